Context: an optimization exercise on an open-source flow, tuned for small area, a short achievable clock period and few clock cycles. The choices shown serve that exercise and are no tape-out recipe.
The RTL was checked by simulation tests, not by an equivalence proof against the original design.
Order is by start time. A run may have started before the one above it ended, and the first run may already hold edits.
Not every run is shown, and edits may drop behaviour that the tests do not exercise.
Power is estimated from default activity; no workload was simulated.

--- design/flow/config.mk ---
export PLATFORM = sky130hd
export DESIGN_NAME = mips_top
export DESIGN_NICKNAME = mips_top
export VERILOG_FILES = /design/flow/design.v
export SDC_FILE = /design/flow/constraint.sdc
export NUM_CORES = 4
export LEC_CHECK = 0
export CAP_MARGIN = 20
export CORE_MARGIN = 2
export CORE_UTILIZATION = 40
export PLACE_DENSITY = 0.6
export SLEW_MARGIN = 20
--- design/flow/constraint.sdc ---
create_clock -name core_clock -period 8.0 [get_ports {clk}]
set_input_delay 1.6000 -clock core_clock [delete_from_list [all_inputs] [get_ports {clk}]]
set_output_delay 1.6000 -clock core_clock [all_outputs]
set_load 0.01 [all_outputs]
--- design/flow/design.v ---
`timescale 1ns/1ns
module IF (
    input           clk,rst,sel,
    input   [31:0]  Shift_address,
    output  [31:0]  PC,
    output  [31:0]  PC_out);
    wire [31:0] PC1;
    assign PC_out = PC + 32'd1;
    mux2_1 mux (PC_out, Shift_address,sel,PC1);
    D_32 d1(PC1,PC,clk,rst);
endmodule
module IF_ID (
    input   [31:0]  in1,in2,
    input           clk,rst,flush,
    output  [31:0]  out1,out2);
    reg [31:0] instr;
    D_32 d1(in1,out1,clk,rst);
    always @ (posedge clk or posedge rst)
    begin
    if(rst==1)
    instr<=32'hFC000000;
    else if(flush)
    instr<=32'hFC000000;
    else
    instr<=in2;
    end
    assign out2 = instr;
endmodule
module ID (
    input       [31:0]  in1,WriteData,
    input               clk,rst,RegWrite,
    input       [4:0]   Destination,
    output      [31:0]  Data1,Data2,
    output      [31:0]  extend,
    output      [4:0]   Rd,Rs,Rt);
    assign extend = {{16{in1[15]}}, in1[15:0]};
    assign Rd = in1[15:11];
    assign Rs = in1[25:21];
    assign Rt = in1[20:16];
    RegFile File (clk,rst,RegWrite,in1[25:21],in1[20:16],Destination,WriteData,Data1,Data2);
endmodule
module control( Instruction, WB,MEM,EX);
    input [31:0] Instruction;
    output       MEM,WB;
    output [3:0] EX;
    reg     [1:0]   ALUOp;
    reg             ALUSrc,Branch,RegWrite,RegDst;
    always @(*) begin
        case(Instruction[31:26])
            6'b000000: begin
                ALUOp = 2'b10;
                ALUSrc = 0;
                Branch = 0;
                RegWrite = 1;
                RegDst = 1;
            end
            6'b000100: begin
                ALUOp = 2'b01;
                ALUSrc = 0;
                Branch = 1;
                RegWrite = 0;
                RegDst = 0;
            end
            6'b001000: begin
                ALUOp = 2'b00;
                ALUSrc = 1;
                Branch = 0;
                RegWrite = 1;
                RegDst = 0;
            end
            default: begin
                ALUOp = 2'b00;
                ALUSrc = 0;
                Branch = 0;
                RegWrite = 0;
                RegDst = 0;
            end
        endcase
    end
    assign WB = RegWrite;
    assign MEM = Branch;
    assign EX = {RegDst,ALUOp,ALUSrc};
endmodule
module RegFile(
    input           clk,reset,RegWrite,
    input   [4:0]   ReadReg1,ReadReg2,WriteReg,
    input   [31:0]  WriteData,
    output  [31:0]  ReadData1,ReadData2);
    wire [31:0] r[31:0];
    wire [31:0] enable;
    wire [31:0] out1,out2;
    genvar i;
    decoder d(WriteReg,enable);
    generate
    for(i=0;i<32;i=i+1) begin : regs
    dff_reg f(clk,reset,RegWrite & enable[i],WriteData,r[i]);
    end
    endgenerate
    assign out1 = r[ReadReg1];
    assign out2 = r[ReadReg2];
    assign ReadData1 = (RegWrite && WriteReg == ReadReg1) ? WriteData : out1;
    assign ReadData2 = (RegWrite && WriteReg == ReadReg2) ? WriteData : out2;
endmodule
module ID_EX (
    input   [31:0]  in1, in2, in3, in4,
    input   [4:0]   in5,in6,in7,
    input   [3:0]   ex_in,
    input           clk,rst,flush,mem_in,wb_in,
    output  [4:0]   Rd,Rs,Rt,
    output  [31:0]  A,B,Address,extend,
    output          mem_out,wb_out,ALUSrc,RegDst,
    output  [1:0]   ALUOp);
    D_32 d1(in1,A,clk,rst);
    D_32 d2(in2,B,clk,rst);
    D_32 d3(in3,Address,clk,rst);
    D_32 d4(in4,extend,clk,rst);
    D_5 d5(in5,Rd,clk,rst);
    D_5 d6(in6,Rs,clk,rst);
    D_5 d7(in7,Rt,clk,rst);
    d_ff     ff1     (.clk(clk),.rst(rst),.d(wb_in & ~flush),.q(wb_out));
    d_ff     ff3     (.clk(clk),.rst(rst),.d(mem_in & ~flush),.q(mem_out));
    d_ff     ff6     (.clk(clk),.rst(rst),.d(ex_in[0]),.q(ALUSrc));
    d_ff     ff8     (.clk(clk),.rst(rst),.d(ex_in[1]),.q(ALUOp[0]));
    d_ff     ff9     (.clk(clk),.rst(rst),.d(ex_in[2]),.q(ALUOp[1]));
    d_ff     ff10    (.clk(clk),.rst(rst),.d(ex_in[3]),.q(RegDst));
endmodule
module EX(
    input   [31:0]  pc,extended,reg1,reg2,data,wbdata,
    input           ALUSrc,RegDst,
    input   [1:0]   ALUOp,
    input   [4:0]   Rd,Rt,
    input   [1:0]   A,B,
    output  [31:0]  pc_in,alu_result,
    output  [4:0]   dst,
    output          zero);
    wire [31:0] ALUIn1,ALUIn2,ALUIn2_temp;
    wire op0,op1,op2;
    bit32ADD pc_add      (.in1(pc),.in2(extended<<2),.out(pc_in));
    mux2_1   mux_alu     (.in1(ALUIn2_temp),.in2(extended),.sel(ALUSrc),.out(ALUIn2));
    mux3_1   mux_alu_2   (.in1(reg2),.in2(data),.in3(wbdata),.sel(B),.out(ALUIn2_temp));
    mux3_1   mux_alu_1   (.in1(reg1),.in2(data),.in3(wbdata),.sel(A),.out(ALUIn1));
    MyALU    alu         (.in1(ALUIn1),.in2(ALUIn2),.op({op0|op2,op1}),.alu_result(alu_result),.zero(zero));
    ALU_ctrl ctrl        (.func(extended[5:0]),.alu_op0(ALUOp[0]),.alu_op1(ALUOp[1]),.op({op2,op1,op0}));
    assign dst = RegDst ? Rd : Rt;
endmodule
module MyALU(
    input [31:0] in1,in2,
    input [1:0] op,
    output [31:0] alu_result,
    output zero);
    wire [31:0] and_wire, or_wire, add_wire, sub_wire;
    bit32AND  and_op    (.in1(in1),.in2(in2),.out(and_wire));
    bit32OR   or_op     (.in1(in1),.in2(in2),.out(or_wire));
    bit32ADD  add_op    (.in1(in1),.in2(in2),.out(add_wire));
    bit32SUB  sub_op    (.in1(in1),.in2(in2),.out(sub_wire));
    bit32_4to1mux mux (.in1(and_wire),.in2(add_wire),.in3(or_wire),.in4(sub_wire),.sel(op),.out(alu_result));
    assign zero = (alu_result == 32'b0);
endmodule
module ALU_ctrl (func,alu_op0,alu_op1,op);
    input alu_op0,alu_op1;
    input [5:0] func;
    output [2:0] op;
    assign op[0] = (~alu_op1 & alu_op0) | (alu_op1 & func[1]);
    assign op[1] = (~func[2]) | (~alu_op1);
    assign op[2] = (func[1] & alu_op1) | alu_op0;
endmodule
module EX_MEM(
    input   [31:0]  pc_in,alu_result_in,
    input   [4:0]   dstreg_in,
    input           zero_in,clk,rst,flush,wb_in,mem_in,
    output  [31:0]  pc_out,alu_result_out,
    output  [4:0]   dstreg_out,
    output          zero_out,mem_out,wb_out);
    D_32   pc_reg              (.in(pc_in),.clk(clk),.rst(rst),.out(pc_out));
    D_32   alu_result_reg      (.in(alu_result_in),.clk(clk),.rst(rst),.out(alu_result_out));
    D_5    dstreg_reg          (.in(dstreg_in),.clk(clk),.rst(rst),.out(dstreg_out));
    d_ff   zero_reg            (.d(zero_in),.clk(clk),.rst(rst),.q(zero_out));
    d_ff   RegWrite_reg        (.d(wb_in & ~flush),.clk(clk),.rst(rst),.q(wb_out));
    d_ff   branch_reg          (.d(mem_in & ~flush),.clk(clk),.rst(rst),.q(mem_out));
endmodule
module MEM(
    input           branch,zero,
    output          PCSrc);
    and     g1          (PCSrc,branch,zero);
endmodule
module MEM_WB(
    input   [31:0]  alu_result_in,
    input   [4:0]   dstreg_in,
    input           clk,rst,wb_in,
    output  [31:0]  alu_result_out,
    output  [4:0]   dstreg_out,
    output          RegWrite);
    D_32   alu_result  (.in(alu_result_in),.clk(clk),.rst(rst),.out(alu_result_out));
    D_5    dstreg_reg  (.in(dstreg_in),.clk(clk),.rst(rst),.out(dstreg_out));
    d_ff   wb_reg      (.d(wb_in),.clk(clk),.rst(rst),.q(RegWrite));
endmodule
module WB(
    input   [31:0]  alu_result,
    output  [31:0]  write_data);
    assign write_data = alu_result;
endmodule
module hazard(input [4:0] Rs,Rt,Rd_mem,Rd_wb,
    input wb_mem,wb_wb,
    output reg [1:0] A,B);
    always @(*) begin
        if (wb_mem && Rs == Rd_mem)     A = 2'd1;
        else if (wb_wb && Rs == Rd_wb)  A = 2'd2;
        else                            A = 2'd0;
        if (wb_mem && Rt == Rd_mem)     B = 2'd1;
        else if (wb_wb && Rt == Rd_wb)  B = 2'd2;
        else                            B = 2'd0;
    end
endmodule
module mux2_1(in1,in2,sel,out);
    input [31:0] in1,in2;
    input sel;
    output reg [31:0]out;
    always @*
    begin
    case (sel)
    1'b0: out=in1;
    1'b1: out=in2;
    endcase
    end
endmodule
module mux3_1(in1,in2,in3,sel,out);
    input [31:0] in1,in2,in3;
    input [1:0] sel;
    output reg [31:0]out;
    always @*
    begin
    case (sel)
    2'd1: out=in2;
    2'd2: out=in3;
    default: out=in1;
    endcase
    end
endmodule
module bit32_4to1mux(
    output [31:0] out,
    input [31:0] in1,in2,in3,in4,
    input [1:0] sel);
    wire [31:0] out1,out2;
    mux2_1 mux1(.out(out1),.sel(sel[0]),.in1(in1),.in2(in2));
    mux2_1 mux2(.out(out2),.sel(sel[0]),.in1(in3),.in2(in4));
    mux2_1 mux3(.out(out),.sel(sel[1]),.in1(out1),.in2(out2));
endmodule
module bit32AND (
    output [31:0] out,
    input [31:0] in1,in2);
    assign {out}=in1 & in2;
endmodule
module bit32OR (
    output [31:0] out,
    input [31:0] in1,in2);
    assign {out}=in1 | in2;
endmodule
module bit32ADD (
    output [31:0] out,
    input [31:0] in1,in2);
    assign {out}=in1 + in2;
endmodule
module bit32SUB (
    output [31:0] out,
    input [31:0] in1,in2);
    assign {out}=in1 + (~in2) + 1;
endmodule
module d_ff(
    input d,clk,rst,
    output reg q);
    always @(posedge clk or posedge rst) begin
        if(rst)
            q <= 1'b0;
        else
            q <= d;
    end
endmodule
module D_32(in,out,clk,rst);
    input[31:0] in;
    input clk,rst;
    output reg [31:0] out;
    always @ (posedge clk or posedge rst)
    begin
    if(rst==1)
    out<=0;
    else
    out<=in;
    end
endmodule
module dff_reg(clk,rst,en,D,Q);
    input [31:0] D;
    input clk,rst,en;
    output reg [31:0]Q;
    always @(posedge clk or posedge rst)
    begin
    if(rst==1)
    Q<=32'd0;
    else if(en)
    Q<=D;
    end
endmodule
module D_5(in,out,clk,rst);
    input[4:0] in;
    input clk,rst;
    output reg [4:0] out;
    always @ (posedge clk or posedge rst)
    begin
    if(rst==1)
    out<=0;
    else
    out<=in;
    end
endmodule
module decoder(in,out);
    input [4:0] in;
    output [31:0] out;
    assign out = 32'd1 << in;
endmodule
module mips_top (
    input           clk,
    input           rst,
    output  [31:0]  imem_addr,
    input   [31:0]  imem_data,
    output          wb_en,
    output  [4:0]   wb_reg,
    output  [31:0]  wb_data);
    wire            flush;
    wire            PCSrc,RegWrite,ALUSrc,RegDst,zero_EXOut,zero_MEMIn,branch;
    wire    [1:0]   ALUOp;
    wire    [3:0]   EX_ctrl;
    wire            MEM_ctrl,MEM_ctrl1;
    wire            WB_ctrl,WB_ctrl1,WB_ctrl2;
    wire    [31:0]  Shift_address,WriteData;
    wire    [31:0]  Rs_IDOut,Rt_IDOut,Rs_EXIn,Rt_EXIn;
    wire    [31:0]  extended_IDOut,extended_EXIn;
    wire    [31:0]  instr_IDIn;
    wire    [31:0]  PC_IFOut,PC_IDIn,PC_EXIn,PC_EXOut;
    wire    [31:0]  ALUResult_EXOut,ALUResult_MEMIn,ALUResult_WBIn;
    wire    [1:0]   a,b;
    wire    [4:0]   WriteReg,Rs_out,Rt_out,Rd_addr_IDOut,Rs_Addr_ID_out,Rt_Addr_ID_out,Rd_addr_EXIn,Dst_EXOut,Rd_addr_MEMIn;
    IF      fetch   (.clk(clk),.rst(rst),.sel(PCSrc),.Shift_address(Shift_address),.PC_out(PC_IFOut),.PC(imem_addr));
    IF_ID   if_id   (.clk(clk),.rst(rst),.flush(flush),.in1(PC_IFOut),.in2(imem_data),.out1(PC_IDIn),.out2(instr_IDIn));
    ID      decode  (.clk(clk),.rst(rst),.in1(instr_IDIn),.WriteData(WriteData),.RegWrite(RegWrite),
                     .Destination(WriteReg),.Data1(Rs_IDOut),.Data2(Rt_IDOut),.extend(extended_IDOut),
                     .Rd(Rd_addr_IDOut),.Rs(Rs_out),.Rt(Rt_out));
    control ctrl    (.Instruction(instr_IDIn),.EX(EX_ctrl),.MEM(MEM_ctrl),.WB(WB_ctrl));
    ID_EX   id_ex   (.clk(clk),.rst(rst),.flush(flush),.in1(Rs_IDOut),.in2(Rt_IDOut),.in3(PC_IDIn),.in4(extended_IDOut),
                     .in5(Rd_addr_IDOut),.in6(Rs_out),.in7(Rt_out),.ex_in(EX_ctrl),.mem_in(MEM_ctrl),.wb_in(WB_ctrl),
                     .Rd(Rd_addr_EXIn),.A(Rs_EXIn),.B(Rt_EXIn),.Address(PC_EXIn),.extend(extended_EXIn),
                     .wb_out(WB_ctrl1),.mem_out(MEM_ctrl1),.ALUSrc(ALUSrc),.RegDst(RegDst),.ALUOp(ALUOp),
                     .Rs(Rs_Addr_ID_out),.Rt(Rt_Addr_ID_out));
    EX      execute (.pc(PC_EXIn),.extended(extended_EXIn),.reg1(Rs_EXIn),.reg2(Rt_EXIn),.ALUSrc(ALUSrc),.RegDst(RegDst),
                     .ALUOp(ALUOp),.Rd(Rd_addr_EXIn),.Rt(Rt_Addr_ID_out),.dst(Dst_EXOut),
                     .pc_in(PC_EXOut),.alu_result(ALUResult_EXOut),.zero(zero_EXOut),
                     .data(ALUResult_MEMIn),.wbdata(WriteData),.A(a),.B(b));
    EX_MEM  ex_mem  (.clk(clk),.rst(rst),.flush(flush),.pc_in(PC_EXOut),.alu_result_in(ALUResult_EXOut),.dstreg_in(Dst_EXOut),
                     .zero_in(zero_EXOut),.wb_in(WB_ctrl1),.mem_in(MEM_ctrl1),.pc_out(Shift_address),
                     .alu_result_out(ALUResult_MEMIn),.dstreg_out(Rd_addr_MEMIn),.zero_out(zero_MEMIn),.mem_out(branch),
                     .wb_out(WB_ctrl2));
    MEM     mem     (.PCSrc(PCSrc),.branch(branch),.zero(zero_MEMIn));
    MEM_WB  mem_wb  (.clk(clk),.rst(rst),.alu_result_in(ALUResult_MEMIn),.dstreg_in(Rd_addr_MEMIn),.wb_in(WB_ctrl2),
                     .alu_result_out(ALUResult_WBIn),.dstreg_out(WriteReg),.RegWrite(RegWrite));
    WB      WriteBack (.alu_result(ALUResult_WBIn),.write_data(WriteData));
    hazard  hz      (.Rs(Rs_Addr_ID_out),.Rt(Rt_Addr_ID_out),.Rd_mem(Rd_addr_MEMIn),.Rd_wb(WriteReg),
                     .wb_mem(WB_ctrl2),.wb_wb(RegWrite),.A(a),.B(b));
    assign flush = PCSrc;
    assign wb_en   = RegWrite;
    assign wb_reg  = WriteReg;
    assign wb_data = WriteData;
endmodule
--- design/flow/run.sh ---
#!/bin/bash
# synth_recipe.tcl (not shown) runs the flow's synth.tcl, then flattens the netlist and writes it again
# the make line also repeats each setting of config.mk as NAME=value (left out here)
make -C /OpenROAD-flow-scripts/flow DESIGN_CONFIG=/design/flow/config.mk WORK_HOME=/design/flow/orfs CLKGATE_MAP_FILE= SYNTH_SCRIPT=/design/flow/synth_recipe.tcl finish
==> results of run 1 <==
[stage by stage]
stage | hold WS, ns | cells | setup slack (ns) | utilization | total power [W]
floorplan | 0.331 | 5808 | -12.38 | - | 0.00800
global placement | 0.332 | 7773 | 1.52 | 0.426 | 0.00849
detailed placement | 0.335 | 7774 | 1.47 | 0.426 | 0.00850
CTS | 0.325 | 8049 | 1.41 | 0.456 | 0.0156
global route | 0.336 | 8051 | 0.936 | 0.456 | 0.0161
finish | 0.323 | 8055 | 1.39 | 0.456 | 0.0157
[layout by cell type, fill, tap and decap left out, types with 42 or more instances in the layout]
| cell type | instances |
|---|---|
| a211oi_1 | 64 |
| nor2_1 | 151 |
| o32ai_1 | 60 |
| dfrtp_1 | 1345 |
| nand2_1 | 168 |
| a22o_1 | 320 |
| o21ai_0 | 142 |
| a221oi_1 | 329 |
| mux2i_1 | 70 |
| nand4_1 | 139 |
| mux2_2 | 1061 |
| a22oi_1 | 322 |
| xnor2_1 | 67 |
| nor2_4 | 77 |
| nand3_1 | 89 |
| buf_4 | 175 |
| ha_1 | 126 |
| inv_1 | 117 |
| clkbuf_16 | 150 |
| clkdlybuf4s50_1 | 103 |
| and2_1 | 42 |
| a21oi_1 | 166 |
[worst min path at each step]
stage / from / to / cells after the start
after floorplan: id_ex.d3.out[0] / ex_mem.pc_reg.out[0] / 0
after global placement: if_id.d1.out[24] / id_ex.d3.out[24] / 0
after detailed placement: if_id.d1.out[15] / id_ex.d3.out[15] / 0
after CTS: if_id.d1.out[23] / id_ex.d3.out[23] / 0
after global routing: if_id.d1.out[23] / id_ex.d3.out[23] / 0
final: if_id.d1.out[23] / id_ex.d3.out[23] / 0
[routing by layer]
layer  share of wire  vias up  routed length [um]  track usage
met5         0.00050        -                 155      0.00139
met4           0.085       16               26200        0.229
met1            0.37    28777              113000        0.442
met3            0.15     1589               46100        0.149
met2            0.40     4817              124000        0.485
li1                -    21935                   -            -
[cell families (layout without fill, tap and decap cells)]
logic type      after synthesis  in the layout  synth area share
flops                      1358           1358             0.499
buf+inv                     664            688            0.0372
simple gates                839            839            0.0618
mux                        1132           1132             0.186
fa+ha+maj                   128            128            0.0237
compound gates             1579           1579             0.178
other cells                   0              5                 0
xor+xnor                    108            108            0.0139
[critical path: cells and delay by family (launching register included)]
kind | cells | cell delay, ns
compound gates | 6 | 1.14
xor+xnor | 1 | 0.14
fa+ha+maj | 2 | 0.71
buf+inv | 2 | 0.60
flops | 1 | 0.81
mux | 1 | 0.17
simple gates | 9 | 2.88
[power groups by stage]
| stage | clock (W) | combinational, W | sequential [W] |
|---|---|---|---|
| floorplan | 0 | 0.000679 | 0.00732 |
| global placement | 0 | 0.00113 | 0.00736 |
| detailed placement | 0 | 0.00114 | 0.00736 |
| CTS | 0.00726 | 0.00115 | 0.00724 |
| global route | 0.00756 | 0.00125 | 0.00726 |
| finish | 0.00725 | 0.00118 | 0.00724 |
[cell type report]
| type | instances | share of cell area |
|---|---|---|
| Antenna cell | 5 | 0.000162 |
| Clock buffer | 214 | 0.0556 |
| Clock inverter | 61 | 0.0104 |
| Inverter | 121 | 0.00593 |
| Multi-Input combinational cell | 3786 | 0.418 |
| Sequential cell | 1358 | 0.440 |
| Tap cell | 2218 | 0.0359 |
| Timing Repair Buffer | 292 | 0.0340 |
==> results.sh, run 1 <==
export IMPL_final_area_sq_um=77200
export IMPL_ant_nets=0
export IMPL_postCtsSetupRepairBufs=0
export IMPL_dpl_hpwl_um=175000
export IMPL_crit_slowest_cell="dfrtp_1"
export IMPL_grt_use_total=0.349
export IMPL_tns_ns=0
export IMPL_path_cells="xor2_1 > nor4_1 > and3_2 > buf_4 > mux2i_1 > o21ai_0 > inv_1 > ha_1 > fa_1 > nor2_1 > o31a_1 > o22ai_2 > nor4_4 > o31ai_1 > o211ai_1 > a31oi_1 > or4_1 > or4_1 > nor4_1 > nand4b_1 > nor4_2"
export IMPL_grt_overflow=0
export IMPL_drc=0
export IMPL_syn_area_per_cell_sq_um=11.7
export IMPL_max_cap_violations=0
export IMPL_ir_worst_vdd_uv=189
export IMPL_skew_ns=0.0651
export IMPL_first_iter_violations=9935
export IMPL_ios=104
export IMPL_slew_violations=0
export IMPL_wl_per_cell_um=38.4
export IMPL_clk_path_buf_depth=3
export IMPL_hold_viol_final=0
export IMPL_vias=57134
export IMPL_synth_edf_count=0
export IMPL_hold_class="reg -> reg"
export IMPL_cts_sinks=1358
export IMPL_tightestPinTransition_ns=1.26
export IMPL_nets=5869
export IMPL_grt_first_pass_wirelength_um=431000
export IMPL_required_ns=8.69
export IMPL_worstPathArrival_ns=7.30
export IMPL_multi_input_area_sq_um=32300
export IMPL_slew_headroom=0.155
export IMPL_dr_pass1_iters=8
export IMPL_regArea_sq_um=34000
export IMPL_yosysTopAreaCell="dfrtp_1"
export IMPL_cts_tree="done"
export IMPL_cp_max_fo=31
export IMPL_synth_cell_type_count=99
export IMPL_netlist_instances=5808
export IMPL_setup_violations=0
export IMPL_worstReg2RegEnd="ex_mem.zero_reg.q"
export IMPL_reg2reg_slack_ns=1.39
export IMPL_rsz0062_at_grt="no"
export IMPL_p_switching_w=0.00406
export IMPL_leakagePower_nw=35.4
export IMPL_synth_common_cells="dfrtp_1 (1352), mux2_2 (1061), clkbuf_1 (448)"
export IMPL_cts_resized_gates=0
export IMPL_gp_congestion=0.939
export IMPL_die_y_um=417
export IMPL_die_w_um=417
export IMPL_fillers=15380
export IMPL_crit_start="mem_wb.dstreg_reg.out[2]"
export IMPL_placed_area_sq_um=72100
export IMPL_reg2regPathDepth=21
export IMPL_synth_seq_cells=1358
export IMPL_grt_pass1_vias=55039
export IMPL_die_area_sq_um=174000
export IMPL_ys_seq_area_frac=0.499
export IMPL_period_needed_ns=6.61
export IMPL_synth_top_area_share=0.497
export IMPL_cts_root_buffer_cell="clkbuf_16"
export IMPL_p_int_w=0.0116
export IMPL_synth_area_leaders="dfrtp_1 (50%), mux2_2 (18%), a221oi_1 (4.2%), a22o_1 (4.1%), a22oi_1 (3.6%)"
export IMPL_cts_hold_buffers=0
export IMPL_wirelength_um=310000
export IMPL_syn_num_nets=5970
export IMPL_synthArstFlopShare=1.00
export IMPL_swShare=0.259
export IMPL_synthFlopType="dfrtp_1"
export IMPL_port_buffers=103
export IMPL_core_area_sq_um=169000
export IMPL_rows=151
export IMPL_antenna_found_initial=19
export IMPL_regToRegStartpoint="mem_wb.dstreg_reg.out[2]"
export IMPL_grt_max_degree=173
export IMPL_p_seq_frac=0.462
export IMPL_period_share=0.827
export IMPL_yosysWarnings=10
export IMPL_via_per_inst=7.09
export IMPL_outcome="complete, no violations"
export IMPL_fmax_mhz=151
export IMPL_cpPeakStageDelay_ns=0.81
export IMPL_endpoint="ex_mem.zero_reg.q"
export IMPL_largest_reg_flops=1024
export IMPL_initial_core_util=0.402
export IMPL_synth_area_sq_um=68100
export IMPL_yosysMostFrequentCell="dfrtp_1"
export IMPL_p_per_area_nw_per_um2=203
export IMPL_clkTransAtPathRegs_ns=0.06
export IMPL_clkPwrFrac=0.463
export IMPL_insertion_delay_ns=0.84
export IMPL_combPwrFrac=0.075
export IMPL_drive_gt1_frac=0.283
export IMPL_critical_path_class="reg -> reg"
export IMPL_critPathLaunchType="flip-flop"
export IMPL_syn_to_final_growth_pct=13.4
export IMPL_cts_max_level=4
export IMPL_top_register="decode.File.regs.f.Q"
export IMPL_endpoint_kind="flip-flop"
export IMPL_numCtsBuffers=148
Testbench counts, summed over its fixed seeds: cycles 22,818.
==> inputs of run 2 (changes only) <==
==> design/flow/design.v (replaced) <==
`timescale 1ns/1ns
module mips_top (
    input           clk,
    input           rst,
    output  [31:0]  imem_addr,
    input   [31:0]  imem_data,
    output          wb_en,
    output  [4:0]   wb_reg,
    output  [31:0]  wb_data);
    reg  [31:0] pc;
    reg         e_we, e_br;
    reg  [4:0]  e_dst;
    reg  [1:0]  e_op;            
    reg  [31:0] e_a, e_b, e_tgt;
    reg         e_fa, e_fb;      
    reg         w_en;
    reg  [4:0]  w_reg;
    reg  [31:0] w_data;
    reg  [31:0] rf [0:31];
    reg  [31:0] rf_v;
    wire [31:0] a = e_fa ? w_data : e_a;
    wire [31:0] b = e_fb ? w_data : e_b;
    wire [31:0] sum = a + ((e_op == 2'd1) ? ~b : b) + {31'd0, e_op == 2'd1};
    reg  [31:0] res;
    always @(*) begin
        case (e_op)
            2'd2:    res = a & b;
            2'd3:    res = a | b;
            default: res = sum;
        endcase
    end
    wire taken_e = e_br && (a == b);
    wire [31:0] ins = imem_data;
    wire [5:0]  op  = ins[31:26];
    wire [4:0]  rs  = ins[25:21];
    wire [4:0]  rt  = ins[20:16];
    wire [4:0]  rd  = ins[15:11];
    wire [31:0] imm = {{16{ins[15]}}, ins[15:0]};
    wire is_r    = (op == 6'b000000);
    wire is_addi = (op == 6'b001000);
    wire is_beq  = (op == 6'b000100);
    wire same    = (rs == rt);
    wire br_u    = is_beq && same;                           
    wire br_c    = is_beq && !same && (ins[15:0] != 16'd0);  
    wire [31:0] pc1 = pc + 32'd1;
    wire [31:0] tgt = pc1 + {imm[29:0], 2'b00};
    reg [31:0] ra, rb;
    integer k;
    always @(*) begin
        ra = 32'd0; rb = 32'd0;
        for (k = 0; k < 32; k = k + 1) begin
            ra = ra | (((rs == k) && rf_v[k]) ? rf[k] : 32'd0);
            rb = rb | (((rt == k) && rf_v[k]) ? rf[k] : 32'd0);
        end
    end
    wire [31:0] da = (w_en && w_reg == rs) ? w_data : ra;
    wire [31:0] db = (w_en && w_reg == rt) ? w_data : rb;
    always @(posedge clk or posedge rst) begin
        if (rst) begin
            pc   <= 32'd0;
            e_we <= 1'b0;
            e_br <= 1'b0;
            w_en <= 1'b0;
            rf_v <= 32'd0;
        end else begin
            pc   <= taken_e ? e_tgt : (br_u ? tgt : pc1);
            e_we <= !taken_e && (is_r || is_addi);
            e_br <= !taken_e && br_c;
            w_en <= e_we;
            if (w_en) rf_v[w_reg] <= 1'b1;
        end
    end
    always @(posedge clk) begin
        e_dst  <= is_r ? rd : rt;
        e_op   <= is_r ? ins[2:1] : 2'd0;
        e_a    <= da;
        e_b    <= is_addi ? imm : db;
        e_tgt  <= tgt;
        e_fa   <= e_we && (e_dst == rs);
        e_fb   <= e_we && (e_dst == rt) && !is_addi;
        w_reg  <= e_dst;
        w_data <= res;
        if (w_en) rf[w_reg] <= w_data;
    end
    assign imem_addr = pc;
    assign wb_en     = w_en;
    assign wb_reg    = w_reg;
    assign wb_data   = w_data;
endmodule
==> run 2 against run 1 <==
Effect of this change:
- flip-flop and latch count decreased by 125
- register-to-register slack improved by 1.6 ns
- utilization increased by 0.40 points
- maximum frequency is 31% higher
- cell area shrank 18%
- largest power group is now sequential cells
- setup slack better by 1.6 ns
- hold slack improved by 0.073 ns
- largest cell class unchanged
- non-clock buffer count fell by 29
- sequential share of layout area is 12 points higher
- clock power decreased by 16%
- sequential power is 2% higher
- synthesized cell count is 28% lower
==> results.sh, run 2 <==
export IMPL_layout_common_cells="edfxtp_1 (1024), a22oi_1 (448), a221oi_1 (289)"
export IMPL_initial_core_util=0.404
export IMPL_rsz0062_at_grt="no"
export IMPL_core_area_sq_um=138000
export IMPL_ios=104
export IMPL_synth_area_leaders="edfxtp_1 (55%), a22oi_1 (6.0%), dfxtp_1 (5.1%), a221oi_1 (4.5%), a22o_1 (4.5%)"
export IMPL_yosysWarnings=1
export IMPL_hold_viol_final=0
export IMPL_wirelength_um=258000
export IMPL_grt_first_pass_wirelength_um=349000
export IMPL_path_cells="buf_4 > nor2b_4 > buf_4 > xnor2_1 > fa_1 > a21o_1 > a21oi_1 > o21ai_1 > a21oi_1 > o2111ai_1 > a41oi_1 > a31oi_1 > o21a_1 > o31ai_2"
export IMPL_gp_congestion=0.986
export IMPL_synth_compound_area_frac=0.195
export IMPL_slew_violations=0
export IMPL_clk_path_buf_depth=3
export IMPL_cp_max_fo=56
export IMPL_synth_area_sq_um=55700
export IMPL_cts_hold_buffers=0
export IMPL_yosysTopAreaCell="edfxtp_1"
export IMPL_fillers=12145
export IMPL_finalNonFillerCells=6182
export IMPL_leakagePower_nw=22.1
export IMPL_synth_seq_cells=1233
export IMPL_endpoint_kind="flip-flop"
export IMPL_grt_use_total=0.355
export IMPL_syn_to_final_growth_pct=13.9
export IMPL_ant_nets=0
export IMPL_netlist_instances=4205
export IMPL_layout_commonest_cell="edfxtp_1"
export IMPL_grt_pass1_vias=43680
export IMPL_die_y_um=377
export IMPL_synthAdderAreaFrac=0.0295
export IMPL_fmax_mhz=199
export IMPL_synthXorXnorAreaFrac=0.0223
export IMPL_cts_max_level=4
export IMPL_dpl_hpwl_um=142000
export IMPL_synth_top_area_share=0.552
export IMPL_synthFlopType="edfxtp_1"
export IMPL_p_per_area_nw_per_um2=239
export IMPL_place_inst=5933
export IMPL_port_buffers=103
export IMPL_wl_per_cell_um=41.7
export IMPL_cts_resized_gates=0
export IMPL_hold_class="reg -> reg"
export IMPL_vias=46641
export IMPL_outcome="complete, no violations"
export IMPL_yosysMostFrequentCell="edfxtp_1"
export IMPL_synth_top_family_by_area="compound AO/OA/AOI/OAI gates"
export IMPL_synthArstFlopShare=0.0543
export IMPL_clkTransAtPathRegs_ns=0.06
export IMPL_nets=4435
export IMPL_grt_max_degree=68
export IMPL_cts_sinks=1233
export IMPL_synthMuxAreaShare=0.0178
export IMPL_synth_cell_type_count=78
export IMPL_first_iter_violations=12004
export IMPL_crit_slowest_cell="a41oi_1"
export IMPL_crit_buf_inv=2
export IMPL_cts_tree="done"
export IMPL_tns_ns=0
export IMPL_via_per_inst=7.54
export IMPL_syn_num_nets=4369
export IMPL_cts_root_buffer_cell="clkbuf_16"
export IMPL_numCtsBuffers=130
export IMPL_synth_edf_count=1024
export IMPL_worstPathArrival_ns=5.74
export IMPL_max_cap_violations=0
export IMPL_crit_family="compound AO/OA/AOI/OAI gates"
export IMPL_synth_simple_gate_area_frac=0.0710
export IMPL_cpPeakStageDelay_ns=0.56
export IMPL_ys_seq_area_frac=0.633
export IMPL_grt_overflow=0
export IMPL_antenna_found_initial=8
export IMPL_syn_area_per_cell_sq_um=13.2
export IMPL_setup_violations=0
export IMPL_required_ns=8.70
export IMPL_critical_path_class="reg -> reg"
export IMPL_dr_pass1_iters=17
export IMPL_postCtsSetupRepairBufs=0
export IMPL_tightestPinTransition_ns=1.32
export IMPL_insertion_delay_ns=0.80
export IMPL_post_place_ws_ns=2.65
export IMPL_die_area_sq_um=142000
export IMPL_top_register="rf"
export IMPL_period_needed_ns=5.03
export IMPL_ir_worst_vdd_uv=224
export IMPL_largest_reg_flops=1024
export IMPL_slew_headroom=0.120
export IMPL_die_w_um=377
export IMPL_timing_final_ws_setup_ns=2.97
export IMPL_drc=0
export IMPL_critPathLaunchType="flip-flop"
export IMPL_rows=136
export IMPL_skew_ns=0.0332
export IMPL_drive_gt1_frac=0.109
export IMPL_synth_common_cells="edfxtp_1 (1024), a22oi_1 (448), a221oi_1 (289)"
export IMPL_period_share=0.629
run 2: changes by cell type after synthesis, moves of 85 or more:
cell,change
dfrtp_1,-1285
buf_2,+87
edfxtp_1,+1024
nor2_1,-102
o21ai_0,-85
mux2_2,-1054
a22oi_1,+126
clkbuf_1,-245
dfxtp_1,+142
run 2: worst reg2reg max path, delay by kind of cell, from the launching register on:
family                     cells  cell delay, ns
AOI/OAI and AO/OA              9            2.63
buffers and inverters          2            1.02
adders and majority gates      1            0.45
DFF                            1            0.32
and+or+nand+nor                1            0.31
xor gates and xnor gates       1            0.24
run 2: per-stage QoR:
step / total power (W) / hold slack [ns] / instance area (sq um) / util
floorplan: 0.00855 / 0.366 / 55700 / -
global placement: 0.00915 / 0.395 / 59200 / 0.429
detailed placement: 0.00918 / 0.392 / 59200 / 0.429
CTS: 0.0152 / 0.400 / 63400 / 0.460
global route: 0.0156 / 0.402 / 63400 / 0.460
finish: 0.0152 / 0.397 / 63400 / 0.460
run 2: worst paths after layout:
| check | start | end | slack [ns] | cells after the start |
|---|---|---|---|---|
| min in group asynchronous | rst | pc[21] | 1.41 | 3 |
| max in group asynchronous | rst | pc[2] | 5.99 | 3 |
| hold / removal | e_dst[3] | w_reg[3] | 0.40 | 0 |
| hold reg to reg | e_dst[3] | w_reg[3] | 0.40 | 0 |
| setup / recovery | e_op[0] | w_data[30] | 2.97 | 14 |
| setup reg to reg | e_op[0] | w_data[30] | 2.97 | 14 |
run 2: per-layer routing:
metal	vias to the layer above	part of all wire	global-route usage
met4	20	0.090	0.239
met5	-	0.0010	0.00377
met1	22269	0.34	0.444
met2	5402	0.39	0.482
met3	1681	0.18	0.168
li1	17269	-	-
run 2: final cells by class:
class | count | area (sq um) | share of cell area
diodes | 13 | 32.5 | 0.000513
clock buffers | 173 | 3550 | 0.0559
clock inverters | 63 | 669 | 0.0106
inverters | 100 | 375 | 0.00592
multi-input cells | 2543 | 19000 | 0.300
flip-flops and latches | 1233 | 35300 | 0.556
well taps | 1794 | 2240 | 0.0354
repair buffers | 263 | 2240 | 0.0354
run 2: kinds of logic (layout without fill, tap and decap cells):
kind of cell / Yosys count / after routing
buffers and inverters: 429 / 599
adder cells (fa/ha/maj): 130 / 130
XOR/XNOR: 142 / 142
AND/OR/NAND/NOR: 755 / 755
other: 0 / 13
AO/OA/AOI/OAI: 1418 / 1418
multiplexers: 98 / 98
flip-flops: 1233 / 1233
run 2: power breakdown:
part           switching (W)  internal (W)
registers           0.000187       0.00722
logic               0.000988      0.000681
clock network        0.00264       0.00347
Testbench counts for the RTL of run 2, summed over its fixed seeds: cycles 17,895.
==> inputs of run 3 (changes only) <==
==> design/flow/design.v (replaced) <==
`timescale 1ns/1ns
module add_sk #(parameter W = 32, parameter L = 5) (
    input  [W-1:0] a, b,
    input          ci,
    output [W-1:0] s);
    wire [W-1:0] p = a ^ b;
    wire [W-1:0] g = {a[W-1:1] & b[W-1:1], (a[0] & b[0]) | (p[0] & ci)};
    wire [W-1:0] gg [0:L];
    wire [W-1:0] pp [0:L];
    assign gg[0] = g;
    assign pp[0] = p;
    genvar l, i;
    generate
        for (l = 0; l < L; l = l + 1) begin : lv
            for (i = 0; i < W; i = i + 1) begin : bt
                if ((i >> l) & 1) begin : m
                    assign gg[l+1][i] = gg[l][i] | (pp[l][i] & gg[l][((i >> l) << l) - 1]);
                    assign pp[l+1][i] = pp[l][i] & pp[l][((i >> l) << l) - 1];
                end else begin : k
                    assign gg[l+1][i] = gg[l][i];
                    assign pp[l+1][i] = pp[l][i];
                end
            end
        end
    endgenerate
    assign s = p ^ {gg[L][W-2:0], ci};
endmodule
module mips_top (
    input           clk,
    input           rst,
    output  [31:0]  imem_addr,
    input   [31:0]  imem_data,
    output          wb_en,
    output  [4:0]   wb_reg,
    output  [31:0]  wb_data);
    reg  [31:0] pc;
    reg         e_we, e_br;
    reg  [4:0]  e_dst;
    reg         e_sub, e_log, e_and;     
    reg  [31:0] e_a, e_b, e_tgt;
    reg         e_fa, e_fb;              
    reg         w_en;
    reg  [4:0]  w_reg;
    reg  [31:0] w_data;
    reg  [31:0] rf [0:31];
    reg  [31:0] rf_v;
    wire [31:0] a = e_fa ? w_data : e_a;
    wire [31:0] b = e_fb ? w_data : e_b;
    wire [31:0] sum;
    add_sk #(32, 5) alu_add (.a(a), .b(b ^ {32{e_sub}}), .ci(e_sub), .s(sum));
    wire [31:0] lres = e_and ? (a & b) : (a | b);
    wire [31:0] res  = e_log ? lres : sum;
    wire taken_e = e_br && (a == b);
    wire [31:0] ins = imem_data;
    wire [5:0]  op  = ins[31:26];
    wire [4:0]  rs  = ins[25:21];
    wire [4:0]  rt  = ins[20:16];
    wire [4:0]  rd  = ins[15:11];
    wire [31:0] imm = {{16{ins[15]}}, ins[15:0]};
    wire is_r    = (op == 6'b000000);
    wire is_addi = (op == 6'b001000);
    wire is_beq  = (op == 6'b000100);
    wire same    = (rs == rt);
    wire br_u    = is_beq && same;                           
    wire br_c    = is_beq && !same && (ins[15:0] != 16'd0);  
    wire [31:0] pc1 = pc + 32'd1;
    wire [13:0] hi_p = pc1[31:18] + 14'd1;
    wire [13:0] hi_m = pc1[31:18] - 14'd1;
    wire [16:0] lo;
    add_sk #(17, 5) tgt_add (.a({1'b0, pc1[17:2]}), .b({1'b0, ins[15:0]}), .ci(1'b0), .s(lo));
    wire [13:0] hi = ins[15] ? (lo[16] ? pc1[31:18] : hi_m)
                             : (lo[16] ? hi_p : pc1[31:18]);
    wire [31:0] tgt = {hi, lo[15:0], pc1[1:0]};
    wire [31:0] wsel = w_en ? (32'd1 << w_reg) : 32'd0;
    wire byp_a = w_en && (w_reg == rs);
    wire byp_b = w_en && (w_reg == rt) && !is_addi;
    reg [31:0] da, db;
    integer k;
    always @(*) begin
        da = byp_a ? w_data : 32'd0;
        db = (byp_b ? w_data : 32'd0) | (is_addi ? imm : 32'd0);
        for (k = 0; k < 32; k = k + 1) begin
            da = da | (((rs == k) && rf_v[k] && !wsel[k]) ? rf[k] : 32'd0);
            db = db | (((rt == k) && rf_v[k] && !wsel[k] && !is_addi) ? rf[k] : 32'd0);
        end
    end
    always @(posedge clk or posedge rst) begin
        if (rst) begin
            pc   <= 32'd0;
            e_we <= 1'b0;
            e_br <= 1'b0;
            w_en <= 1'b0;
            rf_v <= 32'd0;
        end else begin
            pc   <= taken_e ? e_tgt : (br_u ? tgt : pc1);
            e_we <= !taken_e && (is_r || is_addi);
            e_br <= !taken_e && br_c;
            w_en <= e_we;
            rf_v <= rf_v | wsel;
        end
    end
    always @(posedge clk) begin
        e_dst  <= is_r ? rd : rt;
        e_sub  <= is_r && (ins[2:1] == 2'd1);
        e_log  <= is_r && ins[2];
        e_and  <= !ins[1];
        e_a    <= da;
        e_b    <= db;
        e_tgt  <= tgt;
        e_fa   <= e_we && (e_dst == rs);
        e_fb   <= e_we && (e_dst == rt) && !is_addi;
        w_reg  <= e_dst;
        w_data <= res;
        if (w_en) rf[w_reg] <= w_data;
    end
    assign imem_addr = pc;
    assign wb_en     = w_en;
    assign wb_reg    = w_reg;
    assign wb_data   = w_data;
endmodule
--- a/design/flow/config.mk
+++ b/design/flow/config.mk
@@ -9,4 +9,5 @@
 export CORE_MARGIN = 2
 export CORE_UTILIZATION = 40
 export PLACE_DENSITY = 0.6
+export SETUP_SLACK_MARGIN = 4.0
 export SLEW_MARGIN = 20
==> run 3 against run 2 <==
Effect of this change:
- hold slack got worse by 0.0072 ns
- clock power rose by 2%
- via count down 1.4%
- critical endpoint is now e_b[21]
- highest routed layer unchanged
==> results.sh, run 3 <==
export IMPL_max_cap_violations=0
export IMPL_skew_ns=0.0244
export IMPL_wirelength_um=260000
export IMPL_p_switching_w=0.00343
export IMPL_largest_reg_flops=1024
export IMPL_period_share=0.505
export IMPL_ant_nets=0
export IMPL_netlist_instances=4019
export IMPL_cp_max_fo=32
export IMPL_synth_edf_count=1024
export IMPL_cts_root_buffer_cell="clkbuf_16"
export IMPL_grt_pass1_vias=42248
export IMPL_fillers=11663
export IMPL_first_iter_violations=12455
export IMPL_via_per_inst=7.55
export IMPL_yosysMostFrequentCell="edfxtp_1"
export IMPL_grt_use_total=0.359
export IMPL_drc=0
export IMPL_insertion_delay_ns=0.80
export IMPL_gp_congestion=0.941
export IMPL_crit_buf_inv=2
export IMPL_min_from="e_dst[2]"
export IMPL_endpoint_kind="flip-flop"
export IMPL_hold_class="reg -> reg"
export IMPL_grt_overflow=0
export IMPL_synth_top_area_share=0.564
export IMPL_synth_area_sq_um=54500
export IMPL_syn_area_per_cell_sq_um=13.6
export IMPL_cpPeakStageDelay_ns=0.64
export IMPL_yosysWarnings=3
export IMPL_initial_core_util=0.403
export IMPL_layout_common_cells="edfxtp_1 (1024), a22oi_1 (446), a221oi_1 (258)"
export IMPL_outcome="complete, no violations"
export IMPL_drive_gt1_frac=0.147
export IMPL_clk_path_buf_depth=3
export IMPL_path_cells="clkdlybuf4s15_1 > nand2b_1 > or3b_2 > nor3_2 > buf_6 > a22o_1 > a221oi_1 > nand4_1 > nor3_1 > nand2_1"
export IMPL_fmax_mhz=248
export IMPL_port_buffers=103
export IMPL_ir_worst_vdd_uv=263
export IMPL_dr_pass1_iters=14
export IMPL_core_area_sq_um=135000
export IMPL_clkPwrFrac=0.428
export IMPL_rsz0062_at_grt="yes"
export IMPL_top_layer="met5"
export IMPL_p_per_area_nw_per_um2=228
export IMPL_crit_start="imem_data[16]"
export IMPL_clkTransAtPathRegs_ns=0.06
export IMPL_period_needed_ns=4.04
export IMPL_leakagePower_nw=24.2
export IMPL_rows=135
export IMPL_slew_violations=0
export IMPL_wl_per_cell_um=42.7
export IMPL_wl_met2_um=103000
export IMPL_combPwrFrac=0.078
export IMPL_cts_hold_buffers=0
export IMPL_top_register="rf"
export IMPL_cts_max_level=4
export IMPL_syn_num_nets=4173
export IMPL_p_int_w=0.0111
export IMPL_synth_common_cells="edfxtp_1 (1024), a22oi_1 (446), a221oi_1 (258)"
export IMPL_die_area_sq_um=139000
export IMPL_dpl_hpwl_um=128000
export IMPL_hold_viol_final=0
export IMPL_cts_sinks=1234
export IMPL_tightestPinTransition_ns=1.19
export IMPL_layout_commonest_cell="edfxtp_1"
export IMPL_numCtsBuffers=130
export IMPL_multi_input_area_sq_um=18600
export IMPL_grt_max_degree=68
export IMPL_critical_path_class="in -> reg"
export IMPL_slew_headroom=0.208
export IMPL_ios=104
export IMPL_vias=45971
export IMPL_crit_family="simple AND/OR/NAND/NOR gates"
export IMPL_cts_tree="done"
export IMPL_regArea_sq_um=35300
export IMPL_p_seq_frac=0.494
export IMPL_yosysTopAreaCell="edfxtp_1"
export IMPL_synth_seq_cells=1234
export IMPL_regToRegStartpoint="w_reg[3]"
export IMPL_die_y_um=373
export IMPL_wl_met3_um=48600
export IMPL_drt_met1_wl_um=84800
export IMPL_synth_area_leaders="edfxtp_1 (56%), a22oi_1 (6.1%), dfxtp_1 (5.3%), a221oi_1 (4.1%), a22o_1 (3.9%)"
export IMPL_die_w_um=373
export IMPL_antenna_found_initial=13
export IMPL_synthFlopType="edfxtp_1"
export IMPL_worstPathArrival_ns=4.77
export IMPL_grt_first_pass_wirelength_um=346000
export IMPL_required_ns=8.73
export IMPL_setup_violations=0
export IMPL_swShare=0.236
export IMPL_total_power_w=0.0145
export IMPL_synth_cell_type_count=81
export IMPL_crit_slowest_cell="buf_6"
export IMPL_ys_seq_area_frac=0.647
export IMPL_tns_ns=0
export IMPL_nets=4350
export IMPL_syn_to_final_growth_pct=16.8
export IMPL_critPathLaunchType="primary input"
export IMPL_synthArstFlopShare=0.0543
export IMPL_fin_util=0.471
[run 3: through the flow]
step	instance area, sq um	hold WS (ns)	setup slack, ns	cells
2_1_floorplan	54500	0.366	4.01	4019
3_3_place_gp	58500	0.382	2.18	5802
3_5_place_dp	58500	0.383	2.20	5802
4_1_cts	63200	0.390	3.98	6058
5_1_grt	63700	0.400	3.92	6084
6_report	63700	0.389	3.96	6092
[run 3: cells by family after synthesis]
logic type,count (synthesis),synth area share
AOI/OAI and AO/OA,1238,0.179
DFF,1234,0.647
and+or+nand+nor,830,0.0795
buffers and inverters,371,0.0272
xor gates and xnor gates,148,0.0239
adders and majority gates,120,0.0288
muxes,78,0.0145
[run 3: worst paths after layout]
| check | to | slack [ns] | depth (start not counted) |
|---|---|---|---|
| max | e_b[21] | 3.96 | 10 |
| min | w_reg[2] | 0.39 | 0 |
| max reg2reg | e_a[24] | 4.07 | 10 |
| min reg2reg | w_reg[2] | 0.39 | 0 |
| max in group asynchronous | pc[0] | 5.84 | 3 |
| min in group asynchronous | rf_v[1] | 1.43 | 3 |
[run 3: metal layers]
metal	global-route usage	vias to the layer above
met5	0.0144	-
met1	0.437	21925
met3	0.178	1691
li1	-	16846
met2	0.499	5497
met4	0.232	12
[run 3: power groups by stage]
stage / clock [W] / combinational (W) / sequential, W
floorplan: 0 / 0.000647 / 0.00730
global placement: 0 / 0.000992 / 0.00730
detailed placement: 0 / 0.00101 / 0.00730
CTS: 0.00619 / 0.00104 / 0.00717
global route: 0.00645 / 0.00124 / 0.00720
finish: 0.00621 / 0.00113 / 0.00718
[run 3: layout make-up]
type / count / area share
Antenna cell: 8 / 0.000314
Clock buffer: 177 / 0.0571
Clock inverter: 62 / 0.0104
Inverter: 103 / 0.00611
Multi-Input combinational cell: 2414 / 0.292
Sequential cell: 1234 / 0.554
Tap cell: 1781 / 0.0350
Timing Repair Buffer: 313 / 0.0444
[run 3: what timing repair did]
item | CTS | global route
gates cloned | 0 | 1
gates resized for setup | 75 | 75
setup endpoints to repair | 108 | 84
pin swaps | 5 | 21
setup buffers | 17 | 25
[run 3: worst reg2reg max path: stages, from the launching register on]
cell and delay (ns):
dfxtp_1 0.72, nand3b_1 0.60, o21ai_0 0.57, nor3_2 0.12
buf_4 0.28, buf_4 0.40, a22o_1 0.32, a221oi_1 0.22
nand4_1 0.14, nor3_1 0.24, nand2_1 0.16
Testbench counts for the RTL of run 3, summed over its fixed seeds: cycles 17,895.
==> inputs of run 4 (changes only) <==
--- a/design/flow/design.v
+++ b/design/flow/design.v
@@ -73,15 +73,15 @@
     wire [31:0] tgt = {hi, lo[15:0], pc1[1:0]};
     wire [31:0] wsel = w_en ? (32'd1 << w_reg) : 32'd0;
     wire byp_a = w_en && (w_reg == rs);
-    wire byp_b = w_en && (w_reg == rt) && !is_addi;
+    wire byp_b = w_en && (w_reg == rt);
     reg [31:0] da, db;
     integer k;
     always @(*) begin
         da = byp_a ? w_data : 32'd0;
-        db = (byp_b ? w_data : 32'd0) | (is_addi ? imm : 32'd0);
+        db = byp_b ? w_data : 32'd0;
         for (k = 0; k < 32; k = k + 1) begin
             da = da | (((rs == k) && rf_v[k] && !wsel[k]) ? rf[k] : 32'd0);
-            db = db | (((rt == k) && rf_v[k] && !wsel[k] && !is_addi) ? rf[k] : 32'd0);
+            db = db | (((rt == k) && rf_v[k] && !wsel[k]) ? rf[k] : 32'd0);
         end
     end
     always @(posedge clk or posedge rst) begin
@@ -105,7 +105,7 @@
         e_log  <= is_r && ins[2];
         e_and  <= !ins[1];
         e_a    <= da;
-        e_b    <= db;
+        e_b    <= is_addi ? imm : db;
         e_tgt  <= tgt;
         e_fa   <= e_we && (e_dst == rs);
         e_fb   <= e_we && (e_dst == rt) && !is_addi;
==> design/flow/flow/run.sh (new file) <==
#!/bin/bash
# The standard layout (standard.sh: the standard flow's own synthesis, floorplan, power
# grid, placement, CTS and routing), with one change: the buffers that
# placement puts on every input and output port are sky130_fd_sc_hd__buf_4
# cells, which timing repair can resize, instead of the default delay-cell
# buffer. The make output goes to standard.log; each ORFS step keeps its own
# log under orfs/logs/.
set -euo pipefail
export BUFFER_PORTS_ARGS="-buffer_cell sky130_fd_sc_hd__buf_4"
bash standard.sh > standard.log 2>&1
==> design/flow/standard.sh (new file) <==
#!/bin/bash
# synth_recipe.tcl (not shown) runs the flow's synth.tcl, then flattens the netlist and writes it again
# the make line also repeats each setting of config.mk as NAME=value (left out here)
make -C /OpenROAD-flow-scripts/flow DESIGN_CONFIG=/design/flow/config.mk WORK_HOME=/design/flow/orfs CLKGATE_MAP_FILE= SYNTH_SCRIPT=/design/flow/synth_recipe.tcl "${@:-finish}"
--- a/design/flow/config.mk
+++ b/design/flow/config.mk
@@ -8,6 +8,9 @@
 export CAP_MARGIN = 20
 export CORE_MARGIN = 2
 export CORE_UTILIZATION = 40
+export CTS_BUF_LIST = sky130_fd_sc_hd__clkbuf_16
+export CTS_CLUSTER_DIAMETER = 60
+export CTS_CLUSTER_SIZE = 20
 export PLACE_DENSITY = 0.6
-export SETUP_SLACK_MARGIN = 4.0
+export SETUP_SLACK_MARGIN = 4.5
 export SLEW_MARGIN = 20
removed: design/flow/run.sh
==> run 4 against run 3 <==
Effect of this change:
- non-clock buffer count up 23
- clock skew grew 0.0090 ns
- cell count up 0.15%
- power decreased by 1.6%
- hold slack better by 0.0026 ns
- global-route usage grew 0.41 points
- via count increased by 1.6%
- setup slack improved by 0.42 ns
- die area up 0.60%
- register-to-register slack gained 0.36 ns
- combinational power rose by 42%
- clock power fell by 15%
- highest routed layer unchanged
==> results.sh, run 4 <==
export IMPL_dpl_hpwl_um=135000
export IMPL_yosysWarnings=3
export IMPL_syn_to_final_growth_pct=15.6
export IMPL_slew_violations=0
export IMPL_p_per_area_nw_per_um2=225
export IMPL_synthFlopType="edfxtp_1"
export IMPL_tightestPinTransition_ns=1.26
export IMPL_port_buffers=103
export IMPL_ys_seq_area_frac=0.643
export IMPL_regToRegStartpoint="pc[1]"
export IMPL_numCtsBuffers=97
export IMPL_synth_edf_count=1024
export IMPL_cts_sinks=1234
export IMPL_min_path_cells=0
export IMPL_ir_worst_vdd_uv=185
export IMPL_dr_pass1_iters=11
export IMPL_via_per_inst=7.66
export IMPL_wl_per_cell_um=43.3
export IMPL_die_y_um=374
export IMPL_reg2regPathDepth=15
export IMPL_wirelength_um=264000
export IMPL_synth_area_leaders="edfxtp_1 (56%), a22oi_1 (5.7%), dfxtp_1 (5.2%), a22o_1 (4.6%), a221oi_1 (4.6%)"
export IMPL_tns_ns=0
export IMPL_leakagePower_nw=21.9
export IMPL_total_power_w=0.0143
export IMPL_critPathLaunchType="primary input"
export IMPL_layout_commonest_cell="edfxtp_1"
export IMPL_synth_common_cells="edfxtp_1 (1024), a22oi_1 (415), a22o_1 (291)"
export IMPL_rsz0062_at_grt="yes"
export IMPL_first_iter_violations=12005
export IMPL_min_from="e_dst[3]"
export IMPL_drc=0
export IMPL_synthArstFlopShare=0.0543
export IMPL_critical_path_class="in -> reg"
export IMPL_cts_tree="done"
export IMPL_cp_max_fo=26
export IMPL_timing_final_ws_setup_ns=4.38
export IMPL_cts_root_buffer_cell="clkbuf_16"
export IMPL_cts_max_level=3
export IMPL_max_cap_violations=0
export IMPL_die_w_um=374
export IMPL_yosysTopAreaCell="edfxtp_1"
export IMPL_grt_first_pass_wirelength_um=352000
export IMPL_die_area_sq_um=140000
export IMPL_grt_pass1_vias=42316
export IMPL_layout_common_cells="edfxtp_1 (1024), a22oi_1 (415), buf_4 (300)"
export IMPL_skew_ns=0.0334
export IMPL_endpoint_kind="flip-flop"
export IMPL_hold_ws_ns=0.392
export IMPL_core_area_sq_um=136000
export IMPL_syn_num_nets=4215
export IMPL_synth_top_area_share=0.561
export IMPL_final_area_sq_um=63400
export IMPL_hold_viol_final=0
export IMPL_synth_area_sq_um=54800
export IMPL_insertion_delay_ns=0.73
export IMPL_outcome="complete, no violations"
export IMPL_setup_violations=0
export IMPL_ant_nets=0
export IMPL_initial_core_util=0.404
export IMPL_top_register="rf"
export IMPL_synth_seq_cells=1234
export IMPL_post_place_ws_ns=3.49
export IMPL_slew_headroom=0.157
export IMPL_crit_start="imem_data[16]"
export IMPL_yosysMostFrequentCell="edfxtp_1"
export IMPL_nets=4383
export IMPL_drive_gt1_frac=0.180
export IMPL_grt_use_total=0.363
export IMPL_rows=135
export IMPL_clkTransAtPathRegs_ns=0.07
export IMPL_fmax_mhz=276
export IMPL_syn_area_per_cell_sq_um=13.5
export IMPL_period_needed_ns=3.62
export IMPL_netlist_instances=4061
export IMPL_grt_overflow=0
export IMPL_ios=104
export IMPL_largest_reg_flops=1024
export IMPL_worstPathArrival_ns=4.22
export IMPL_placed_area_sq_um=58800
export IMPL_hold_class="reg -> reg"
export IMPL_vias=46718
export IMPL_gp_congestion=0.952
export IMPL_required_ns=8.60
export IMPL_antenna_found_initial=12
export IMPL_grt_max_degree=68
export IMPL_synth_cell_type_count=81
export IMPL_clk_path_buf_depth=3
export IMPL_period_share=0.453
run 4: cell types whose count changed after synthesis, sizes merged, moves of 14 or more:
cell	delta
a222oi	-47
nor2	+19
a22oi	-32
or3	-14
clkbuf	-84
a221oi	+32
a22o	+50
a31oi	+26
buf	+83
run 4: cell families after synthesis:
family,synth area share
AOI/OAI and AO/OA,0.183
muxes,0.0157
adders and majority gates,0.0286
DFF,0.643
xor gates and xnor gates,0.0236
and+or+nand+nor,0.0786
buffers and inverters,0.0274
run 4: area by class of cell:
cell class / count / area, sq um
Clock buffer: 101 / 2530
Clock inverter: 77 / 872
Fill cell: 11968 / 72400
Timing Repair Buffer: 336 / 2760
Multi-Input combinational cell: 2458 / 19300
Antenna cell: 12 / 30.0
Inverter: 102 / 383
Tap cell: 1781 / 2230
Sequential cell: 1234 / 35300
run 4: final timing paths:
kind | to | slack (ns)
worst max-delay path | e_b[22] | 4.38
worst min-delay path | w_reg[3] | 0.39
worst max register to register | pc[30] | 4.43
worst min register to register | w_reg[3] | 0.39
max in group asynchronous | pc[0] | 6.06
min in group asynchronous | pc[30] | 1.19
run 4: where the power goes:
group	internal [W]	switching (W)	total (W)
registers	0.00721	0.000204	0.00741
clock network	0.00262	0.00263	0.00526
logic	0.000666	0.000948	0.00161
run 4: routing by layer:
| layer | global-route usage | share of wire | up-vias |
|---|---|---|---|
| li1 | - | - | 16951 |
| met1 | 0.447 | 0.33 | 22490 |
| met2 | 0.503 | 0.40 | 5522 |
| met3 | 0.180 | 0.18 | 1731 |
| met4 | 0.228 | 0.089 | 24 |
| met5 | 0.00206 | 0.00081 | - |
run 4: worst max-delay path, cell delays in order:
cell      delay [ns]
buf_4           0.19
nor2_1          0.12
nand2_1         0.16
nor3_2          0.28
buf_4           0.28
buf_4           0.69
a22o_1          0.26
a221oi_1        0.05
nand4_1         0.16
nor3_1          0.07
a31oi_1         0.26
run 4: through the flow:
step                std cells   util
floorplan                4061      -
global placement         5862  0.433
detailed placement       5862  0.433
CTS                      6064  0.461
global route             6089  0.467
finish                   6101  0.467
run 4: timing repair:
item	in CTS	in global routing
setup endpoints to repair	114	114
setup buffers	23	23
gates resized for setup	60	122
gates cloned	1	0
pin swaps	15	29
hold buffers	0	0
Testbench counts for the RTL of run 4, summed over its fixed seeds: cycles 17,895.
==> inputs of run 5 (changes only) <==
--- a/design/flow/config.mk
+++ b/design/flow/config.mk
@@ -9,8 +9,8 @@
 export CORE_MARGIN = 2
 export CORE_UTILIZATION = 40
 export CTS_BUF_LIST = sky130_fd_sc_hd__clkbuf_16
-export CTS_CLUSTER_DIAMETER = 60
-export CTS_CLUSTER_SIZE = 20
+export CTS_CLUSTER_DIAMETER = 70
+export CTS_CLUSTER_SIZE = 25
 export PLACE_DENSITY = 0.6
 export SETUP_SLACK_MARGIN = 4.5
 export SLEW_MARGIN = 20
==> run 5 against run 4 <==
Effect of this change:
- cell area shrank 1.4%
- synthesized area is the same
- synthesized cell count is the same
- first-iteration DRC count shrank 3.8%
- critical path depth shrank 3
- power shrank 5.9%
- via count shrank 1.2%
- die area is the same
- clock power shrank 17%
==> results.sh, run 5 <==
export IMPL_insertion_delay_ns=0.75
export IMPL_die_area_sq_um=140000
export IMPL_ir_worst_vdd_uv=175
export IMPL_p_per_area_nw_per_um2=215
export IMPL_port_buffers=103
export IMPL_timing_final_ws_setup_ns=4.38
export IMPL_outcome="complete, no violations"
export IMPL_via_per_inst=7.62
export IMPL_gp_congestion=0.952
export IMPL_rows=135
export IMPL_synth_area_leaders="edfxtp_1 (56%), a22oi_1 (5.7%), dfxtp_1 (5.2%), a22o_1 (4.6%), a221oi_1 (4.6%)"
export IMPL_ios=104
export IMPL_required_ns=8.58
export IMPL_synthFlopType="edfxtp_1"
export IMPL_ant_nets=0
export IMPL_synth_seq_cells=1234
export IMPL_dr_pass1_iters=12
export IMPL_clk_path_buf_depth=3
export IMPL_rsz0062_at_grt="yes"
export IMPL_core_area_sq_um=136000
export IMPL_crit_start="imem_data[27]"
export IMPL_cts_sinks=1234
export IMPL_grt_overflow=0
export IMPL_grt_first_pass_wirelength_um=351000
export IMPL_cts_tree="done"
export IMPL_synthArstFlopShare=0.0543
export IMPL_dpl_hpwl_um=135000
export IMPL_tightestPinTransition_ns=1.27
export IMPL_wirelength_um=263000
export IMPL_min_from="e_dst[3]"
export IMPL_regToRegStartpoint="pc[0]"
export IMPL_period_share=0.452
export IMPL_cts_root_buffer_cell="clkbuf_16"
export IMPL_die_y_um=374
export IMPL_syn_area_per_cell_sq_um=13.5
export IMPL_largest_reg_flops=1024
export IMPL_endpoint_kind="flip-flop"
export IMPL_drive_gt1_frac=0.171
export IMPL_first_iter_violations=11550
export IMPL_ys_seq_area_frac=0.643
export IMPL_max_cap_violations=0
export IMPL_period_needed_ns=3.62
export IMPL_critical_path_class="in -> reg"
export IMPL_crit_top_cell="buf_6"
export IMPL_netlist_instances=4061
export IMPL_synth_top_area_share=0.561
export IMPL_wl_per_cell_um=43.4
export IMPL_cp_max_fo=31
export IMPL_synth_area_sq_um=54800
export IMPL_initial_core_util=0.404
export IMPL_synth_common_cells="edfxtp_1 (1024), a22oi_1 (415), a22o_1 (291)"
export IMPL_yosysMostFrequentCell="edfxtp_1"
export IMPL_antenna_found_initial=9
export IMPL_clkTransAtPathRegs_ns=0.10
export IMPL_layout_commonest_cell="edfxtp_1"
export IMPL_synth_edf_count=1024
export IMPL_hold_viol_final=0
export IMPL_cts_max_level=3
export IMPL_slew_violations=0
export IMPL_grt_busiest_layer="met2"
export IMPL_yosysTopAreaCell="edfxtp_1"
export IMPL_grt_use_total=0.362
export IMPL_hold_class="reg -> reg"
export IMPL_crit_slowest_cell="or4_1"
export IMPL_skew_ns=0.0355
export IMPL_drc=0
export IMPL_crit_family="simple AND/OR/NAND/NOR gates"
export IMPL_slew_headroom=0.156
export IMPL_fmax_mhz=276
export IMPL_worstPathArrival_ns=4.20
export IMPL_reg2reg_slack_ns=4.43
export IMPL_crit_buf_inv=3
export IMPL_path_cells="buf_4 > or4_1 > nor2_1 > nand2_4 > buf_6 > nor2_2 > buf_6 > a31oi_1"
export IMPL_grt_met2_usage=0.502
export IMPL_post_place_ws_ns=3.49
export IMPL_grt_pass1_vias=42089
export IMPL_grt_met3_usage=0.176
export IMPL_leakagePower_nw=21.5
export IMPL_syn_num_nets=4215
export IMPL_critPathLaunchType="primary input"
export IMPL_synth_cell_type_count=81
export IMPL_hold_ws_ns=0.397
export IMPL_cpPeakStageDelay_ns=0.64
export IMPL_die_w_um=374
export IMPL_top_register="rf"
export IMPL_setup_violations=0
export IMPL_tns_ns=0
export IMPL_yosysWarnings=3
export IMPL_use_met1=0.448
export IMPL_nets=4362
export IMPL_vias=46159
export IMPL_fillers=12023
export IMPL_numCtsBuffers=72
export IMPL_layout_common_cells="edfxtp_1 (1024), a22oi_1 (414), buf_4 (303)"
export IMPL_syn_to_final_growth_pct=14.0
export IMPL_grt_max_degree=68
## run 5: worst paths after layout
path | to | depth (start not counted)
worst min-delay path | w_reg[3] | 0
worst min register to register | w_reg[3] | 0
worst max-delay path | e_b[28] | 8
max in group asynchronous | pc[0] | 3
worst max register to register | pc[30] | 15
min in group asynchronous | pc[30] | 3
## run 5: cell type report
| class | instances | area (sq um) | share of cell area |
|---|---|---|---|
| diodes | 13 | 32.5 | 0.000520 |
| well taps | 1781 | 2230 | 0.0356 |
| clock buffers | 74 | 1850 | 0.0296 |
| flip-flops and latches | 1234 | 35300 | 0.565 |
| inverters | 102 | 383 | 0.00612 |
| clock inverters | 59 | 674 | 0.0108 |
| repair buffers | 340 | 2810 | 0.0449 |
| multi-input cells | 2458 | 19200 | 0.308 |
## run 5: timing repair
action                     CTS  global route
gates resized for setup     72           102
hold endpoints to repair     0             0
pin swaps                   18            25
setup buffers               24            26
hold buffers                 0             0
setup endpoints to repair  112           117
cloned                       1             0
## run 5: routing by layer
metal  vias to the layer above  routed length, um  share of wire
li1                      16866                  -              -
met1                     22328              87400           0.33
met2                      5338             105000           0.40
met3                      1609              47400           0.18
met4                        18              22600          0.086
met5                         -                355         0.0013
## run 5: report_power, final
group	internal, W	total (W)	leakage [nW]	switching [W]
Combinational	0.000699	0.00166	8.80	0.000958
Sequential	0.00721	0.00741	11.4	0.000199
Clock	0.00196	0.00438	1.28	0.00242
## run 5: logic make-up after synthesis
| family | count (synthesis) | share of synthesized area |
|---|---|---|
| xor+xnor | 147 | 0.0236 |
| mux | 85 | 0.0157 |
| compound gates | 1278 | 0.183 |
| flops | 1234 | 0.643 |
| simple gates | 828 | 0.0786 |
| fa+ha+maj | 120 | 0.0286 |
| buf+inv | 369 | 0.0274 |
## run 5: stage by stage
stage / util / cell area (sq um) / cells / power [W]
2_1_floorplan: - / 54900 / 4061 / 0.00842
3_3_place_gp: 0.433 / 58700 / 5862 / 0.00894
3_5_place_dp: 0.433 / 58800 / 5862 / 0.00896
4_1_cts: 0.455 / 61800 / 6020 / 0.0133
5_1_grt: 0.460 / 62500 / 6048 / 0.0138
6_report: 0.461 / 62500 / 6061 / 0.0134
## run 5: worst register-to-register path, stage by stage (launching register included)
cell      delay [ns]
dfrtp_2         0.44
ha_4            0.18
and3_2          0.28
nand3_1         0.15
xor2_2          0.22
inv_1           0.08
ha_1            0.27
o21ai_0         0.09
o21ai_1         0.18
nor3b_2         0.31
o22ai_4         0.19
nor3_4          0.36
nand2_1         0.18
a211oi_2        0.29
xnor2_1         0.15
a21oi_1         0.08
==> inputs of run 6 (changes only) <==
--- a/design/flow/config.mk
+++ b/design/flow/config.mk
@@ -12,5 +12,5 @@
 export CTS_CLUSTER_DIAMETER = 70
 export CTS_CLUSTER_SIZE = 25
 export PLACE_DENSITY = 0.6
-export SETUP_SLACK_MARGIN = 4.5
+export SETUP_SLACK_MARGIN = 4.7
 export SLEW_MARGIN = 20
==> run 6 against run 5 <==
Effect of this change:
- still clean on timing, DRC and antenna
- sequential power grew 0.5%
- via count grew 1.2%
- die area is the same
- cell area grew 3.3%
- power is essentially flat
- flip-flop and latch count is the same
- synthesized area is the same
- first-iteration DRC count grew 4.8%
- cell count grew 0.96%
- critical endpoint is now w_data[16]
- largest power group unchanged
==> results.sh, run 6 <==
export IMPL_min_path_cells=0
export IMPL_yosysTopAreaCell="edfxtp_1"
export IMPL_rows=135
export IMPL_setup_violations=0
export IMPL_synth_area_leaders="edfxtp_1 (56%), a22oi_1 (5.7%), dfxtp_1 (5.2%), a22o_1 (4.6%), a221oi_1 (4.6%)"
export IMPL_layout_commonest_cell="edfxtp_1"
export IMPL_p_switching_w=0.00362
export IMPL_ys_seq_area_frac=0.643
export IMPL_worstPathArrival_ns=4.14
export IMPL_grt_pass1_vias=42584
export IMPL_reg2regPathDepth=17
export IMPL_die_w_um=374
export IMPL_period_share=0.449
export IMPL_cts_max_level=3
export IMPL_tightestPinTransition_ns=1.28
export IMPL_first_iter_violations=12105
export IMPL_hold_ws_ns=0.392
export IMPL_ios=104
export IMPL_slew_headroom=0.146
export IMPL_core_area_sq_um=136000
export IMPL_yosysWarnings=3
export IMPL_cts_sinks=1234
export IMPL_yosysMostFrequentCell="edfxtp_1"
export IMPL_critical_path_class="reg -> reg"
export IMPL_synth_area_sq_um=54800
export IMPL_period_needed_ns=3.59
export IMPL_synth_top_area_share=0.561
export IMPL_via_per_inst=7.63
export IMPL_netlist_instances=4061
export IMPL_die_y_um=374
export IMPL_ir_worst_vdd_uv=162
export IMPL_largest_reg_flops=1024
export IMPL_layout_common_cells="edfxtp_1 (1024), a22oi_1 (414), a22o_1 (291)"
export IMPL_gp_congestion=0.936
export IMPL_p_seq_frac=0.555
export IMPL_grt_first_pass_wirelength_um=357000
export IMPL_grt_use_total=0.368
export IMPL_drive_gt1_frac=0.208
export IMPL_dr_pass1_iters=10
export IMPL_dpl_hpwl_um=131000
export IMPL_clkTransAtPathRegs_ns=0.10
export IMPL_outcome="complete, no violations"
export IMPL_endpoint_kind="flip-flop"
export IMPL_leakagePower_nw=22.6
export IMPL_grt_overflow=0
export IMPL_slew_violations=0
export IMPL_rsz0062_at_grt="yes"
export IMPL_port_buffers=103
export IMPL_combPwrFrac=0.129
export IMPL_fmax_mhz=279
export IMPL_wirelength_um=270000
export IMPL_synth_seq_cells=1234
export IMPL_initial_core_util=0.404
export IMPL_cts_hold_buffers=0
export IMPL_nets=4426
export IMPL_ant_nets=0
export IMPL_synthArstFlopShare=0.0543
export IMPL_drc=0
export IMPL_synth_common_cells="edfxtp_1 (1024), a22oi_1 (415), a22o_1 (291)"
export IMPL_max_cap_violations=0
export IMPL_syn_area_per_cell_sq_um=13.5
export IMPL_hold_viol_final=0
export IMPL_vias=46706
export IMPL_required_ns=8.55
export IMPL_tns_ns=0
export IMPL_p_int_w=0.00981
export IMPL_antenna_found_initial=10
export IMPL_skew_ns=0.0535
export IMPL_syn_to_final_growth_pct=17.8
export IMPL_insertion_delay_ns=0.74
export IMPL_numCtsBuffers=70
export IMPL_cts_root_buffer_cell="clkbuf_16"
export IMPL_synthFlopType="edfxtp_1"
export IMPL_wl_per_cell_um=44.2
export IMPL_cp_max_fo=5
export IMPL_die_area_sq_um=140000
export IMPL_clkPwrFrac=0.316
export IMPL_syn_num_nets=4215
export IMPL_hold_class="reg -> reg"
export IMPL_critPathLaunchType="flip-flop"
export IMPL_swShare=0.270
export IMPL_synth_edf_count=1024
export IMPL_clk_path_buf_depth=3
export IMPL_cts_tree="done"
export IMPL_synth_cell_type_count=81
export IMPL_p_per_area_nw_per_um2=208
export IMPL_top_register="rf"
export IMPL_grt_max_degree=65
==> run 6: cell counts after synthesis <==
Identical to the previous run, type by type.
==> run 6: worst paths after layout <==
kind | from | endpoint | slack (ns)
setup reg to reg | e_fb | w_data[16] | 4.41
hold reg to reg | e_dst[0] | w_reg[0] | 0.39
hold / removal | e_dst[0] | w_reg[0] | 0.39
min in group asynchronous | rst | pc[31] | 0.78
max in group asynchronous | rst | pc[3] | 5.99
setup / recovery | e_fb | w_data[16] | 4.41
==> run 6: what timing repair did <==
item | CTS | global route
buffers inserted | 66 | 58
gates cloned | 4 | 7
pin swaps | 54 | 61
gates resized for setup | 255 | 207
endpoints found under the setup margin | 149 | 127
==> run 6: routing by layer <==
metal / vias to the layer above / global-route usage / part of all wire
li1: 17028 / - / -
met1: 22624 / 0.450 / 0.33
met2: 5446 / 0.512 / 0.40
met3: 1584 / 0.189 / 0.19
met4: 24 / 0.226 / 0.084
met5: - / 0.0178 / 0.0014
==> run 6: cell type report <==
class	count	area, sq um
clock buffers	74	1850
repair buffers	406	3920
well taps	1781	2230
flip-flops and latches	1234	35300
inverters	102	383
clock inverters	56	520
diodes	8	20.0
multi-input cells	2458	20300
fillers	11686	71200
==> run 6: cells by family after synthesis <==
kind of cell | count (synthesis) | synth area share
flops | 1234 | 0.643
mux | 85 | 0.0157
buf+inv | 369 | 0.0274
compound gates | 1278 | 0.183
xor+xnor | 147 | 0.0236
fa+ha+maj | 120 | 0.0286
simple gates | 828 | 0.0786
==> run 6: stage by stage <==
stage	util	total power, W	instance area, sq um	std cells	setup WS, ns
after detailed placement	0.435	0.00897	59000	5846	3.08
after CTS	0.464	0.0132	63100	6046	4.48
after global routing	0.475	0.0138	64600	6112	4.24
after global placement	0.435	0.00894	59000	5844	2.85
after floorplan	-	0.00844	55500	4061	4.22
final	0.476	0.0134	64600	6119	4.41
==> run 6: power by group through the flow <==
stage / clock [W] / sequential (W) / combinational (W)
5_1_grt: 0.00442 / 0.00748 / 0.00188
4_1_cts: 0.00420 / 0.00742 / 0.00158
3_3_place_gp: 0 / 0.00754 / 0.00140
6_report: 0.00424 / 0.00745 / 0.00174
3_5_place_dp: 0 / 0.00755 / 0.00143
2_1_floorplan: 0 / 0.00759 / 0.000846
==> run 6: critical path, cell delays in order (launching register included) <==
cell and delay (ns):
dfxtp_4 0.38, buf_6 0.12, buf_6 0.11, buf_16 0.13, mux2_4 0.33, nand2_4 0.08
o21ai_4 0.06, fa_2 0.42, nor2b_2 0.15, o31a_1 0.22, nor2_4 0.07, buf_12 0.14
o21ai_4 0.30, nor2_4 0.06, o31ai_4 0.26, fa_2 0.46, nor2_1 0.09, a21oi_1 0.05
==> inputs of run 7 (changes only) <==
--- a/design/flow/config.mk
+++ b/design/flow/config.mk
@@ -7,10 +7,10 @@
 export LEC_CHECK = 0
 export CAP_MARGIN = 20
 export CORE_MARGIN = 2
-export CORE_UTILIZATION = 40
+export CORE_UTILIZATION = 55
 export CTS_BUF_LIST = sky130_fd_sc_hd__clkbuf_16
 export CTS_CLUSTER_DIAMETER = 70
 export CTS_CLUSTER_SIZE = 25
-export PLACE_DENSITY = 0.6
-export SETUP_SLACK_MARGIN = 4.7
+export PLACE_DENSITY = 0.7
+export SETUP_SLACK_MARGIN = 4.6
 export SLEW_MARGIN = 20
==> run 7 against run 6 <==
Effect of this change:
- still clean on timing, DRC and antenna
- clock skew decreased by 0.025 ns
- routed wire length decreased by 7.0%
- via count about the same
- flip-flop and latch count unchanged
- power decreased by 0.38%
- largest cell class unchanged
- highest routed layer unchanged
==> results.sh, run 7 <==
export IMPL_syn_to_final_growth_pct=14.1
export IMPL_cts_root_buffer_cell="clkbuf_16"
export IMPL_slew_violations=0
export IMPL_yosysMostFrequentCell="edfxtp_1"
export IMPL_worstPathArrival_ns=4.21
export IMPL_synth_common_cells="edfxtp_1 (1024), a22oi_1 (415), a22o_1 (291)"
export IMPL_layout_commonest_cell="edfxtp_1"
export IMPL_dr_pass1_iters=17
export IMPL_synth_area_leaders="edfxtp_1 (56%), a22oi_1 (5.7%), dfxtp_1 (5.2%), a22o_1 (4.6%), a221oi_1 (4.6%)"
export IMPL_cts_sinks=1234
export IMPL_required_ns=8.57
export IMPL_clk_path_buf_depth=3
export IMPL_via_per_inst=8.38
export IMPL_nets=4369
export IMPL_grt_first_pass_wirelength_um=337000
export IMPL_cp_max_fo=6
export IMPL_wl_per_cell_um=45.1
export IMPL_critPathLaunchType="flip-flop"
export IMPL_grt_use_total=0.480
export IMPL_syn_num_nets=4215
export IMPL_cts_max_level=3
export IMPL_rsz0062_at_grt="yes"
export IMPL_hold_viol_final=0
export IMPL_leakagePower_nw=22.0
export IMPL_period_needed_ns=3.64
export IMPL_fmax_mhz=275
export IMPL_drc=0
export IMPL_wirelength_um=251000
export IMPL_tightestPinTransition_ns=1.20
export IMPL_top_register="rf"
export IMPL_gp_congestion=0.958
export IMPL_port_buffers=103
export IMPL_grt_pass1_vias=42798
export IMPL_ir_worst_vdd_uv=234
export IMPL_antenna_found_initial=13
export IMPL_fin_util=0.635
export IMPL_place_inst=5341
export IMPL_numCtsBuffers=70
export IMPL_yosysWarnings=3
export IMPL_synthFlopType="edfxtp_1"
export IMPL_slew_headroom=0.202
export IMPL_ant_nets=0
export IMPL_ios=104
export IMPL_critical_path_class="reg -> reg"
export IMPL_die_area_sq_um=102000
export IMPL_grt_overflow=0
export IMPL_die_y_um=320
export IMPL_setup_violations=0
export IMPL_insertion_delay_ns=0.71
export IMPL_layout_common_cells="edfxtp_1 (1024), a22oi_1 (414), a22o_1 (291)"
export IMPL_finalNonFillerCells=5575
export IMPL_initial_core_util=0.556
export IMPL_endpoint_kind="flip-flop"
export IMPL_skew_ns=0.0280
export IMPL_synth_seq_cells=1234
export IMPL_hold_class="reg -> reg"
export IMPL_synth_area_sq_um=54800
export IMPL_synthArstFlopShare=0.0543
export IMPL_syn_area_per_cell_sq_um=13.5
export IMPL_cts_tree="done"
export IMPL_ys_seq_area_frac=0.643
export IMPL_outcome="complete, no violations"
export IMPL_die_w_um=320
export IMPL_clkTransAtPathRegs_ns=0.09
export IMPL_period_share=0.455
export IMPL_tns_ns=0
export IMPL_grt_max_degree=68
export IMPL_rows=115
export IMPL_netlist_instances=4061
export IMPL_vias=46719
export IMPL_synth_cell_type_count=81
export IMPL_first_iter_violations=12757
export IMPL_p_per_area_nw_per_um2=214
export IMPL_total_power_w=0.0134
export IMPL_synth_top_area_share=0.561
export IMPL_core_area_sq_um=98600
export IMPL_synth_edf_count=1024
export IMPL_drive_gt1_frac=0.183
export IMPL_dpl_hpwl_um=122000
export IMPL_largest_reg_flops=1024
export IMPL_max_cap_violations=0
export IMPL_yosysTopAreaCell="edfxtp_1"
-- run 7: power breakdown --
part / total [W] / leakage [nW] / switching (W) / internal [W]
logic: 0.00173 / 9.29 / 0.000990 / 0.000741
registers: 0.00742 / 11.5 / 0.000216 / 0.00721
clock network: 0.00423 / 1.23 / 0.00235 / 0.00187
-- run 7: timing repair --
action                                  CTS  global route
gates resized for setup                 160           129
buffers inserted                         44            43
endpoints found under the setup margin  150           123
hold buffers                              0             0
pin swaps                                38            31
cloned                                    2             0
-- run 7: logic make-up (layout without fill, tap and decap cells) --
family	after synthesis	in the layout	share of synthesized area
fa+ha+maj	120	120	0.0286
xor+xnor	147	147	0.0236
simple gates	828	828	0.0786
buf+inv	369	579	0.0274
mux	85	85	0.0157
flops	1234	1234	0.643
other cells	0	16	0
compound gates	1278	1279	0.183
-- run 7: worst max-delay path: stages, from the launching register on --
cell      delay (ns)
dfrtp_2         0.41
buf_4           0.14
and4_4          0.30
nand2_4         0.11
nor2_1          0.17
xor2_1          0.28
ha_1            0.25
nand3_1         0.17
nor3b_4         0.40
o22ai_4         0.16
buf_4           0.16
buf_6           0.11
nor3_4          0.26
nand2_2         0.13
a211oi_2        0.25
xnor2_1         0.14
a21oi_1         0.08
-- run 7: final cells by class --
class,instances,area (sq um)
Inverter,102,384
Fill cell,7179,36000
Clock inverter,55,539
Multi-Input combinational cell,2459,19800
Tap cell,1287,1610
Timing Repair Buffer,348,2960
Clock buffer,74,1850
Sequential cell,1234,35300
Antenna cell,16,40.0
-- run 7: metal layers --
layer	vias to the layer above	wire, um	track usage
li1	16911	-	-
met1	21898	76100	0.570
met2	5871	97900	0.650
met3	2013	48700	0.246
met4	26	28400	0.379
met5	-	388	0.0199
-- run 7: through the flow --
| step | area (sq um) | hold slack (ns) | setup WS, ns |
|---|---|---|---|
| finish | 62600 | 0.385 | 4.36 |
| global route | 62500 | 0.393 | 4.23 |
| CTS | 61600 | 0.394 | 4.49 |
| detailed placement | 58200 | 0.382 | 3.21 |
| global placement | 58200 | 0.380 | 3.36 |
| floorplan | 55200 | 0.359 | 4.22 |
-- run 7: worst paths after layout --
path | endpoint | cells past startpoint | slack (ns) | start
worst max-delay path | pc[30] | 16 | 4.36 | pc[0]
worst min-delay path | w_reg[4] | 0 | 0.39 | e_dst[4]
worst max register to register | pc[30] | 16 | 4.36 | pc[0]
worst min register to register | w_reg[4] | 0 | 0.39 | e_dst[4]
max in group asynchronous | pc[0] | 3 | 6.11 | rst
min in group asynchronous | pc[26] | 3 | 1.20 | rst
==> inputs of run 8 (changes only) <==
--- a/design/flow/design.v
+++ b/design/flow/design.v
@@ -50,7 +50,9 @@
     add_sk #(32, 5) alu_add (.a(a), .b(b ^ {32{e_sub}}), .ci(e_sub), .s(sum));
     wire [31:0] lres = e_and ? (a & b) : (a | b);
     wire [31:0] res  = e_log ? lres : sum;
-    wire taken_e = e_br && (a == b);
+    wire eq = (e_fa && e_fb) || (!e_fa && !e_fb && (e_a == e_b)) ||
+              (e_fa && !e_fb && (w_data == e_b)) || (!e_fa && e_fb && (e_a == w_data));
+    wire taken_e = e_br && eq;
     wire [31:0] ins = imem_data;
     wire [5:0]  op  = ins[31:26];
     wire [4:0]  rs  = ins[25:21];
@@ -64,13 +66,14 @@
     wire br_u    = is_beq && same;                           
     wire br_c    = is_beq && !same && (ins[15:0] != 16'd0);  
     wire [31:0] pc1 = pc + 32'd1;
-    wire [13:0] hi_p = pc1[31:18] + 14'd1;
-    wire [13:0] hi_m = pc1[31:18] - 14'd1;
+    wire [13:0] hi_0 = pc[31:18];
+    wire [13:0] hi_p = pc[31:18] + 14'd1;
+    wire [13:0] hi_m = pc[31:18] - 14'd1;
     wire [16:0] lo;
-    add_sk #(17, 5) tgt_add (.a({1'b0, pc1[17:2]}), .b({1'b0, ins[15:0]}), .ci(1'b0), .s(lo));
-    wire [13:0] hi = ins[15] ? (lo[16] ? pc1[31:18] : hi_m)
-                             : (lo[16] ? hi_p : pc1[31:18]);
-    wire [31:0] tgt = {hi, lo[15:0], pc1[1:0]};
+    add_sk #(17, 5) tgt_add (.a({1'b0, pc[17:2]}), .b({1'b0, ins[15:0]}), .ci(pc[1] & pc[0]), .s(lo));
+    wire [13:0] hi = ins[15] ? (lo[16] ? hi_0 : hi_m)
+                             : (lo[16] ? hi_p : hi_0);
+    wire [31:0] tgt = {hi, lo[15:0], pc[1] ^ pc[0], ~pc[0]};
     wire [31:0] wsel = w_en ? (32'd1 << w_reg) : 32'd0;
     wire byp_a = w_en && (w_reg == rs);
     wire byp_b = w_en && (w_reg == rt);
--- a/design/flow/config.mk
+++ b/design/flow/config.mk
@@ -7,10 +7,10 @@
 export LEC_CHECK = 0
 export CAP_MARGIN = 20
 export CORE_MARGIN = 2
-export CORE_UTILIZATION = 55
+export CORE_UTILIZATION = 40
 export CTS_BUF_LIST = sky130_fd_sc_hd__clkbuf_16
 export CTS_CLUSTER_DIAMETER = 70
 export CTS_CLUSTER_SIZE = 25
-export PLACE_DENSITY = 0.7
-export SETUP_SLACK_MARGIN = 4.6
+export PLACE_DENSITY = 0.6
+export SETUP_SLACK_MARGIN = 4.5
 export SLEW_MARGIN = 20
==> run 8 against run 7 <==
Effect of this change:
- highest routed layer unchanged
- flip-flop and latch count did not move
- still clean
- synthesized area rose by 0.58%
- non-clock buffer count is 7 higher
- largest power group unchanged
==> results.sh, run 8 <==
export IMPL_fmax_mhz=272
export IMPL_syn_area_per_cell_sq_um=13.5
export IMPL_layout_common_cells="edfxtp_1 (1024), a22oi_1 (537), buf_4 (292)"
export IMPL_ir_worst_vdd_uv=160
export IMPL_grt_use_total=0.361
export IMPL_yosysTopAreaCell="edfxtp_1"
export IMPL_rows=136
export IMPL_grt_overflow=0
export IMPL_initial_core_util=0.402
export IMPL_cts_tree="done"
export IMPL_period_share=0.460
export IMPL_wirelength_um=265000
export IMPL_first_iter_violations=11717
export IMPL_synth_edf_count=1024
export IMPL_post_place_ws_ns=2.74
export IMPL_ios=104
export IMPL_nets=4314
export IMPL_fillers=12054
export IMPL_synth_common_cells="edfxtp_1 (1024), a22oi_1 (537), a22o_1 (227)"
export IMPL_ant_nets=0
export IMPL_cts_hold_buffers=0
export IMPL_synthFlopType="edfxtp_1"
export IMPL_syn_num_nets=4181
export IMPL_cp_max_fo=24
export IMPL_synth_area_sq_um=55200
export IMPL_synth_area_leaders="edfxtp_1 (56%), a22oi_1 (7.3%), dfxtp_1 (5.2%), a22o_1 (3.6%), a221oi_1 (3.5%)"
export IMPL_layout_commonest_cell="edfxtp_1"
export IMPL_port_buffers=103
export IMPL_hold_viol_final=0
export IMPL_required_ns=8.61
export IMPL_synth_top_area_share=0.557
export IMPL_synthArstFlopShare=0.0543
export IMPL_top_register="rf"
export IMPL_numCtsBuffers=73
export IMPL_max_cap_violations=0
export IMPL_largest_reg_flops=1024
export IMPL_period_needed_ns=3.68
export IMPL_endpoint_kind="flip-flop"
export IMPL_core_area_sq_um=137000
export IMPL_timing_final_ws_setup_ns=4.32
export IMPL_insertion_delay_ns=0.76
export IMPL_wl_per_cell_um=43.5
export IMPL_vias=46280
export IMPL_setup_violations=0
export IMPL_synth_seq_cells=1234
export IMPL_leakagePower_nw=23.0
export IMPL_syn_to_final_growth_pct=14.3
export IMPL_p_per_area_nw_per_um2=200
export IMPL_outcome="complete, no violations"
export IMPL_synth_cell_type_count=85
export IMPL_cts_sinks=1234
export IMPL_antenna_found_initial=10
export IMPL_tightestPinTransition_ns=1.24
export IMPL_grt_first_pass_wirelength_um=352000
export IMPL_yosysMostFrequentCell="edfxtp_1"
export IMPL_grt_pass1_vias=42492
export IMPL_clkTransAtPathRegs_ns=0.09
export IMPL_die_y_um=375
export IMPL_rsz0062_at_grt="yes"
export IMPL_gp_congestion=0.950
export IMPL_grt_max_degree=68
export IMPL_via_per_inst=7.61
export IMPL_dr_pass1_iters=13
export IMPL_worstPathArrival_ns=4.29
export IMPL_tns_ns=0
export IMPL_die_w_um=375
export IMPL_drive_gt1_frac=0.177
export IMPL_critical_path_class="in -> reg"
export IMPL_critPathLaunchType="primary input"
export IMPL_yosysWarnings=3
export IMPL_die_area_sq_um=141000
export IMPL_skew_ns=0.0529
export IMPL_slew_violations=0
export IMPL_cts_root_buffer_cell="clkbuf_16"
export IMPL_hold_class="reg -> reg"
export IMPL_slew_headroom=0.174
export IMPL_cts_max_level=3
export IMPL_dpl_hpwl_um=136000
export IMPL_drc=0
export IMPL_netlist_instances=4091
export IMPL_ys_seq_area_frac=0.640
export IMPL_clk_path_buf_depth=3
## run 8: changes by cell type after synthesis, moves of 53 or more
cell,change
a22oi_1,+122
a221oi_1,-69
ha_1,-65
a22o_1,-64
inv_1,-62
xnor2_1,+53
## run 8: critical path, cell delays in order
cell	delay (ns)
buf_4	0.24
nand3_1	0.32
nor3_2	0.26
buf_4	0.59
buf_4	0.43
a22o_1	0.20
a221oi_1	0.06
nand4_1	0.15
nor3_1	0.07
a31oi_1	0.32
## run 8: metal layers
layer	part of all wire	track usage
met1	0.32	0.433
met4	0.089	0.234
met3	0.18	0.184
met2	0.40	0.509
met5	0.0013	0.00823
## run 8: final cells by class
cell class | count | area (sq um) | share of cell area
well taps | 1794 | 2240 | 0.0356
repair buffers | 355 | 3140 | 0.0498
diodes | 8 | 20.0 | 0.000317
inverters | 40 | 163 | 0.00258
multi-input cells | 2520 | 19700 | 0.312
clock inverters | 59 | 651 | 0.0103
clock buffers | 74 | 1850 | 0.0294
flip-flops and latches | 1234 | 35300 | 0.560
## run 8: timing repair
action                     in CTS  in global routing
setup endpoints to repair     131                 75
cloned                          3                  2
pin swaps                      23                 27
buffers inserted               43                 24
gates resized for setup       112                102
## run 8: kinds of logic after synthesis
group                    after synthesis  synth area share
buffers and inverters                337            0.0272
XOR/XNOR                             210            0.0333
AO/OA/AOI/OAI                       1282             0.183
multiplexers                          97            0.0183
flip-flops                          1234             0.640
AND/OR/NAND/NOR                      867            0.0833
adder cells (fa/ha/maj)               64            0.0155
## run 8: through the flow
stage | hold WS [ns] | power, W | std cells | cell area, sq um | util
floorplan | 0.359 | 0.00785 | 4091 | 55300 | -
global placement | 0.378 | 0.00818 | 5871 | 58900 | 0.430
detailed placement | 0.384 | 0.00819 | 5871 | 58900 | 0.430
CTS | 0.365 | 0.0125 | 6050 | 62300 | 0.454
global route | 0.364 | 0.0129 | 6076 | 63000 | 0.460
finish | 0.361 | 0.0126 | 6084 | 63100 | 0.460
## run 8: path summary, 6_finish.rpt
kind | startpoint | end | slack (ns) | depth (start not counted)
max | imem_data[20] | e_b[21] | 4.32 | 10
min reg2reg | e_dst[3] | w_reg[3] | 0.36 | 0
max reg2reg | pc[0] | pc[21] | 4.47 | 14
max in group asynchronous | rst | w_en | 6.15 | 3
min in group asynchronous | rst | pc[4] | 1.19 | 3
min | e_dst[3] | w_reg[3] | 0.36 | 0
## run 8: report_power, final
part           internal (W)  switching [W]
clock               0.00191        0.00246
combinational      0.000472       0.000572
sequential          0.00702       0.000163
total               0.00940        0.00319
Testbench counts for the RTL of run 8, summed over its fixed seeds: cycles 17,895.

## re-timing with driven ports
In the flow no input, the clock included, has a driving cell. The finished layouts below were timed again as built, in two steps.
Step 1: set_driving_cell puts a clkbuf_16 on clk and a buf_2 on each other input, an assumption about the parent block.
Step 2 times the ports against the registers' clock, not the clock port: input delays grow and output delays shrink by t, the midpoint of the rising clock arrivals with the driver on.
Three values: no drivers, after step 1, after step 2; two values: the first two.
| run | shift t [ns] | slack for setup (ns) | worst setup path at the end | latest minus earliest clock arrival (ns) |
|---|---|---|---|---|
| run 1 | 0.885 | 1.388 / 1.388 / 1.388 | register to register | 0.071 / 0.071 |
| run 2 | 0.871 | 2.967 / 2.967 / 2.178 | input to register | 0.035 / 0.035 |
| run 3 | 0.860 | 3.961 / 4.010 / 3.150 | input to register | 0.032 / 0.032 |
| run 4 | 0.786 | 4.377 / 4.408 / 3.623 | input to register | 0.041 / 0.041 |
| run 5 | 0.807 | 4.382 / 4.429 / 3.632 | input to register | 0.036 / 0.036 |
| run 6 | 0.788 | 4.410 / 4.410 / 3.721 | input to register | 0.054 / 0.054 |
| run 7 | 0.774 | 4.363 / 4.363 / 3.789 | input to register | 0.030 / 0.030 |
| run 8 | 0.811 | 4.321 / 4.375 / 3.563 | input to register | 0.053 / 0.053 |
After both steps setup and hold are still met in every run listed. For run 3, which loses most, drivers alone change the setup slack by +0.049 ns; drivers and shift together by -0.811 ns.
